What follows belongs to an exercise in optimizing a design on an open flow for small area, a short achievable clock period and few clock cycles per item; a production flow would make more cautious choices. Where RTL was checked, it was by simulation tests only, not by an equivalence proof against the original. Runs are listed by start time; runs that overlapped did not see each other's results, and the first one shown may already differ from the original design. Not every run is shown, and edits may drop behaviour that the tests do not exercise. For run 1, only the layout was checked, not whether the RTL still works. Power and IR drop assume default switching activity.

## design.v

```verilog
module systolic_1x1(
	input CLOCK,
	input input_valid,
	input reset,
	input mult_over,
	input [7:0] in_col,
	input [7:0] in_row,
	input [7:0] in_data,
	output reg [7:0] out_col,
	output reg [7:0] out_row,
	output reg [7:0] out_data
);
	reg [7:0] mac;
	wire [7:0] mac_next;
	wire [7:0] mult_res;
	wire [7:0] mac_shifted;
	assign mult_res = out_col * out_row;
	assign mac_next = mac + mult_res;
	assign mac_shifted = mac_next[7:0];
	always @ (posedge CLOCK, posedge reset) begin
		if (reset) begin
			out_col <= 0;
			out_row <= 0;
			out_data <= 0;
			mac <= 0;
		end
		else if (input_valid) begin
			mac <= mac_next;
			out_col <= in_col;
			out_row <= in_row;
			out_data <= mult_over? in_data : mac_shifted;
		end
	end
endmodule
module systolic_2x2(
	input CLOCK,
	input input_valid,
	input reset,
	input mult_over,
	input [15:0] in_col,
	input [15:0] in_row,
	input [15:0] in_data,
	output [15:0] out_col,
	output [15:0] out_row,
	output [15:0] out_data
);
	wire [15:0] internal_col;
	wire [15:0] internal_row;
	wire [15:0] internal_data;
	systolic_1x1 m00(
		.CLOCK(CLOCK),
		.input_valid(input_valid),
		.reset(reset),
		.mult_over(mult_over),
		.in_col(in_col[7:0]),
		.in_row(in_row[7:0]),
		.in_data(internal_data[7:0]),
		.out_col(internal_col[7:0]),
		.out_row(internal_row[7:0]),
		.out_data(out_data[7:0])
	);
	systolic_1x1 m10(
		.CLOCK(CLOCK),
		.input_valid(input_valid),
		.reset(reset),
		.mult_over(mult_over),
		.in_col(internal_col[7:0]),
		.in_row(in_row[15:8]),
		.in_data(internal_data[15:8]),
		.out_col(out_col[7:0]),
		.out_row(internal_row[15:8]),
		.out_data(out_data[15:8])
	);
	systolic_1x1 m01(
		.CLOCK(CLOCK),
		.input_valid(input_valid),
		.reset(reset),
		.mult_over(mult_over),
		.in_col(in_col[15:8]),
		.in_row(internal_row[7:0]),
		.in_data(in_data[7:0]),
		.out_col(internal_col[15:8]),
		.out_row(out_row[7:0]),
		.out_data(internal_data[7:0])
	);
	systolic_1x1 m11(
		.CLOCK(CLOCK),
		.input_valid(input_valid),
		.reset(reset),
		.mult_over(mult_over),
		.in_col(internal_col[15:8]),
		.in_row(internal_row[15:8]),
		.in_data(in_data[15:8]),
		.out_col(out_col[15:8]),
		.out_row(out_row[15:8]),
		.out_data(internal_data[15:8])
	);
endmodule
module systolic_4x4(
	input CLOCK,
	input input_valid,
	input reset,
	input mult_over,
	input [31:0] in_col,
	input [31:0] in_row,
	input [31:0] in_data,
	output [31:0] out_col,
	output [31:0] out_row,
	output [31:0] out_data
);
	wire [31:0] internal_col;
	wire [31:0] internal_row;
	wire [31:0] internal_data;
	systolic_2x2 m00(
		.CLOCK(CLOCK),
		.input_valid(input_valid),
		.reset(reset),
		.mult_over(mult_over),
		.in_col(in_col[15:0]),
		.in_row(in_row[15:0]),
		.in_data(internal_data[15:0]),
		.out_col(internal_col[15:0]),
		.out_row(internal_row[15:0]),
		.out_data(out_data[15:0])
	);
	systolic_2x2 m10(
		.CLOCK(CLOCK),
		.input_valid(input_valid),
		.reset(reset),
		.mult_over(mult_over),
		.in_col(internal_col[15:0]),
		.in_row(in_row[31:16]),
		.in_data(internal_data[31:16]),
		.out_col(out_col[15:0]),
		.out_row(internal_row[31:16]),
		.out_data(out_data[31:16])
	);
	systolic_2x2 m01(
		.CLOCK(CLOCK),
		.input_valid(input_valid),
		.reset(reset),
		.mult_over(mult_over),
		.in_col(in_col[31:16]),
		.in_row(internal_row[15:0]),
		.in_data(in_data[15:0]),
		.out_col(internal_col[31:16]),
		.out_row(out_row[15:0]),
		.out_data(internal_data[15:0])
	);
	systolic_2x2 m11(
		.CLOCK(CLOCK),
		.input_valid(input_valid),
		.reset(reset),
		.mult_over(mult_over),
		.in_col(internal_col[31:16]),
		.in_row(internal_row[31:16]),
		.in_data(in_data[31:16]),
		.out_col(out_col[31:16]),
		.out_row(out_row[31:16]),
		.out_data(internal_data[31:16])
	);
endmodule
module systolic_8x8(
	input CLOCK,
	input input_valid,
	input reset,
	input mult_over,
	input [63:0] in_col,
	input [63:0] in_row,
	input [63:0] in_data,
	output [63:0] out_col,
	output [63:0] out_row,
	output [63:0] out_data
);
	wire [63:0] internal_col;
	wire [63:0] internal_row;
	wire [63:0] internal_data;
	systolic_4x4 m00(
		.CLOCK(CLOCK),
		.input_valid(input_valid),
		.reset(reset),
		.mult_over(mult_over),
		.in_col(in_col[31:0]),
		.in_row(in_row[31:0]),
		.in_data(internal_data[31:0]),
		.out_col(internal_col[31:0]),
		.out_row(internal_row[31:0]),
		.out_data(out_data[31:0])
	);
	systolic_4x4 m10(
		.CLOCK(CLOCK),
		.input_valid(input_valid),
		.reset(reset),
		.mult_over(mult_over),
		.in_col(internal_col[31:0]),
		.in_row(in_row[63:32]),
		.in_data(internal_data[63:32]),
		.out_col(out_col[31:0]),
		.out_row(internal_row[63:32]),
		.out_data(out_data[63:32])
	);
	systolic_4x4 m01(
		.CLOCK(CLOCK),
		.input_valid(input_valid),
		.reset(reset),
		.mult_over(mult_over),
		.in_col(in_col[63:32]),
		.in_row(internal_row[31:0]),
		.in_data(in_data[31:0]),
		.out_col(internal_col[63:32]),
		.out_row(out_row[31:0]),
		.out_data(internal_data[31:0])
	);
	systolic_4x4 m11(
		.CLOCK(CLOCK),
		.input_valid(input_valid),
		.reset(reset),
		.mult_over(mult_over),
		.in_col(internal_col[63:32]),
		.in_row(internal_row[63:32]),
		.in_data(in_data[63:32]),
		.out_col(out_col[63:32]),
		.out_row(out_row[63:32]),
		.out_data(internal_data[63:32])
	);
endmodule
module systolic_16x16(
	input CLOCK,
	input input_valid,
	input reset,
	input mult_over,
	input [127:0] in_col,
	input [127:0] in_row,
	input [127:0] in_data,
	output [127:0] out_col,
	output [127:0] out_row,
	output [127:0] out_data
);
	wire [127:0] internal_col;
	wire [127:0] internal_row;
	wire [127:0] internal_data;
	systolic_8x8 m00(
		.CLOCK(CLOCK),
		.input_valid(input_valid),
		.reset(reset),
		.mult_over(mult_over),
		.in_col(in_col[63:0]),
		.in_row(in_row[63:0]),
		.in_data(internal_data[63:0]),
		.out_col(internal_col[63:0]),
		.out_row(internal_row[63:0]),
		.out_data(out_data[63:0])
	);
	systolic_8x8 m10(
		.CLOCK(CLOCK),
		.input_valid(input_valid),
		.reset(reset),
		.mult_over(mult_over),
		.in_col(internal_col[63:0]),
		.in_row(in_row[127:64]),
		.in_data(internal_data[127:64]),
		.out_col(out_col[63:0]),
		.out_row(internal_row[127:64]),
		.out_data(out_data[127:64])
	);
	systolic_8x8 m01(
		.CLOCK(CLOCK),
		.input_valid(input_valid),
		.reset(reset),
		.mult_over(mult_over),
		.in_col(in_col[127:64]),
		.in_row(internal_row[63:0]),
		.in_data(in_data[63:0]),
		.out_col(internal_col[127:64]),
		.out_row(out_row[63:0]),
		.out_data(internal_data[63:0])
	);
	systolic_8x8 m11(
		.CLOCK(CLOCK),
		.input_valid(input_valid),
		.reset(reset),
		.mult_over(mult_over),
		.in_col(internal_col[127:64]),
		.in_row(internal_row[127:64]),
		.in_data(in_data[127:64]),
		.out_col(out_col[127:64]),
		.out_row(out_row[127:64]),
		.out_data(internal_data[127:64])
	);
endmodule
module systolic_32x32(
	input CLOCK,
	input input_valid,
	input reset,
	input mult_over,
	input [255:0] in_col,
	input [255:0] in_row,
	input [255:0] in_data,
	output [255:0] out_col,
	output [255:0] out_row,
	output [255:0] out_data
);
	wire [255:0] internal_col;
	wire [255:0] internal_row;
	wire [255:0] internal_data;
	systolic_16x16 m00(
		.CLOCK(CLOCK),
		.input_valid(input_valid),
		.reset(reset),
		.mult_over(mult_over),
		.in_col(in_col[127:0]),
		.in_row(in_row[127:0]),
		.in_data(internal_data[127:0]),
		.out_col(internal_col[127:0]),
		.out_row(internal_row[127:0]),
		.out_data(out_data[127:0])
	);
	systolic_16x16 m10(
		.CLOCK(CLOCK),
		.input_valid(input_valid),
		.reset(reset),
		.mult_over(mult_over),
		.in_col(internal_col[127:0]),
		.in_row(in_row[255:128]),
		.in_data(internal_data[255:128]),
		.out_col(out_col[127:0]),
		.out_row(internal_row[255:128]),
		.out_data(out_data[255:128])
	);
	systolic_16x16 m01(
		.CLOCK(CLOCK),
		.input_valid(input_valid),
		.reset(reset),
		.mult_over(mult_over),
		.in_col(in_col[255:128]),
		.in_row(internal_row[127:0]),
		.in_data(in_data[127:0]),
		.out_col(internal_col[255:128]),
		.out_row(out_row[127:0]),
		.out_data(internal_data[127:0])
	);
	systolic_16x16 m11(
		.CLOCK(CLOCK),
		.input_valid(input_valid),
		.reset(reset),
		.mult_over(mult_over),
		.in_col(internal_col[255:128]),
		.in_row(internal_row[255:128]),
		.in_data(in_data[255:128]),
		.out_col(out_col[255:128]),
		.out_row(out_row[255:128]),
		.out_data(internal_data[255:128])
	);
endmodule
`timescale 1 ps / 1 ps
module systolic_array_top (
		input  wire reset_sink_reset,
		input  wire clock_sink,
		output wire [127:0] data_out_data,  
		input  wire data_out_ready,
		output reg data_out_valid,
		input  wire [127:0] st_rows_data,  
		output wire st_rows_ready,
		input  wire st_rows_valid,
		input  wire [127:0] st_cols_data,
		output wire st_cols_ready,
		input  wire st_cols_valid,
		input  wire [31:0] st_instr_data,
		output wire st_instr_ready,
		input wire st_instr_valid
	);
	wire CLOCK;
	wire reset;
	assign CLOCK = clock_sink;
	assign reset = reset_sink_reset;
	localparam STATE_WAITING = 0;
	localparam STATE_READING = 1;
	localparam STATE_COMPUTE = 2;
	localparam STATE_WRITING = 3;
	reg [3:0] state;
	localparam N_CYCLES_FOR_COMPUTE = 31;
	reg [31:0] instr_n_cols;
	reg [31:0] instr_n_rows;
	reg [31:0] cycle_count;
	reg mult_over;
	reg data_in_ready;
	wire data_in_valid;
	assign data_in_valid = st_cols_valid && st_rows_valid;
	assign st_cols_ready = data_in_ready && (cycle_count < instr_n_cols);
	assign st_rows_ready = data_in_ready && (cycle_count < instr_n_rows);
	reg array_reset;
	always @ (posedge CLOCK, posedge reset) begin
		if (reset) begin
			array_reset <= 1;
		end else begin
			array_reset <= (state == STATE_WAITING && !st_instr_valid) ||
				(state == STATE_WRITING && data_out_ready && cycle_count == instr_n_cols - 1);
		end
	end
	wire [127:0] in_col;
	wire [127:0] in_row;
	wire [127:0] data_out_compute;
	systolic_16x16_buffered compute(
		.CLOCK(CLOCK),
		.reset(array_reset),
		.input_valid(1'b1),
		.backpressure(!data_out_ready && (state == STATE_WRITING)),
		.mult_over(state == STATE_WRITING),
		.in_col(in_col),
		.in_row(in_row),
		.out_data(data_out_compute) 
	);
	assign data_out_data = swap_endian(data_out_compute);
	assign st_instr_ready = (state == STATE_WAITING);
	assign in_col = (state == STATE_READING && cycle_count < instr_n_cols && data_in_valid)? swap_endian(st_cols_data) : 0;
	assign in_row = (state == STATE_READING && cycle_count < instr_n_rows && data_in_valid)? swap_endian(st_rows_data) : 0;
	always @ (posedge CLOCK, posedge reset) begin
		if (reset) begin
			state <= STATE_WAITING;
			instr_n_cols <= 0;
			instr_n_rows <= 0;
			mult_over <= 0;
			data_out_valid <= 0;
			data_in_ready <= 0;
			cycle_count <= 0;
		end
		else begin
			if (state == STATE_WAITING) begin
				if (st_instr_valid) begin
					state <= STATE_READING;
					instr_n_cols <= 32'd16;  
					instr_n_rows <= 32'd16;  
					mult_over <= 0;
					data_out_valid <= 0;
					data_in_ready <= 1;
					cycle_count <= 0;
				end
			end else if (state == STATE_READING) begin
				if (data_in_valid) begin
					cycle_count <= cycle_count + 1;
					if (cycle_count == 15 ) begin
						state <= STATE_COMPUTE;
						mult_over <= 0;
						data_out_valid <= 0;
						data_in_ready <= 0;
						cycle_count <= 0;
					end
				end
			end else if (state == STATE_COMPUTE) begin
				cycle_count <= cycle_count + 1;
				if (cycle_count == N_CYCLES_FOR_COMPUTE - 1) begin
					state <= STATE_WRITING;
					mult_over <= 1;
					data_out_valid <= 1;
					data_in_ready <= 0;
					cycle_count <= 0;
				end
			end else if (state == STATE_WRITING) begin
				if (data_out_ready) begin
					cycle_count <= cycle_count + 1;
					if (cycle_count == instr_n_cols - 1) begin
						state <= STATE_WAITING;
						mult_over <= 1;
						data_out_valid <= 0;
						data_in_ready <= 0;
						cycle_count <= 0;
					end
				end
			end
		end
	end	
	function automatic [127:0] swap_endian(input [127:0] v) ;
	begin
		swap_endian[007:000] = v[127:120];
		swap_endian[015:008] = v[119:112];
		swap_endian[023:016] = v[111:104];
		swap_endian[031:024] = v[103:096];
		swap_endian[039:032] = v[095:088];
		swap_endian[047:040] = v[087:080];
		swap_endian[055:048] = v[079:072];
		swap_endian[063:056] = v[071:064];
		swap_endian[071:064] = v[063:056];
		swap_endian[079:072] = v[055:048];
		swap_endian[087:080] = v[047:040];
		swap_endian[095:088] = v[039:032];
		swap_endian[103:096] = v[031:024];
		swap_endian[111:104] = v[023:016];
		swap_endian[119:112] = v[015:008];
		swap_endian[127:120] = v[007:000];
	end
	endfunction
endmodule
module systolic_16x16_buffered(
	input CLOCK,
	input reset,
	input input_valid,
	input backpressure,
	input mult_over,
	input [127:0] in_col,
	input [127:0] in_row,
	output [127:0] out_data
);
	wire [127:0] delay_row;
	wire [127:0] delay_col;
	assign delay_col[7:0] = in_col[7:0];
	assign delay_row[7:0] = in_row[7:0];
	genvar i;
	generate
		for (i = 1; i < 16; i = i + 1) begin: delay_data
			wide_delay #(i) d_col(
				.CLOCK(CLOCK),
				.en(input_valid && !backpressure),
				.reset(reset),
				.in(in_col[(i+1)*8-1:i*8]),
				.out(delay_col[(i+1)*8-1:i*8])
			);
			wide_delay #(i) d_row(
				.CLOCK(CLOCK),
				.en(input_valid && !backpressure),
				.reset(reset),
				.in(in_row[(i+1)*8-1:i*8]),
				.out(delay_row[(i+1)*8-1:i*8])
			);
		end
	endgenerate
	systolic_16x16 sys_mod0(
		.CLOCK(CLOCK),
		.input_valid(input_valid && !backpressure),
		.reset(reset),
		.mult_over(mult_over),
		.in_col(delay_col),
		.in_row(delay_row),
		.in_data(128'b0),
		.out_data(out_data)
	);
endmodule
module systolic_32x32_buffered(
	input CLOCK,
	input reset,
	input input_valid,
	input backpressure,
	input mult_over,
	input [255:0] in_col,
	input [255:0] in_row,
	output [255:0] out_data
);
	wire [255:0] delay_row;
	wire [255:0] delay_col;
	assign delay_col[7:0] = in_col[7:0];
	assign delay_row[7:0] = in_row[7:0];
	genvar i;
	generate
		for (i = 1; i < 32; i = i + 1) begin: delay_data
			wide_delay #(i) d_col(
				.CLOCK(CLOCK),
				.en(input_valid && !backpressure),
				.reset(reset),
				.in(in_col[(i+1)*8-1:i*8]),
				.out(delay_col[(i+1)*8-1:i*8])
			);
			wide_delay #(i) d_row(
				.CLOCK(CLOCK),
				.en(input_valid && !backpressure),
				.reset(reset),
				.in(in_row[(i+1)*8-1:i*8]),
				.out(delay_row[(i+1)*8-1:i*8])
			);
		end
	endgenerate
	systolic_32x32 sys_mod0(
		.CLOCK(CLOCK),
		.input_valid(input_valid && !backpressure),
		.reset(reset),
		.mult_over(mult_over),
		.in_col(delay_col),
		.in_row(delay_row),
		.in_data(256'b0),
		.out_data(out_data)
	);
endmodule
module wide_delay
#(
	parameter DEPTH = 1,
	parameter DATA_WIDTH = 8
)
(
	input CLOCK,
	input en,
	input reset,
	input [DATA_WIDTH-1:0] in,
	output [DATA_WIDTH-1:0] out
);
	reg [DATA_WIDTH-1:0] delay [DEPTH-1:0];
	assign out = delay[DEPTH-1];
	integer idx;
	generate
	always @ (posedge CLOCK, posedge reset) begin
		if (reset) begin
			for (idx = 0; idx < DEPTH; idx = idx + 1) begin
				delay[idx] <= 0;
			end
		end
		else if (en) begin
			delay[0] <= in;
			for (idx = 1; idx < DEPTH; idx = idx + 1) begin : delay_line
				delay[idx] <= delay[idx-1];
			end
		end
	end
	endgenerate
endmodule
```

## run.sh

```bash
#!/bin/bash
# synth_recipe.tcl (not shown) runs the flow's synth.tcl, then flattens the netlist and writes it again
# the make line also repeats each setting of config.mk as NAME=value (left out here)
make -C /OpenROAD-flow-scripts/flow DESIGN_CONFIG=/design/flow/config.mk WORK_HOME=/design/flow/orfs CLKGATE_MAP_FILE= SYNTH_SCRIPT=/design/flow/synth_recipe.tcl finish
```

## config.mk

```make
export PLATFORM = sky130hd
export DESIGN_NAME = systolic_array_top
export DESIGN_NICKNAME = systolic_array_top
export VERILOG_FILES = /design/flow/design.v
export SDC_FILE = /design/flow/constraint.sdc
export NUM_CORES = 8
export LEC_CHECK = 0
export CAP_MARGIN = 20
export CORE_MARGIN = 2
export CORE_UTILIZATION = 45
export SLEW_MARGIN = 20
```

## constraint.sdc

```tcl
create_clock -name core_clock -period 6.0 [get_ports {clock_sink}]
set_input_delay 1.2000 -clock core_clock [delete_from_list [all_inputs] [get_ports {clock_sink}]]
set_output_delay 1.2000 -clock core_clock [all_outputs]
set_load 0.01 [all_outputs]
```

==> metrics.md, run 1 <==
| Metric | Value |
|---|---|
| DR vias/cell | `4.88` |
| DRT iter0 DRCs | `approximately 26000` |
| Most common cell after layout, fill and taps aside | `nand2_1` |
| Initial Utilization | `45.1%` |
| Worst slew pin tran | `about 1.2 ns` |
| Crit Path Class | `reg -> out` |
| Hold slack | `~0.35 ns` |
| CTS tree | `built` |
| Clock Sinks | `a little over 10000` |
| Antenna violations before repair | `19` |
| Num CTS Buffers | `between 1000 and 1500` |
| Share of cells above drive strength 1 | `under 10%` |
| Mapped Nets | `83700` |
| ANT nets after route | `0` |
| Post-synth EDFFs | `0` |
| IO buf count | `between 300 and 400` |
| Non-Filler Instances | `about 94000` |
| Clk_skew | `around 0.095 ns` |
| Clock Latency Late Sink | `approximately 1.3 ns` |
| Fillers | `about 140k` |
| Total grt overflow | `0` |
| Relative slew slack | `between 20% and 30%` |
| Drt wl/cell | `17.7 um` |
| Vias in the first global route | `between 400k and 500k` |
| Total Routing Usage GR | `between 20 and 25%` |
| Distinct cells, synth | `57` |
| Root buffer cell | `clkbuf_16` |
| Area Growth Syn to Fin | `9.94%` |
| Hold WC Path Type | `in -> async` |
| Crit. End Element | `output port` |
| Largest registers | `compute.delay_data.d_col.delay x960, compute.delay_data.d_row.delay x960, cycle_count x32` |
| R2R setup slack | `roughly 1.8 ns` |
| Total Wirelength | `around 1700000 um` |
| FF-to-FF path depth | `15` |
| CTS hold repair buffers | `0` |
| Ports | `approximately 430` |
| First-pass GRT wire length | `2720000 um` |
| H-tree levels | `7` |
| HPWL Detailed | `about 1200000 um` |
| CP startpoint kind | `flop` |
| Die height | `1220 um` |
| Setup TNS | `0 ns` |
| DRC viols | `0` |
| Synthesis warning total | `32` |
| Period utilization | `77.6%` |
| Largest net degree at the start of global routing | `around 220` |
| Nets | `approximately 83000` |
| Final hold vios | `0` |
| WP data required | `about 4.8 ns` |
| R2r startpoint | `compute.sys_mod0.m00.m10.m00.m10.out_row[0]` |
| Final Wtd Congestion | `around 0.86` |
| Commonest non-fill, non-tap cells in the layout | `nand2_1, dfrtp_1, inv_1` |
| Post-Synthesis Cell Area | `663000 um2` |
| CP arrival | `~3.5 ns` |
| Slew Viols, Final | `0` |
| Clk buf depth | `6` |
| Resize count post-CTS | `0` |
| Async S/R FF share, synth | `100%` |
| Top_reg_cell synth | `dfrtp_1` |
| Core area | `between 1000000 and 1500000 um2` |
| Post-CTS Setup Inserts | `0` |
| Mean Syn Cell Area | `just under 9 um2` |
| Post-synthesis sequential area ratio | `a little under two fifths` |
| Std cell rows | `445` |
| Register Area | `between 200000 and 300000 um2` |
| First drt pass iteration count | `8` |
| Final setup vio count | `0` |
| Max Fclk | `around 0.21 GHz` |
| Fin crit period | `about 4.7 ns` |
| Die area | `about 1500000 um2` |
| Multi-input gate area | `approximately 360000 um2` |
| CP max FO | `7` |
| RSZ-0062 raised after global routing | `no` |
| Die W | `1220 um` |
| Max Cap Viol | `0` |
| Final WS setup | `~1.3 ns` |
| Synth Register Bits | `10200` |
| Reg clk slew, reported paths | `0.06 ns` |
| Dpl ws | `between 1.5 and 2 ns` |
| Outcome | `no timing/DRC/antenna violations` |
| Placed instance count | `approximately 90000` |
| Routed vias | `between 400k and 500k` |
| Reg2reg end | `compute.sys_mod0.m00.m10.m00.m10.mac[7]` |
| Post-synthesis cell count | `around 74000` |
-- cell families after synthesis --
family	share of synthesized area (%)
AOI/OAI and AO/OA	3.80
and+or+nand+nor	19.2
xor gates and xnor gates	6.10
adders and majority gates	22.1
buffers and inverters	7.01
muxes	3.41
DFF	38.3
-- cell usage after synthesis (all sizes together) (4+ instances only) --
library cell  instances  area (um2)
nor2               1964        7370
a22o                257        2250
o21ai              1375        6880
fa                 4608       92200
buf                 350        1570
ha                 4360       54600
nor4                 10        62.6
nand2             26200       98400
xor2                812        7110
dfrtp             10100      254000
mux2                251        2830
mux2i              1973       19700
a21o                515        3870
or3                   4        30.0
nand2b                4        25.0
a21oi              2245       11200
inv                8843       33200
nor3                 11        65.1
and2               3363       21000
nand3                27         135
nand4                 4        25.0
and4                  5        46.3
xnor2              3802       33300
o21a                 13        97.6
o22ai               112         701
or4                  10        75.1
and3                  9        56.3
clkbuf             3111       11700
-- through the flow --
stage	utilization, %	area, um2
after floorplan	-	663000
after global placement	46.8	686000
after detailed placement	46.8	687000
after CTS	49.6	729000
after global routing	49.6	729000
final	49.6	729000
-- final cells by class --
type	instances	area share [%]
multi-input combinational	52000	49.7
sequential	10200	34.9
clock buffer	1770	5.04
inverter	8843	4.56
tap	19400	3.34
timing repair buffer	1077	1.72
clock inverter	436	0.749
antenna	14	0.00481
-- critical path, stage by stage, from the launching register on --
cell             delay (ns)
dfrtp_1                0.44
nor4_1                 0.37
nand4_1                0.21
nor2_1                 0.32
and3_1                 0.26
clkdlybuf4s50_1        0.55
-- worst max path at each step --
stage | depth (start not counted) | endpoint | startpoint
2_1_floorplan | 1 | compute.delay_data[10].d_col.delay[0][0] | array_reset
6_report | 5 | st_cols_ready | cycle_count[10]
5_1_grt | 5 | st_rows_ready | cycle_count[12]
3_5_place_dp | 15 | compute.sys_mod0.m00.m10.m00.m00.mac[7] | compute.sys_mod0.m00.m10.m00.m00.out_row[0]
4_1_cts | 5 | st_cols_ready | cycle_count[18]
3_3_place_gp | 7 | compute.delay_data[11].d_row.delay[7][7] | data_out_ready
-- layer usage --
metal | wire length [um] | vias up | part of all wire, % | global-route usage (%)
li1 | - | 224000 | - | -
met1 | 761000 | 226000 | 46 | 31.6
met2 | 800000 | 5470 | 48 | 38.4
met3 | 49200 | 2159 | 3.0 | 2.11
met4 | 45600 | 16 | 2.8 | 5.55
met5 | 124 | - | 0.0075 | 0
Power of run 1 is not shown: the default activity estimate is doubtful for this run.
==> inputs of run 2 (changes only) <==
==> design.v (replaced) <==
module systolic_fa(input a, input b, input c, output s, output co);
	assign s = a ^ b ^ c;
	assign co = (a & b) | (c & (a ^ b));
endmodule
module systolic_xor2(input a, input b, output y);
	assign y = a ^ b;
endmodule
module systolic_xnor2(input a, input b, output y);
	assign y = ~(a ^ b);
endmodule
module systolic_mux2(input a0, input a1, input s, output y);
	assign y = s ? a1 : a0;
endmodule
module systolic_nor2(input a, input b, output y);
	assign y = ~(a | b);
endmodule
`timescale 1 ps / 1 ps
module systolic_array_top (
		input  wire reset_sink_reset,
		input  wire clock_sink,
		output wire [127:0] data_out_data,  
		input  wire data_out_ready,
		output reg data_out_valid,
		input  wire [127:0] st_rows_data,  
		output wire st_rows_ready,
		input  wire st_rows_valid,
		input  wire [127:0] st_cols_data,
		output wire st_cols_ready,
		input  wire st_cols_valid,
		input  wire [31:0] st_instr_data,
		output reg st_instr_ready,
		input wire st_instr_valid
	);
	wire CLOCK = clock_sink;
	wire reset = reset_sink_reset;
	reg [1:0] credits;
	reg [3:0] beat;
	reg [127:0] in_a;
	reg [127:0] in_a3;
	reg [63:0] in_s1;
	reg [63:0] in_s2;
	reg [63:0] in_s3;
	reg v0, last0;
	reg active;
	reg pending;
	reg [3:0] phase;
	reg [4:0] next_col;
	reg [127:0] out_reg;
	reg rdy_a, rdy_b;	 
	reg ld_a, ld_b;		 
	reg here;		 
	reg idle;		 
	wire in_ready = rdy_a || (rdy_b && data_out_ready);
	assign st_rows_ready = in_ready;
	assign st_cols_ready = in_ready;
	wire load = ld_a || (ld_b && data_out_ready);
	wire out_free = !data_out_valid || data_out_ready;
	wire xfer = here && out_free;
	wire clr = load || idle;
	wire data_in_valid = st_rows_valid && st_cols_valid;
	wire fire = in_ready && data_in_valid;
	wire ifire = st_instr_ready && st_instr_valid;
	wire waiting = pending || last0;
	wire [1:0] credits_n = credits + {1'b0, ifire} - {1'b0, fire && beat == 4'd15};
	wire last0_n = fire && beat == 4'd15;
	wire active_n = (active || v0) && !load;
	wire pending_n = waiting && !load;
	wire [3:0] phase_n = load ? 4'd0 : phase + 4'd1;
	wire [4:0] next_col_n = load ? 5'd0 : next_col + {4'd0, xfer};
	wire dv_n = xfer || (data_out_valid && !data_out_ready);
	wire waiting_n = pending_n || last0_n;
	wire last_here_n = (next_col_n == 5'd15) && (phase_n == 4'd15);
	wire hasi_n = credits_n != 2'd0;
	always @ (posedge CLOCK, posedge reset) begin
		if (reset) begin
			credits <= 0;
			st_instr_ready <= 0;
			beat <= 0;
			last0 <= 0;
			v0 <= 0;
			active <= 0;
			pending <= 0;
			phase <= 0;
			next_col <= 5'd16;
			data_out_valid <= 0;
			rdy_a <= 0;
			rdy_b <= 0;
			ld_a <= 0;
			ld_b <= 0;
			here <= 0;
			idle <= 1;
		end else begin
			credits <= credits_n;
			st_instr_ready <= credits_n != 2'd2;
			if (fire)
				beat <= beat + 4'd1;
			last0 <= last0_n;
			v0 <= fire;
			active <= active_n;
			pending <= pending_n;
			phase <= phase_n;
			next_col <= next_col_n;
			data_out_valid <= dv_n;
			rdy_a <= hasi_n && (!waiting_n || next_col_n[4] || (last_here_n && !dv_n));
			rdy_b <= hasi_n && waiting_n && last_here_n && dv_n;
			ld_a <= waiting_n && (next_col_n[4] || (last_here_n && !dv_n));
			ld_b <= waiting_n && last_here_n && dv_n;
			here <= !next_col_n[4] && (phase_n == next_col_n[3:0]);
			idle <= !active_n && !fire;
		end
	end
	genvar r, c, k;
	generate
		for (r = 0; r < 16; r = r + 1) begin: pre_row
			wire [7:0] av = st_rows_data[127-8*r -: 8];
			always @ (posedge CLOCK) begin
				in_a[8*r+7 -: 8] <= av;
				in_a3[8*r+7 -: 8] <= av + {av[6:0], 1'b0};
			end
		end
		for (c = 0; c < 16; c = c + 1) begin: pre_col
			for (k = 0; k < 4; k = k + 1) begin: digit
				wire [1:0] d = st_cols_data[127-8*c-7+2*k +: 2];
				always @ (posedge CLOCK) begin
					in_s1[4*c+k] <= fire && d == 2'd1;
					in_s2[4*c+k] <= fire && d == 2'd2;
					in_s3[4*c+k] <= fire && d == 2'd3;
				end
			end
		end
	endgenerate
	wire [7:0] sum [0:15][0:15];
	reg [7:0] shadow [0:15][0:15];
	generate
		for (c = 0; c < 16; c = c + 1) begin: col
			for (r = 0; r < 16; r = r + 1) begin: row
				wire [7:0] a = in_a[8*r+7 -: 8];
				wire [7:0] a3 = in_a3[8*r+7 -: 8];
				wire [3:0] s1 = in_s1[4*c+3 -: 4];
				wire [3:0] s2 = in_s2[4*c+3 -: 4];
				wire [3:0] s3 = in_s3[4*c+3 -: 4];
				wire [7:0] sum_p;
				reg [7:0] acc;	 
				wire pp0_0, pp0_1, pp0_2, pp0_3, pp0_4, pp0_5, pp0_6, pp0_7, pp1_2, pp1_3, pp1_4, pp1_5, pp1_6, pp1_7, pp2_4, pp2_5, pp2_6, pp2_7, pp3_6, pp3_7, x0, x1, x2, x3, x4, x5, x6, x7, fs0, fc0, fs1, fc1, fs2, fc2, fs3, fc3, fs4, fc4, fs5, fc5, fs6, fc6, fs7, fc7, fs8, fc8, p0, g0, p1, g1, p2, g2, p3, g3, p4, g4, p5, g5, p6, g6, G0_1, P0_1, G0_3, P0_3, G0_5, P0_5, G1_2, P1_2, G1_3, P1_3, G1_6, P1_6, G2_4, P2_4, G2_5, P2_5, G2_6, P2_6, sum0, sum1, sum2, sum3, sum4, sum5, sum6, xs0, xs1, xs2, xs3, xs4, xs5, xs6, xs7, sum7;
				assign pp0_0 = ~((s1[0] | s3[0]) & a[0]);
				assign pp0_1 = ~((s1[0] & a[1]) | (s2[0] & a[0]) | (s3[0] & a3[1]));
				assign pp0_2 = ~((s1[0] & a[2]) | (s2[0] & a[1]) | (s3[0] & a3[2]));
				assign pp0_3 = ~((s1[0] & a[3]) | (s2[0] & a[2]) | (s3[0] & a3[3]));
				assign pp0_4 = ~((s1[0] & a[4]) | (s2[0] & a[3]) | (s3[0] & a3[4]));
				assign pp0_5 = ~((s1[0] & a[5]) | (s2[0] & a[4]) | (s3[0] & a3[5]));
				assign pp0_6 = ~((s1[0] & a[6]) | (s2[0] & a[5]) | (s3[0] & a3[6]));
				assign pp0_7 = ~((s1[0] & a[7]) | (s2[0] & a[6]) | (s3[0] & a3[7]));
				assign pp1_2 = ~((s1[1] | s3[1]) & a[0]);
				assign pp1_3 = ~((s1[1] & a[1]) | (s2[1] & a[0]) | (s3[1] & a3[1]));
				assign pp1_4 = ~((s1[1] & a[2]) | (s2[1] & a[1]) | (s3[1] & a3[2]));
				assign pp1_5 = ~((s1[1] & a[3]) | (s2[1] & a[2]) | (s3[1] & a3[3]));
				assign pp1_6 = ~((s1[1] & a[4]) | (s2[1] & a[3]) | (s3[1] & a3[4]));
				assign pp1_7 = ~((s1[1] & a[5]) | (s2[1] & a[4]) | (s3[1] & a3[5]));
				assign pp2_4 = ~((s1[2] | s3[2]) & a[0]);
				assign pp2_5 = ~((s1[2] & a[1]) | (s2[2] & a[0]) | (s3[2] & a3[1]));
				assign pp2_6 = ~((s1[2] & a[2]) | (s2[2] & a[1]) | (s3[2] & a3[2]));
				assign pp2_7 = ~((s1[2] & a[3]) | (s2[2] & a[2]) | (s3[2] & a3[3]));
				assign pp3_6 = ~((s1[3] | s3[3]) & a[0]);
				assign pp3_7 = ~((s1[3] & a[1]) | (s2[3] & a[0]) | (s3[3] & a3[1]));
				assign x0 = acc[0];
				assign x1 = acc[1];
				assign x2 = acc[2];
				assign x3 = acc[3];
				assign x4 = acc[4];
				assign x5 = acc[5];
				assign x6 = acc[6];
				assign x7 = acc[7];
				systolic_fa fa0(.a(x2), .b(pp0_2), .c(pp1_2), .s(fs0), .co(fc0));
				systolic_fa fa1(.a(x3), .b(pp0_3), .c(pp1_3), .s(fs1), .co(fc1));
				systolic_fa fa2(.a(x4), .b(pp0_4), .c(pp1_4), .s(fs2), .co(fc2));
				systolic_fa fa3(.a(pp2_4), .b(fc1), .c(fs2), .s(fs3), .co(fc3));
				systolic_fa fa4(.a(x5), .b(pp0_5), .c(pp1_5), .s(fs4), .co(fc4));
				systolic_fa fa5(.a(pp2_5), .b(fc2), .c(fs4), .s(fs5), .co(fc5));
				systolic_fa fa6(.a(x6), .b(pp0_6), .c(pp1_6), .s(fs6), .co(fc6));
				systolic_fa fa7(.a(pp2_6), .b(pp3_6), .c(fc4), .s(fs7), .co(fc7));
				systolic_fa fa8(.a(fs6), .b(fs7), .c(fc5), .s(fs8), .co(fc8));
				systolic_xor2 px0(.a(x0), .b(pp0_0), .y(p0));
				systolic_nor2 gx0(.a(x0), .b(pp0_0), .y(g0));
				systolic_xor2 px1(.a(x1), .b(pp0_1), .y(p1));
				systolic_nor2 gx1(.a(x1), .b(pp0_1), .y(g1));
				assign p2 = ~fs0;
				assign g2 = 1'b0;
				systolic_xor2 px3(.a(fc0), .b(fs1), .y(p3));
				systolic_nor2 gx3(.a(fc0), .b(fs1), .y(g3));
				assign p4 = ~fs3;
				assign g4 = 1'b0;
				systolic_xor2 px5(.a(fc3), .b(fs5), .y(p5));
				systolic_nor2 gx5(.a(fc3), .b(fs5), .y(g5));
				assign p6 = ~fs8;
				assign g6 = 1'b0;
				assign G0_1 = g1 | (p1 & g0);
				assign P0_1 = p1 & p0;
				assign G0_3 = g3 | (p3 & g2);
				assign P0_3 = p3 & p2;
				assign G0_5 = g5 | (p5 & g4);
				assign P0_5 = p5 & p4;
				assign G1_2 = g2 | (p2 & G0_1);
				assign P1_2 = p2 & P0_1;
				assign G1_3 = G0_3 | (P0_3 & G0_1);
				assign P1_3 = P0_3 & P0_1;
				assign G1_6 = g6 | (p6 & G0_5);
				assign P1_6 = p6 & P0_5;
				assign G2_4 = g4 | (p4 & G1_3);
				assign P2_4 = p4 & P1_3;
				assign G2_5 = G0_5 | (P0_5 & G1_3);
				assign P2_5 = P0_5 & P1_3;
				assign G2_6 = G1_6 | (P1_6 & G1_3);
				assign P2_6 = P1_6 & P1_3;
				assign sum0 = p0;
				assign sum1 = p1 ^ g0;
				assign sum2 = p2 ^ G0_1;
				assign sum3 = p3 ^ G1_2;
				assign sum4 = p4 ^ G1_3;
				assign sum5 = p5 ^ G2_4;
				assign sum6 = p6 ^ G2_5;
				systolic_xor2 xg0(.a(x7), .b(pp0_7), .y(xs0));
				systolic_xor2 xg1(.a(pp1_7), .b(pp2_7), .y(xs1));
				systolic_xor2 xg2(.a(pp3_7), .b(xs0), .y(xs2));
				systolic_xor2 xg3(.a(xs1), .b(xs2), .y(xs3));
				systolic_xor2 xg4(.a(fc6), .b(xs3), .y(xs4));
				systolic_xor2 xg5(.a(xs4), .b(fc7), .y(xs5));
				systolic_xor2 xg6(.a(xs5), .b(fc8), .y(xs6));
				systolic_xor2 xg7(.a(xs6), .b(G2_6), .y(xs7));
				assign sum7 = xs7;
				assign sum_p = {sum7, sum6, sum5, sum4, sum3, sum2, sum1, sum0};
				assign sum[c][r] = sum_p;
				wire [7:0] shadow_d;
				systolic_mux2 smux[7:0] (.a0(shadow[(c+1)%16][r]), .a1(sum_p), .s(load), .y(shadow_d));
				always @ (posedge CLOCK) begin
					acc <= clr ? 8'hff : ~sum_p;
					shadow[c][r] <= shadow_d;
				end
			end
		end
	endgenerate
	always @ (posedge CLOCK) begin
		if (xfer)
			out_reg <= {shadow[0][0], shadow[0][1], shadow[0][2], shadow[0][3],
				shadow[0][4], shadow[0][5], shadow[0][6], shadow[0][7],
				shadow[0][8], shadow[0][9], shadow[0][10], shadow[0][11],
				shadow[0][12], shadow[0][13], shadow[0][14], shadow[0][15]};
	end
	assign data_out_data = out_reg;
endmodule
--- a/config.mk
+++ b/config.mk
@@ -8,4 +8,7 @@
 export CAP_MARGIN = 20
 export CORE_MARGIN = 2
-export CORE_UTILIZATION = 45
+export CORE_UTILIZATION = 35
+export PLACE_DENSITY = 0.45
+export SETUP_SLACK_MARGIN = 2.5
 export SLEW_MARGIN = 20
+export SYNTH_HIERARCHICAL = 1
==> run 2 against run 1 <==
  * Count of clock-buffer cells in the layout fell by 939
  * Clock skew decreased by 0.043 ns
  * Fmax rose by 31%
  * Still clean
  * Critical endpoint is now shadow[78][7]
  * Wire length is 1.9% lower
==> metrics.md, run 2 <==
| Metric | Value |
|---|---|
| Total Wirelength | `1620000 um (-1.9%)` |
| Std cell rows | `343 (-23%)` |
| Design area | `352000 um2 (-52%)` |
| Post-synth EDFFs | `128 (+128)` |
| Synthesis warning total | `8 (-75%)` |
| Die area | `880000 um2 (-41%)` |
| Distinct cells, synth | `55 (-3.5%)` |
| Total grt overflow | `0 (unchanged)` |
| Antenna violations before repair | `241 (+222)` |
| Die height | `938 um (-23%)` |
| First drt pass iteration count | `22 (+14)` |
| Async S/R FF share, synth | `0.577% (-99 points)` |
| Mean Syn Cell Area | `11.1 um2 (+25%)` |
| Fin crit period | `3.57 ns (-1.09 ns)` |
| Num CTS Buffers | `580 (-55%)` |
| Clock Latency Late Sink | `1.21 ns (-0.11 ns)` |
| Vias in the first global route | `248000 (-47%)` |
| CP startpoint kind | `flop` |
| Leakage | `around 120 nW` |
| Post-synth top area cell | `dfxtp_1` |
| Most common cell after layout, fill and taps aside | `dfxtp_1` |
| Area Growth Syn to Fin | `15.3%` |
| Pwr dens | `324 nW/um2` |
| Post-synthesis cell count | `27500 (-63%)` |
| Final setup vio count | `0 (unchanged)` |
| CP max FO | `25 (+18)` |
| Synth Register Bits | `4683 (-54%)` |
| Max Cap Viol | `0 (unchanged)` |
| Largest net degree at the start of global routing | `127 (-41%)` |
| Total Power | `around 110 mW` |
| Dpl cell area | `322000 um2 (-53%)` |
| Synth area leaders | `dfxtp_1, fa_1, a222oi_1, xor2_1, mux2_4` |
| Maximum vdd drop | `slightly below 400 uV` |
| Top_reg_cell synth | `dfxtp_1` |
| First-pass GRT wire length | `2130000 um (-22%)` |
| DR vias/cell | `6.54 (+34%)` |
| Nets | `30200 (-63%)` |
| Final Wtd Congestion | `0.884 (+3.4%)` |
| Crit Path Class | `reg -> reg` |
| HPWL Detailed | `945000 um (-23%)` |
| Worst slew pin tran | `1.32 ns (+0.123 ns)` |
| Hold WC Path Type | `in -> async` |
| Outcome | `no timing/DRC/antenna violations` |
| Drt wl/cell | `41.8 um (+140%)` |
| Share of cells above drive strength 1 | `20.9% (+17 points)` |
| Clk buf depth | `4 (-2)` |
| DRT iter0 DRCs | `57100 (+120%)` |
| Met2 wire length | `655000 um (-18%)` |
| Crit. End Element | `flop` |
| Post-synthesis sequential area ratio | `31.1% (-7.2 points)` |
| DR WL met3 | `221000 um (+350%)` |
| Slew Viols, Final | `0 (unchanged)` |
| Max Fclk | `0.280 GHz (+31%)` |
| Ports | `426 (unchanged)` |
| IO buf count | `393 (unchanged)` |
| Die W | `938 um (-23%)` |
| Fillers | `83000 (-41%)` |
| Relative slew slack | `12.3% (-8.2 points)` |
| CTS tree | `built` |
| Wl on met1 | `615000 um (-19%)` |
| Post-Synthesis Cell Area | `306000 um2 (-54%)` |
| ANT nets after route | `0 (unchanged)` |
| Most instantiated cells after synthesis | `dfxtp_1, a222oi_1, xor2_1, nand2_1, clkbuf_1` |
| Clock Sinks | `4683 (-54%)` |
| CTS hold repair buffers | `0 (unchanged)` |
| Final core occ | `40.4% (-9.2 points)` |
| Core area | `871000 um2 (-41%)` |
| CP arrival | `4.63 ns (+1.17 ns)` |
| Total Routing Usage GR | `34.4% (+12 points)` |
| Clk_skew | `0.0520 ns (-0.0427 ns)` |
| Root buffer cell | `clkbuf_16` |
| Final hold vios | `0 (unchanged)` |
| WP data required | `7.06 ns (+2.26 ns)` |
| Top cell type's share of synthesized area | `29.7% (-8.6 points)` |
| Commonest non-fill, non-tap cells in the layout | `dfxtp_1, a222oi_1, xor2_1` |
| RSZ-0062 raised after global routing | `yes` |
| H-tree levels | `6 (-1)` |
| Initial Utilization | `35.1% (-10 points)` |
| Count leader, synth | `dfxtp_1` |
| DR top layer | `met5` |
| Largest registers | `col.row.acc x2048, shadow x2048` |
| Mapped Nets | `31000 (-63%)` |
| Period utilization | `59.4% (-18 points)` |
| Reg clk slew, reported paths | `0.08 ns (+0.02 ns)` |
| DRC viols | `0 (unchanged)` |
| Routed vias | `254000 (-44%)` |
run 2: changes by cell type after synthesis, sizes merged, moves of 2288 or more:
| cell | delta |
|---|---|
| a222oi | +4096 |
| fa | -2288 |
| inv | -8228 |
| and2 | -3342 |
| ha | -3490 |
| xnor2 | -3742 |
| dfrtp | -10100 |
| dfxtp | +4528 |
| nand2 | -23000 |
| xor2 | +3047 |
run 2: layout make-up:
| class | instances | area [um2] | area share, % |
|---|---|---|---|
| inverters | 615 | 2330 | 0.662 |
| well taps | 11600 | 14500 | 4.11 |
| repair buffers | 1781 | 22200 | 6.31 |
| diodes | 149 | 373 | 0.106 |
| multi-input cells | 19000 | 197000 | 55.8 |
| flip-flops and latches | 4683 | 96300 | 27.3 |
| clock inverters | 213 | 2760 | 0.783 |
| clock buffers | 831 | 17100 | 4.85 |
run 2: final timing paths:
kind | end | cells after the start | slack, ns | start
setup / recovery | shadow[78][7] | 8 | 2.43 | in_a3[115]
min in group core_clock | shadow[50][6] | 1 | 0.42 | shadow[66][6]
hold reg to reg | shadow[50][6] | 1 | 0.42 | shadow[66][6]
hold / removal | here | 2 | 0.40 | reset_sink_reset
max in group asynchronous | idle | 2 | 5.20 | reset_sink_reset
setup reg to reg | shadow[78][7] | 8 | 2.43 | in_a3[115]
run 2: Yosys stat by module, one instance, submodules excluded:
module,flops+latches,times used,cell area (um2)
systolic_array_top,4683,1,198000
systolic_fa,0,2304,20.0
systolic_mux2,0,2048,15.0
systolic_nor2,0,1024,3.75
systolic_xor2,0,3072,8.76
run 2: routing by layer:
metal  global-route usage [%]  up-vias
li1                         -    99100
met1                     44.4   129000
met2                     48.4    20800
met3                     11.4     4546
met4                     23.8      114
met5                    0.184        -
run 2: power breakdown:
part / leakage (nW) / total, mW / switching [mW] / internal [mW]
sequential: 38.5 / 41.5 / 4.92 / 36.6
combinational: 70.9 / 34.5 / 22.0 / 12.5
clock: 9.79 / 37.9 / 15.6 / 22.3
run 2: what timing repair did:
item,4_1_cts,5_1_grt
setup endpoints to repair,1214,507
buffers inserted,350,189
gates resized for setup,134,215
gates cloned,6,8
pin swaps,34,129
run 2: kinds of logic (layout without fill, tap and decap cells):
group / Yosys count / count (layout) / share of synthesized area [%]
flops: 4683 / 4683 / 31.1
other cells: 0 / 149 / 0
mux: 2048 / 2048 / 10.1
xor+xnor: 3919 / 3919 / 11.2
fa+ha+maj: 3190 / 3190 / 18.8
buf+inv: 3794 / 3440 / 4.89
simple gates: 5096 / 5096 / 6.89
compound gates: 4767 / 4767 / 17.0
run 2: worst max-delay path, cell delays in order (launching register included):
cell and delay (ns):
dfxtp_2 0.67, buf_6 0.41, a222oi_1 0.21, fa_1 0.48, fa_1 0.48, fa_1 0.60, nor2_1 0.08, xor2_1 0.18
mux2_4 0.27
run 2: stage by stage:
| stage | worst slack (ns) | hold WS [ns] | cells | TNS (ns) |
|---|---|---|---|---|
| floorplan | -3.95 | 0.408 | 27500 | -8110.64 |
| global route | 2.45 | 0.446 | 38700 | 0 |
| finish | 2.43 | 0.401 | 38800 | 0 |
| CTS | 2.49 | 0.435 | 38500 | 0 |
| global placement | 1.76 | 0.431 | 37100 | 0 |
| detailed placement | 1.77 | 0.421 | 37100 | 0 |
Testbench counts for the RTL of run 2, summed over its fixed seeds: cycles 4,248, items 256.
==> inputs of run 3 (changes only) <==
--- a/design.v
+++ b/design.v
@@ -9,6 +9,6 @@
 	assign y = ~(a ^ b);
 endmodule
-module systolic_mux2(input a0, input a1, input s, output y);
-	assign y = s ? a1 : a0;
+module systolic_mux2(input a0, input a1, input s, input sn, output y);
+	assign y = (a1 & s) | (a0 & sn);
 endmodule
 module systolic_nor2(input a, input b, output y);
@@ -36,9 +36,6 @@
 	reg [1:0] credits;
 	reg [3:0] beat;
-	reg [127:0] in_a;
-	reg [127:0] in_a3;
-	reg [63:0] in_s1;
-	reg [63:0] in_s2;
-	reg [63:0] in_s3;
+	reg [127:0] row_m, row_m3, col_m, col_m3;
+	reg [63:0] row_s1, row_s2, row_s3, col_s1, col_s2, col_s3;
 	reg v0, last0;
 	reg active;
@@ -55,4 +52,5 @@
 	assign st_cols_ready = in_ready;
 	wire load = ld_a || (ld_b && data_out_ready);
+	wire load_n = !load;
 	wire out_free = !data_out_valid || data_out_ready;
 	wire xfer = here && out_free;
@@ -112,18 +110,21 @@
 	genvar r, c, k;
 	generate
-		for (r = 0; r < 16; r = r + 1) begin: pre_row
+		for (r = 0; r < 16; r = r + 1) begin: pre
 			wire [7:0] av = st_rows_data[127-8*r -: 8];
+			wire [7:0] bv = st_cols_data[127-8*r -: 8];
 			always @ (posedge CLOCK) begin
-				in_a[8*r+7 -: 8] <= av;
-				in_a3[8*r+7 -: 8] <= av + {av[6:0], 1'b0};
+				row_m[8*r+7 -: 8] <= av;
+				row_m3[8*r+7 -: 8] <= av + {av[6:0], 1'b0};
+				col_m[8*r+7 -: 8] <= bv;
+				col_m3[8*r+7 -: 8] <= bv + {bv[6:0], 1'b0};
 			end
-		end
-		for (c = 0; c < 16; c = c + 1) begin: pre_col
 			for (k = 0; k < 4; k = k + 1) begin: digit
-				wire [1:0] d = st_cols_data[127-8*c-7+2*k +: 2];
 				always @ (posedge CLOCK) begin
-					in_s1[4*c+k] <= fire && d == 2'd1;
-					in_s2[4*c+k] <= fire && d == 2'd2;
-					in_s3[4*c+k] <= fire && d == 2'd3;
+					row_s1[4*r+k] <= fire && av[2*k +: 2] == 2'd1;
+					row_s2[4*r+k] <= fire && av[2*k +: 2] == 2'd2;
+					row_s3[4*r+k] <= fire && av[2*k +: 2] == 2'd3;
+					col_s1[4*r+k] <= fire && bv[2*k +: 2] == 2'd1;
+					col_s2[4*r+k] <= fire && bv[2*k +: 2] == 2'd2;
+					col_s3[4*r+k] <= fire && bv[2*k +: 2] == 2'd3;
 				end
 			end
@@ -135,9 +136,10 @@
 		for (c = 0; c < 16; c = c + 1) begin: col
 			for (r = 0; r < 16; r = r + 1) begin: row
-				wire [7:0] a = in_a[8*r+7 -: 8];
-				wire [7:0] a3 = in_a3[8*r+7 -: 8];
-				wire [3:0] s1 = in_s1[4*c+3 -: 4];
-				wire [3:0] s2 = in_s2[4*c+3 -: 4];
-				wire [3:0] s3 = in_s3[4*c+3 -: 4];
+				localparam DIAG = (r < 8) == (c < 8);
+				wire [7:0] a = DIAG ? row_m[8*r+7 -: 8] : col_m[8*c+7 -: 8];
+				wire [7:0] a3 = DIAG ? row_m3[8*r+7 -: 8] : col_m3[8*c+7 -: 8];
+				wire [3:0] s1 = DIAG ? col_s1[4*c+3 -: 4] : row_s1[4*r+3 -: 4];
+				wire [3:0] s2 = DIAG ? col_s2[4*c+3 -: 4] : row_s2[4*r+3 -: 4];
+				wire [3:0] s3 = DIAG ? col_s3[4*c+3 -: 4] : row_s3[4*r+3 -: 4];
 				wire [7:0] sum_p;
 				reg [7:0] acc;	 
@@ -231,5 +233,5 @@
 				assign sum[c][r] = sum_p;
 				wire [7:0] shadow_d;
-				systolic_mux2 smux[7:0] (.a0(shadow[(c+1)%16][r]), .a1(sum_p), .s(load), .y(shadow_d));
+				systolic_mux2 smux[7:0] (.a0(shadow[(c+1)%16][r]), .a1(sum_p), .s(load), .sn(load_n), .y(shadow_d));
 				always @ (posedge CLOCK) begin
 					acc <= clr ? 8'hff : ~sum_p;
--- a/config.mk
+++ b/config.mk
@@ -9,4 +9,6 @@
 export CORE_MARGIN = 2
 export CORE_UTILIZATION = 35
+export CTS_CLUSTER_DIAMETER = 100
+export CTS_CLUSTER_SIZE = 20
 export PLACE_DENSITY = 0.45
 export SETUP_SLACK_MARGIN = 2.5
==> run 3 against run 2 <==
  * Still clean on timing, DRC and antenna
  * First-iteration DRC count decreased by 3.7%
  * Non-clock buffer count decreased by 363
  * Setup slack improved by 0.020 ns
  * Final cell count increased by 1.1%
  * Hold slack got worse by 0.021 ns
  * Synthesized area decreased by 1.0%
  * Sequential cell count increased by 432
  * Combinational power decreased by 9.9%
  * Wire length decreased by 8.7%
  * Largest power group unchanged
  * Highest routed layer unchanged
==> metrics.md, run 3 <==
| Metric | Value |
|---|---|
| Total grt overflow | `0 (unchanged)` |
| Die area | `872000 um2 (-1.0%)` |
| Slowest stage cell, crit path | `dfxtp_1` |
| Std cell rows | `341 (-0.58%)` |
| Met2 wire length | `591000 um (-9.6%)` |
| CP max FO | `10 (-60%)` |
| Leakage | `112 nW (-5.7%)` |
| Max Cap Viol | `0 (unchanged)` |
| DR top layer | `met5` |
| Crit. End Element | `flop` |
| Final hold vios | `0 (unchanged)` |
| Fin crit period | `3.55 ns (-0.0200 ns)` |
| Total Routing Usage GR | `31.9% (-2.6 points)` |
| CP top delay family | `adder cells` |
| Die height | `934 um (-0.50%)` |
| DRT iter0 DRCs | `55000 (-3.7%)` |
| Wl on met1 | `600000 um (-2.3%)` |
| ANT nets after route | `0 (unchanged)` |
| Slew Viols, Final | `0 (unchanged)` |
| Mux share of post-synthesis cell area | `0.00372% (-10 points)` |
| Crit-path most repeated cell | `fa_1` |
| Post-synthesis sequential area ratio | `34.3% (+3.2 points)` |
| Most common cell after layout, fill and taps aside | `dfxtp_1` |
| Clk_skew | `0.0722 ns (+0.0201 ns)` |
| Largest registers | `col.row.acc x2048, shadow x2048` |
| Commonest non-fill, non-tap cells in the layout | `dfxtp_1, a222oi_1, xor2_1` |
| WP buf/inv | `0 (-1)` |
| Clock Latency Late Sink | `1.11 ns (-0.10 ns)` |
| Mapped Nets | `32500 (+5.1%)` |
| Setup TNS | `0 ns (unchanged)` |
| RSZ-0062 raised after global routing | `yes` |
| Synthesis warning total | `8 (unchanged)` |
| Synth Area in Adders | `20.6% (+1.9 points)` |
| Relative slew slack | `12.5% (+0.20 points)` |
| Count leader, synth | `dfxtp_1` |
| Main combinational cell family by area after synthesis | `compound AO/OA/AOI/OAI gates` |
| Post-synthesis cell count | `28700 (+4.2%)` |
| Post-Synthesis Cell Area | `302000 um2 (-1.0%)` |
| Nets | `31300 (+3.7%)` |
| Final Wtd Congestion | `0.897 (+1.4%)` |
| Crit path largest cell delay | `1.00 ns (+0.33 ns)` |
| Maximum vdd drop | `360 uV (-8.7%)` |
| Fillers | `84500 (+1.9%)` |
| Most instantiated cells after synthesis | `dfxtp_1, a222oi_1, xor2_1, nand2_1, clkbuf_1` |
| Vias in the first global route | `249000 (+0.36%)` |
| Clock Sinks | `5115 (+9.2%)` |
| IO buf count | `393 (unchanged)` |
| Core area | `862000 um2 (-1.1%)` |
| DR vias/cell | `6.46 (-1.2%)` |
| First-pass GRT wire length | `2010000 um (-5.8%)` |
| Synth area leaders | `dfxtp_1, fa_1, a222oi_1, xor2_1, a22o_1` |
| Async S/R FF share, synth | `0.528% (-0.049 points)` |
| R2r startpoint | `col_s1[15]` |
| DR WL met3 | `204000 um (-7.6%)` |
| Distinct cells, synth | `43 (-22%)` |
| Area Growth Syn to Fin | `9.52%` |
| CP arrival | `4.58 ns (-0.05 ns)` |
| Non-Filler Instances | `39300 (+1.1%)` |
| Die W | `934 um (-0.50%)` |
| Initial Utilization | `35.1% (about the same)` |
| Final setup vio count | `0 (unchanged)` |
| Multi-input gate area | `184000 um2 (-6.4%)` |
| Hold WC Path Type | `in -> async` |
| HPWL Detailed | `960000 um (+1.6%)` |
| Antenna violations before repair | `257 (+6.6%)` |
| Top cell type's share of synthesized area | `32.8% (+3.2 points)` |
| Reg clk slew, reported paths | `0.09 ns (about the same)` |
| H-tree levels | `5 (-1)` |
| CTS hold repair buffers | `0 (unchanged)` |
| Top_reg_cell synth | `dfxtp_1` |
| Crit Path Class | `reg -> reg` |
| Worst-path cell chain | `or2_2, nand2_1, fa_1, fa_1, nor2_1, xor2_1, a22o_1` |
| Post-synth EDFFs | `128 (unchanged)` |
| CTS tree | `built` |
| Total Power | `101 mW (-11%)` |
| WP data required | `7.03 ns (-0.03 ns)` |
| Synth Area in XOR/XNOR | `11.6% (+0.39 points)` |
| CP startpoint kind | `flop` |
| Max Fclk | `0.282 GHz (+0.56%)` |
| Mean Syn Cell Area | `10.6 um2 (-5.0%)` |
| Synth Register Bits | `5115 (+9.2%)` |
| Root buffer cell | `clkbuf_16` |
| Share of cells above drive strength 1 | `8.73% (-12 points)` |
| Placed instance count | `38500 (+3.7%)` |
| Design area | `331000 um2 (-5.9%)` |
| Outcome | `no timing/DRC/antenna violations` |
| Post-synth top area cell | `dfxtp_1` |
| Total Wirelength | `1480000 um (-8.7%)` |
| Pwr dens | `306 nW/um2 (-5.5%)` |
| Routed vias | `254000 (-0.16%)` |
| Post-synthesis simple-gate area fraction | `7.05% (+0.15 points)` |
| Largest net degree at the start of global routing | `158 (+24%)` |
| Clk buf depth | `4 (unchanged)` |
| Final core occ | `38.4% (-2.0 points)` |
| Worst Setup SP | `col_s1[15]` |
| Synth Area in Compound Gates | `21.3% (+4.3 points)` |
| Register Area | `105000 um2 (+9.1%)` |
| First drt pass iteration count | `17 (-23%)` |
| Period utilization | `59.1% (-0.33 points)` |
| FF-to-FF path depth | `7 (-1)` |
| Worst slew pin tran | `1.31 ns (-0.00479 ns)` |
| Drt wl/cell | `37.7 um (-9.7%)` |
| Dpl cell area | `318000 um2 (-1.3%)` |
| Ports | `426 (unchanged)` |
| Num CTS Buffers | `320 (-45%)` |
| WP depth | `7 (-1)` |
| DRC viols | `0 (unchanged)` |
-- run 3: cell count changes after synthesis, moves of 254 or more --
cell / change
a31o_2: +256
a31oi_4: -256
or2_4: -256
mux2_4: -2048
inv_1: +257
ha_1: +384
a22o_1: +2048
and2_1: +336
dfxtp_1: +432
a31o_4: -256
a31oi_1: +254
-- run 3: final cells by class --
class	count	area share [%]
Inverter	871	0.989
Clock inverter	90	0.368
Sequential cell	5115	31.7
Clock buffer	391	2.59
Antenna cell	215	0.162
Multi-Input combinational cell	19700	55.6
Tap cell	11500	4.34
Timing Repair Buffer	1418	4.28
-- run 3: cells by family after synthesis --
kind of cell | Yosys count
adders and majority gates | 3590
muxes | 1
xor gates and xnor gates | 4014
and+or+nand+nor | 5160
AOI/OAI and AO/OA | 6921
buffers and inverters | 3864
DFF | 5115
-- run 3: timing repair --
action | CTS | global route
setup endpoints to repair | 657 | 401
endpoints found under the hold margin | 0 | 0
pin swaps | 1 | 81
buffers inserted | 11 | 80
resized for setup | 266 | 300
-- run 3: routing by layer --
metal,up-vias,GRT usage [%]
li1,104000,-
met3,3015,11.3
met4,92,16.2
met5,-,0.0327
met1,129000,43.8
met2,18400,43.7
-- run 3: metrics by stage --
stage	worst slack, ns	hold slack [ns]
2_1_floorplan	-144.17	0.409
3_3_place_gp	1.39	0.421
3_5_place_dp	1.36	0.423
4_1_cts	2.41	0.309
5_1_grt	2.42	0.403
6_report	2.45	0.380
-- run 3: per-module statistics from Yosys (local to each module, per instance) --
module              flops+latches  cell area (um2)  copies in the design  cells inside
systolic_array_top           5115           208000                     1         20200
systolic_fa                     0             20.0                  2304             1
systolic_mux2                   0             8.76                  2048             1
systolic_nor2                   0             3.75                  1024             1
systolic_xor2                   0             8.76                  3072             1
-- run 3: final timing paths --
| path | end | slack (ns) |
|---|---|---|
| worst max-delay path | shadow[50][7] | 2.45 |
| worst min-delay path | credits[1] | 0.38 |
| worst max register to register | shadow[50][7] | 2.45 |
| worst min register to register | shadow[203][0] | 0.42 |
| max in group asynchronous | next_col[4] | 5.06 |
| min in group core_clock | shadow[203][0] | 0.42 |
-- run 3: power breakdown --
part	internal (mW)	leakage [nW]	switching (mW)
logic	11.1	65.5	20.1
clock network	11.0	4.77	13.9
registers	39.6	42.1	5.76
Testbench counts for the RTL of run 3, summed over its fixed seeds: cycles 4,248, items 256.
==> inputs of run 4 (changes only) <==
--- a/config.mk
+++ b/config.mk
@@ -9,6 +9,4 @@
 export CORE_MARGIN = 2
 export CORE_UTILIZATION = 35
-export CTS_CLUSTER_DIAMETER = 100
-export CTS_CLUSTER_SIZE = 20
 export PLACE_DENSITY = 0.45
 export SETUP_SLACK_MARGIN = 2.5
==> run 4 against run 3 <==
  * Critical path depth up 2
  * Count of clock-buffer cells in the layout is 467 higher
  * Highest routed layer unchanged
  * Sequential share of layout area down 1.1 points
  * Critical path type unchanged
  * Still clean on timing, DRC and antenna
==> metrics.md, run 4 <==
| Metric | Value |
|---|---|
| Outcome | `no timing/DRC/antenna violations` |
| CP arrival | `4.58 ns (about the same)` |
| Post-synth top area cell | `dfxtp_1` |
| Clock Latency Late Sink | `1.21 ns (+0.10 ns)` |
| Most instantiated cells after synthesis | `dfxtp_1, a222oi_1, xor2_1, nand2_1, clkbuf_1` |
| Dpl ws | `1.36 ns (unchanged)` |
| Critical Path End | `shadow[65][7]` |
| Multi-input gate area | `184000 um2 (about the same)` |
| Fin crit period | `3.50 ns (-0.0471 ns)` |
| Most common cell after layout, fill and taps aside | `dfxtp_1` |
| Slew Viols, Final | `0 (unchanged)` |
| Crit. End Element | `flop` |
| Non-Filler Instances | `39900 (+1.5%)` |
| Relative slew slack | `14.9% (+2.5 points)` |
| Initial Utilization | `35.1% (unchanged)` |
| CP max FO | `11 (+1)` |
| Maximum vdd drop | `433 uV (+20%)` |
| Worst Setup SP | `row_m3[12]` |
| First drt pass iteration count | `17 (unchanged)` |
| Num CTS Buffers | `622 (+94%)` |
| Largest net degree at the start of global routing | `158 (unchanged)` |
| Clock Sinks | `5115 (unchanged)` |
| Post-synth EDFFs | `128 (unchanged)` |
| Synth area leaders | `dfxtp_1, fa_1, a222oi_1, xor2_1, a22o_1` |
| RSZ-0062 raised after global routing | `yes` |
| Async S/R FF share, synth | `0.528% (unchanged)` |
| Synthesis warning total | `8 (unchanged)` |
| WP data required | `7.08 ns (+0.05 ns)` |
| Drt wl/cell | `37.2 um (-1.4%)` |
| Largest registers | `col.row.acc x2048, shadow x2048` |
| Clk buf depth | `4 (unchanged)` |
| First-pass GRT wire length | `2020000 um (+0.54%)` |
| Reg clk slew, reported paths | `0.06 ns (-0.03 ns)` |
| Core area | `862000 um2 (unchanged)` |
| DRT iter0 DRCs | `54100 (-1.6%)` |
| Hold WC Path Type | `in -> async` |
| Post-synthesis sequential area ratio | `34.3% (unchanged)` |
| Count leader, synth | `dfxtp_1` |
| R2r startpoint | `row_m3[12]` |
| Final Wtd Congestion | `0.897 (unchanged)` |
| R2R setup slack | `2.50 ns (+0.05 ns)` |
| Post-Synthesis Cell Area | `302000 um2 (unchanged)` |
| Final setup vio count | `0 (unchanged)` |
| Area Growth Syn to Fin | `13.3%` |
| Share of cells above drive strength 1 | `10.6% (+1.8 points)` |
| Commonest non-fill, non-tap cells in the layout | `dfxtp_1, a222oi_1, xor2_1` |
| Register Area | `105000 um2 (about the same)` |
| Setup TNS | `0 ns (unchanged)` |
| Max Fclk | `0.286 GHz (+1.3%)` |
| Std cell rows | `341 (unchanged)` |
| H-tree levels | `6 (+1)` |
| Ports | `426 (unchanged)` |
| Synth Register Bits | `5115 (unchanged)` |
| Distinct cells, synth | `43 (unchanged)` |
| Antenna violations before repair | `251 (-2.3%)` |
| CTS hold repair buffers | `0 (unchanged)` |
| Total Routing Usage GR | `32.0% (+0.13 points)` |
| FF-to-FF path depth | `9 (+2)` |
| Leakage | `118 nW (+5.1%)` |
| Max Cap Viol | `0 (unchanged)` |
| Period utilization | `58.3% (-0.79 points)` |
| DR vias/cell | `6.42 (-0.56%)` |
| IO buf count | `393 (unchanged)` |
| Nets | `31600 (+0.87%)` |
| Reg2reg end | `shadow[65][7]` |
| Pwr dens | `343 nW/um2 (+12%)` |
| Design area | `343000 um2 (+3.5%)` |
| Fillers | `83500 (-1.1%)` |
| Dpl cell area | `318000 um2 (unchanged)` |
| Routed vias | `256000 (+0.93%)` |
| CTS tree | `built` |
| Mean Syn Cell Area | `10.6 um2 (unchanged)` |
| Root buffer cell | `clkbuf_16` |
| HPWL Detailed | `960000 um (unchanged)` |
| ANT nets after route | `0 (unchanged)` |
| Top cell type's share of synthesized area | `32.8% (unchanged)` |
| Total Power | `118 mW (+16%)` |
| Total grt overflow | `0 (unchanged)` |
| CP startpoint kind | `flop` |
| Post-synthesis cell count | `28700 (unchanged)` |
| Clk_skew | `0.0669 ns (-0.00524 ns)` |
| Die area | `872000 um2 (unchanged)` |
| Vias in the first global route | `252000 (+1.2%)` |
| Top_reg_cell synth | `dfxtp_1` |
| Total Wirelength | `1480000 um (about the same)` |
| Worst slew pin tran | `1.27 ns (-0.0372 ns)` |
| Die W | `934 um (unchanged)` |
| Final WS setup | `2.50 ns (+0.0471 ns)` |
| DRC viols | `0 (unchanged)` |
| Mapped Nets | `32500 (unchanged)` |
| Crit Path Class | `reg -> reg` |
| Die height | `934 um (unchanged)` |
| Final hold vios | `0 (unchanged)` |
| Placed instance count | `38500 (unchanged)` |
[run 4: worst max-delay path, cell delays in order (launching register included)]
cell	delay (ns)
dfxtp_1	0.71
buf_4	0.40
a222oi_1	0.14
fa_1	0.48
fa_1	0.52
xor2_1	0.21
a31oi_1	0.35
nor2_1	0.09
xor2_1	0.19
a22o_1	0.28
[run 4: worst min-delay path by stage]
stage | startpoint | end | slack [ns] | depth (start not counted)
floorplan | shadow[15][0] | out_reg[0] | 0.41 | 0
global placement | shadow[195][5] | shadow[179][5] | 0.42 | 1
detailed placement | shadow[203][2] | shadow[187][2] | 0.42 | 1
CTS | reset_sink_reset | st_instr_ready | 0.22 | 2
global route | reset_sink_reset | st_instr_ready | 0.32 | 2
finish | reset_sink_reset | st_instr_ready | 0.30 | 2
[run 4: kinds of logic after synthesis]
family | count (synthesis) | share of synthesized area, %
XOR/XNOR | 4014 | 11.6
adder cells (fa/ha/maj) | 3590 | 20.6
flip-flops | 5115 | 34.3
buffers and inverters | 3864 | 5.04
AO/OA/AOI/OAI | 6921 | 21.3
multiplexers | 1 | 0.00372
AND/OR/NAND/NOR | 5160 | 7.05
[run 4: power breakdown]
part	internal [mW]	switching, mW
logic	11.0	20.0
registers	39.7	5.78
clock network	24.1	17.1
[run 4: timing repair]
action / 4_1_cts / 5_1_grt
pin swaps: 1 / 76
setup endpoints to repair: 631 / 361
buffers inserted: 9 / 54
gates resized for setup: 280 / 277
[run 4: metrics by stage]
step	hold slack [ns]	util, %
2_1_floorplan	0.409	-
3_3_place_gp	0.421	36.8
3_5_place_dp	0.423	36.9
4_1_cts	0.224	39.5
5_1_grt	0.318	39.7
6_report	0.295	39.8
[run 4: metal layers]
layer / vias up / wire [um] / GRT usage (%)
met3: 3338 / 204000 / 11.5
met1: 130000 / 600000 / 43.9
met2: 18600 / 588000 / 43.7
met4: 82 / 90400 / 17.0
li1: 104000 / - / -
met5: - / 555 / 0.0327
[run 4: area by class of cell]
class | instances | share of cell area (%)
diodes | 174 | 0.127
clock buffers | 858 | 5.22
clock inverters | 280 | 1.16
inverters | 871 | 0.957
multi-input cells | 19700 | 53.7
flip-flops and latches | 5115 | 30.6
well taps | 11500 | 4.19
repair buffers | 1389 | 4.01
[run 4: modules after synthesis (local to each module, per instance)]
| module | copies in the design | cells |
|---|---|---|
| systolic_array_top | 1 | 20200 |
| systolic_fa | 2304 | 1 |
| systolic_mux2 | 2048 | 1 |
| systolic_xor2 | 3072 | 1 |
| systolic_nor2 | 1024 | 1 |
==> inputs of run 5 (changes only) <==
--- a/config.mk
+++ b/config.mk
@@ -9,6 +9,8 @@
 export CORE_MARGIN = 2
 export CORE_UTILIZATION = 35
+export CTS_CLUSTER_DIAMETER = 100
+export CTS_CLUSTER_SIZE = 20
 export PLACE_DENSITY = 0.45
-export SETUP_SLACK_MARGIN = 2.5
+export SETUP_SLACK_MARGIN = 2.7
 export SLEW_MARGIN = 20
 export SYNTH_HIERARCHICAL = 1
==> run 5 against run 4 <==
  * Cell area increased by 0.17%
  * Setup slack improved by 0.090 ns
  * Synthesized area unchanged
  * Critical path type is now reg -> out
==> metrics.md, run 5 <==
| Metric | Value |
|---|---|
| Largest registers | `col.row.acc x2048, shadow x2048` |
| Routed vias | `261000 (+2.0%)` |
| CP arrival | `2.21 ns (-2.37 ns)` |
| Die W | `934 um (unchanged)` |
| Outcome | `no timing/DRC/antenna violations` |
| Top_reg_cell synth | `dfxtp_1` |
| Fin crit period | `3.41 ns (-0.0904 ns)` |
| Fillers | `83800 (+0.25%)` |
| R2R setup slack | `2.65 ns (+0.15 ns)` |
| H-tree levels | `5 (-1)` |
| WP depth | `1 (-8)` |
| Vias in the first global route | `251000 (-0.19%)` |
| Mean Syn Cell Area | `10.6 um2 (unchanged)` |
| CP top delay family | `flip-flops` |
| R2r startpoint | `col_m[115]` |
| CTS tree | `built` |
| Final Wtd Congestion | `0.897 (unchanged)` |
| Post-synthesis sequential area ratio | `34.3% (unchanged)` |
| IO buf count | `393 (unchanged)` |
| Max Fclk | `0.293 GHz (+2.7%)` |
| Antenna violations before repair | `263 (+4.8%)` |
| Total Routing Usage GR | `32.8% (+0.81 points)` |
| Crit. End Element | `output port` |
| Dpl cell area | `318000 um2 (unchanged)` |
| Initial Utilization | `35.1% (unchanged)` |
| Setup TNS | `0 ns (unchanged)` |
| Hold WC Path Type | `in -> async` |
| WP buf/inv | `1 (unchanged)` |
| Share of cells above drive strength 1 | `12.4% (+1.8 points)` |
| Largest net degree at the start of global routing | `158 (unchanged)` |
| Final setup vio count | `0 (unchanged)` |
| First-pass GRT wire length | `2050000 um (+1.8%)` |
| Area Growth Syn to Fin | `13.5%` |
| Ports | `426 (unchanged)` |
| Die area | `872000 um2 (unchanged)` |
| Pwr dens | `300 nW/um2 (-13%)` |
| Distinct cells, synth | `43 (unchanged)` |
| RSZ-0062 raised after global routing | `yes` |
| Reg2reg end | `shadow[230][7]` |
| Std cell rows | `341 (unchanged)` |
| Worst-path cell chain | `buf_2` |
| Synth Register Bits | `5115 (unchanged)` |
| Crit path largest cell delay | `0.84 ns (+0.13 ns)` |
| Drt wl/cell | `39.2 um (+5.4%)` |
| FF-to-FF path depth | `9 (unchanged)` |
| Total Wirelength | `1560000 um (+5.5%)` |
| Design area | `343000 um2 (+0.17%)` |
| Core area | `862000 um2 (unchanged)` |
| Relative slew slack | `15.1% (+0.16 points)` |
| Post-Synthesis Cell Area | `302000 um2 (unchanged)` |
| Maximum vdd drop | `361 uV (-17%)` |
| CP max FO | `11 (unchanged)` |
| Reg clk slew, reported paths | `0.09 ns (+0.03 ns)` |
| Die height | `934 um (unchanged)` |
| Mapped Nets | `32500 (unchanged)` |
| Commonest non-fill, non-tap cells in the layout | `dfxtp_1, a222oi_1, xor2_1` |
| Nets | `31900 (+1.2%)` |
| Final hold vios | `0 (unchanged)` |
| Register Area | `105000 um2 (+0.22%)` |
| Num CTS Buffers | `320 (-49%)` |
| DR vias/cell | `6.54 (+1.9%)` |
| Crit Path Class | `reg -> out` |
| Count leader, synth | `dfxtp_1` |
| DRC viols | `0 (unchanged)` |
| Max Cap Viol | `0 (unchanged)` |
| Worst slew pin tran | `1.27 ns (-0.00240 ns)` |
| Post-synth top area cell | `dfxtp_1` |
| Synth area leaders | `dfxtp_1, fa_1, a222oi_1, xor2_1, a22o_1` |
| CP startpoint kind | `flop` |
| Top cell type's share of synthesized area | `32.8% (unchanged)` |
| DRT iter0 DRCs | `58100 (+7.3%)` |
| Async S/R FF share, synth | `0.528% (unchanged)` |
| Hold slack | `0.359 ns (+0.0634 ns)` |
| Slew Viols, Final | `0 (unchanged)` |
| Most common cell after layout, fill and taps aside | `dfxtp_1` |
| Post-synthesis cell count | `28700 (unchanged)` |
| Clock Latency Late Sink | `1.13 ns (-0.08 ns)` |
| Multi-input gate area | `187000 um2 (+1.6%)` |
| Leakage | `118 nW (-0.41%)` |
| Post-synth EDFFs | `128 (unchanged)` |
| First drt pass iteration count | `17 (unchanged)` |
| Total grt overflow | `0 (unchanged)` |
| Worst Setup SP | `out_reg[63]` |
| ANT nets after route | `0 (unchanged)` |
| Slowest stage cell, crit path | `edfxtp_1` |
| Most instantiated cells after synthesis | `dfxtp_1, a222oi_1, xor2_1, nand2_1, clkbuf_1` |
| Critical Path End | `data_out_data[63]` |
| Clk buf depth | `4 (unchanged)` |
| Root buffer cell | `clkbuf_16` |
| WP data required | `4.80 ns (-2.28 ns)` |
| Period utilization | `56.8% (-1.5 points)` |
| Clock Sinks | `5115 (unchanged)` |
| Synthesis warning total | `8 (unchanged)` |
| HPWL Detailed | `960000 um (unchanged)` |
| Clk_skew | `0.0868 ns (+0.0199 ns)` |
==> run 5: changes by cell type in the layout (fill, tap and decap cells not counted), moves of 79 or more <==
cell / change
clkbuf_16: -276
dfxtp_4: +79
xor2_2: +145
xor2_1: -156
clkinv_2: -94
a31oi_1: -152
buf_6: +103
buf_4: +263
buf_12: +131
buf_8: +89
clkbuf_8: -94
a31oi_2: +113
==> run 5: repair_timing <==
| item | in CTS | in global routing |
|---|---|---|
| gates resized for setup | 667 | 854 |
| hold buffers | 0 | 0 |
| pin swaps | 81 | 589 |
| setup endpoints to repair | 2003 | 669 |
| gates cloned | 0 | 30 |
| buffers inserted | 187 | 525 |
==> run 5: metal layers <==
layer  track usage, %  up-vias  share of wire [%]
met5            0.185        -              0.074
met4             17.6      106                6.7
met3             12.0     3791                 14
met2             44.9    20300                 39
met1             44.7   132000                 39
li1                 -   105000                  -
==> run 5: report_power, final <==
part	leakage, nW	switching, mW	total, mW	internal [mW]
Combinational	70.7	21.2	33.1	11.8
Clock	4.77	14.0	24.9	11.0
Sequential	42.1	5.54	45.2	39.6
==> run 5: worst min-delay path by stage <==
stage                                start             end  slack, ns  cells after the start
after floorplan              shadow[15][0]      out_reg[0]       0.41                      0
after detailed placement    shadow[203][2]  shadow[187][2]       0.42                      1
final                     reset_sink_reset      credits[1]       0.36                      2
after global placement      shadow[195][5]  shadow[179][5]       0.42                      1
after CTS                 reset_sink_reset      credits[1]       0.31                      2
after global routing      reset_sink_reset  st_instr_ready       0.40                      2
==> run 5: final cells by class <==
cell class,instances,area share [%]
flip-flops and latches,5115,30.7
inverters,871,0.955
diodes,197,0.144
multi-input cells,19700,54.4
clock buffers,391,2.50
clock inverters,90,0.355
repair buffers,2069,6.76
well taps,11500,4.19
==> run 5: cells by family (layout without fill, tap and decap cells) <==
group,count (synthesis),count (layout),share of synthesized area [%]
simple gates,5160,5160,7.05
fa+ha+maj,3590,3590,20.6
mux,1,1,0.00372
flops,5115,5115,34.3
buf+inv,3864,3421,5.04
xor+xnor,4014,4014,11.6
other cells,0,197,0
compound gates,6921,6921,21.3
==> run 5: through the flow <==
stage	instances	utilization [%]	setup slack (ns)	total power [mW]
floorplan	28700	-	-144.17	64.8
global placement	38500	36.8	1.39	75.6
detailed placement	38500	36.9	1.36	75.9
CTS	39200	38.5	2.54	101
global route	39800	39.8	2.56	108
finish	39900	39.8	2.59	103
==> run 5: modules after synthesis (local to each module, per instance) <==
module              area [um2]  cells
systolic_array_top      208000  20200
systolic_fa               20.0      1
systolic_mux2             8.76      1
systolic_xor2             8.76      1
systolic_nor2             3.75      1
==> inputs of run 6 (changes only) <==
--- a/config.mk
+++ b/config.mk
@@ -12,5 +12,5 @@
 export CTS_CLUSTER_SIZE = 20
 export PLACE_DENSITY = 0.45
-export SETUP_SLACK_MARGIN = 2.7
+export SETUP_SLACK_MARGIN = 2.3
 export SLEW_MARGIN = 20
 export SYNTH_HIERARCHICAL = 1
==> run 6 against run 5 <==
  * Clock skew fell by 0.0092 ns
  * First-iteration DRC count is 6.9% lower
  * Cell area shrank 4.3%
  * Register-to-register slack worse by 0.35 ns
  * Combinational power decreased by 7.3%
  * Critical path type is now reg -> reg
  * Critical endpoint is now shadow[1][7]
  * Highest routed layer unchanged
==> metrics.md, run 6 <==
| Metric | Value |
|---|---|
| Commonest non-fill, non-tap cells in the layout | `dfxtp_1, a222oi_1, xor2_1` |
| Total grt overflow | `0 (unchanged)` |
| Most Used Layer, Global Route | `met1` |
| Final hold vios | `0 (unchanged)` |
| Post-synthesis simple-gate area fraction | `7.05% (unchanged)` |
| DR vias/cell | `6.42 (-1.8%)` |
| WP data required | `6.95 ns (+2.15 ns)` |
| Leakage | `111 nW (-5.2%)` |
| Post-synth EDFFs | `128 (unchanged)` |
| Die area | `872000 um2 (unchanged)` |
| Ports | `426 (unchanged)` |
| Post-Synthesis Cell Area | `302000 um2 (unchanged)` |
| First drt pass iteration count | `17 (unchanged)` |
| DRT iter0 DRCs | `54100 (-6.9%)` |
| Total Routing Usage GR | `31.8% (-1.1 points)` |
| Initial Utilization | `35.1% (unchanged)` |
| Post-synthesis sequential area ratio | `34.3% (unchanged)` |
| Most instantiated cells after synthesis | `dfxtp_1, a222oi_1, xor2_1, nand2_1, clkbuf_1` |
| Largest registers | `col.row.acc x2048, shadow x2048` |
| Post-synthesis cell count | `28700 (unchanged)` |
| Largest net degree at the start of global routing | `158 (unchanged)` |
| Clk_skew | `0.0776 ns (-0.00916 ns)` |
| Crit Path Class | `reg -> reg` |
| Met3 GRT Util | `11.2% (-0.80 points)` |
| First-pass GRT wire length | `2000000 um (-2.6%)` |
| Distinct cells, synth | `43 (unchanged)` |
| H-tree levels | `5 (unchanged)` |
| Setup TNS | `0 ns (unchanged)` |
| Nets | `31200 (-2.3%)` |
| Vias in the first global route | `248000 (-1.2%)` |
| Met2 Use GR | `43.6% (-1.2 points)` |
| Clock Latency Late Sink | `1.12 ns (about the same)` |
| Num CTS Buffers | `320 (unchanged)` |
| Synth area leaders | `dfxtp_1, fa_1, a222oi_1, xor2_1, a22o_1` |
| Reg clk slew, reported paths | `0.09 ns (about the same)` |
| Die height | `934 um (unchanged)` |
| Final core occ | `38.1% (-1.7 points)` |
| DRC viols | `0 (unchanged)` |
| Period utilization | `61.7% (+4.9 points)` |
| Synth Register Bits | `5115 (unchanged)` |
| ANT nets after route | `0 (unchanged)` |
| Total Wirelength | `1460000 um (-7.0%)` |
| CP max FO | `33 (+22)` |
| Outcome | `no timing/DRC/antenna violations` |
| Most common cell after layout, fill and taps aside | `dfxtp_1` |
| CTS tree | `built` |
| Area Growth Syn to Fin | `8.62%` |
| Root buffer cell | `clkbuf_16` |
| Mapped Nets | `32500 (unchanged)` |
| Routed vias | `252000 (-3.6%)` |
| Mean Syn Cell Area | `10.6 um2 (unchanged)` |
| Fillers | `84700 (+1.1%)` |
| Share of cells above drive strength 1 | `8.00% (-4.4 points)` |
| Total Power | `101 mW (-2.1%)` |
| Met1 Use GR | `43.7% (-0.93 points)` |
| RSZ-0062 raised after global routing | `no` |
| Max Cap Viol | `0 (unchanged)` |
| Top cell type's share of synthesized area | `32.8% (unchanged)` |
| Core area | `862000 um2 (unchanged)` |
| Synth Area in XOR/XNOR | `11.6% (unchanged)` |
| Mux share of post-synthesis cell area | `0.00372% (unchanged)` |
| Crit. End Element | `flop` |
| Hold slack | `0.376 ns (+0.0171 ns)` |
| Clock Sinks | `5115 (unchanged)` |
| Slew Viols, Final | `0 (unchanged)` |
| Hold WC Path Type | `in -> async` |
| Worst slew pin tran | `1.34 ns (+0.0722 ns)` |
| Top_reg_cell synth | `dfxtp_1` |
| CP startpoint kind | `flop` |
| IO buf count | `393 (unchanged)` |
| Final setup vio count | `0 (unchanged)` |
| Synth Area in Adders | `20.6% (unchanged)` |
| Synthesis warning total | `8 (unchanged)` |
| Post-synth top area cell | `dfxtp_1` |
| Async S/R FF share, synth | `0.528% (unchanged)` |
| Maximum vdd drop | `357 uV (-1.1%)` |
| Final Wtd Congestion | `0.897 (unchanged)` |
| Std cell rows | `341 (unchanged)` |
| Fin crit period | `3.70 ns (+0.292 ns)` |
| Clk buf depth | `4 (unchanged)` |
| Pwr dens | `307 nW/um2 (+2.3%)` |
| Max Fclk | `0.270 GHz (-7.9%)` |
| HPWL Detailed | `960000 um (unchanged)` |
| CTS hold repair buffers | `0 (unchanged)` |
| Antenna violations before repair | `252 (-4.2%)` |
| Die W | `934 um (unchanged)` |
| Main combinational cell family by area after synthesis | `compound AO/OA/AOI/OAI gates` |
| Count leader, synth | `dfxtp_1` |
| CP arrival | `4.65 ns (+2.44 ns)` |
| Drt wl/cell | `37.1 um (-5.3%)` |
| Relative slew slack | `10.3% (-4.8 points)` |
| Synth Area in Compound Gates | `21.3% (unchanged)` |
## run 6: changes by cell type in the layout (fill, tap and decap cells not counted), moves of 99 or more
cell,before,now
a31oi_1,57,256
buf_4,1008,815
xor2_1,3814,4004
xor2_2,179,0
buf_6,198,22
dfxtp_4,343,169
buf_12,262,100
a31oi_2,158,0
dfxtp_2,139,260
buf_8,100,1
## run 6: cells by family after synthesis
| family | count (synthesis) |
|---|---|
| adders and majority gates | 3590 |
| buffers and inverters | 3864 |
| muxes | 1 |
| AOI/OAI and AO/OA | 6921 |
| and+or+nand+nor | 5160 |
| DFF | 5115 |
| xor gates and xnor gates | 4014 |
## run 6: cell type report
cell class / instances / area, um2 / area share (%)
Antenna cell: 220 / 551 / 0.168
Clock buffer: 391 / 8580 / 2.61
Clock inverter: 90 / 1220 / 0.371
Inverter: 871 / 3280 / 0.997
Multi-Input combinational cell: 19700 / 183000 / 55.8
Sequential cell: 5115 / 105000 / 31.9
Tap cell: 11500 / 14400 / 4.38
Timing Repair Buffer: 1332 / 12300 / 3.76
## run 6: per-module statistics from Yosys (local to each module, per instance)
module,flops+latches,times used,cells
systolic_nor2,0,1024,1
systolic_fa,0,2304,1
systolic_mux2,0,2048,1
systolic_xor2,0,3072,1
systolic_array_top,5115,1,20200
## run 6: timing repair
| item | 4_1_cts | 5_1_grt |
|---|---|---|
| buffers inserted | 2 | 3 |
| pin swaps | 0 | 1 |
| gates resized for setup | 51 | 147 |
| setup endpoints to repair | 122 | 289 |
## run 6: critical path, stage by stage, from the launching register on
cell     delay [ns]
dfxtp_2        0.95
or2_2          0.63
nand2_1        0.15
fa_1           0.45
xor2_1         0.18
a31o_2         0.26
a31oi_1        0.25
nor2_1         0.08
xor2_1         0.18
a22o_1         0.32
## run 6: final timing paths
path,from,endpoint,slack [ns],cells after the start
worst min-delay path,reset_sink_reset,credits[1],0.38,2
worst max-delay path,col_s3[1],shadow[1][7],2.30,9
worst max register to register,col_s3[1],shadow[1][7],2.30,9
max in group asynchronous,reset_sink_reset,next_col[4],5.07,3
min in group core_clock,shadow[96][4],shadow[80][4],0.42,1
worst min register to register,shadow[96][4],shadow[80][4],0.42,1
## run 6: metrics by stage
stage	cell area, um2	std cells	setup slack (ns)
6_report	329000	39200	2.30
5_1_grt	328000	39100	2.30
4_1_cts	328000	39000	2.16
3_5_place_dp	318000	38500	1.36
3_3_place_gp	318000	38500	1.39
2_1_floorplan	302000	28700	-144.17
## run 6: per-layer routing
metal,up-vias,part of all wire [%]
li1,103000,-
met4,84,5.8
met1,128000,41
met3,2887,13
met5,-,0.040
met2,17700,40
## run 6: power by group
group | switching [mW] | internal [mW] | total, mW
combinational | 19.8 | 10.9 | 30.7
sequential | 5.83 | 39.6 | 45.5
clock | 13.9 | 11.0 | 24.8

==> port drivers added, routing unchanged <==
The flow's constraints put no driver on any port. The routed layouts listed below were extracted and timed again, unchanged, in two steps.
Step 1 sets driving cells, clkbuf_16 on the clock port and buf_2 on the other inputs (assumed; they add their load-dependent delay and slew).
Step 2, shift: input delay + t, output delay - t, t = (earliest + latest rising clock arrival at the registers) / 2. This alone moves slack from input paths to output paths.
Three values: ideal ports, drivers, drivers and shift; two values: the first two.
run | t, ns | setup WS [ns] | clock arrival spread, ns | worst data-port slew with drivers (ns) | pins driven straight from the clock port
run 1 | 1.448 | 1.342 / 1.164 / 1.778 | 0.104 / 0.104 | 0.09 | 1
run 2 | 1.351 | 2.434 / 2.365 / 1.969 | 0.057 / 0.056 | 0.36 | 1
run 3 | 1.218 | 2.454 / 2.397 / 1.714 | 0.082 / 0.082 | 0.47 | 1
run 4 | 1.314 | 2.501 / 2.379 / 1.571 | 0.077 / 0.076 | 0.46 | 1
run 5 | 1.231 | 2.592 / 2.455 / 1.817 | 0.099 / 0.100 | 0.48 | 1
run 6 | 1.221 | 2.300 / 2.300 / 1.597 | 0.094 / 0.094 | 0.47 | 1
After both steps setup and hold are still met in every run listed. The setup slack of run 4, which loses most, moves by -0.122 ns with the drivers and by -0.930 ns with both steps.
